What follows belongs to an exercise in optimizing a design on an open flow for small area; a production flow would make more cautious choices. Function was checked by simulation only, so behaviour that the tests miss may differ from the original. Runs are listed by start time; runs that overlapped did not see each other's results, and the first one shown may already differ from the original design. Not every run is shown, and edits may drop behaviour that the tests do not exercise.

[design/flow/run.sh]
#!/bin/bash
# synth_recipe.tcl (not shown) runs the flow's synth.tcl, then flattens the netlist and writes it again
# the make line also repeats each setting of config.mk as NAME=value (left out here)
make -C /OpenROAD-flow-scripts/flow DESIGN_CONFIG=/design/flow/config.mk WORK_HOME=/design/flow/orfs CLKGATE_MAP_FILE= SYNTH_SCRIPT=/design/flow/synth_recipe.tcl finish
[design/flow/config.mk]
export PLATFORM = sky130hd
export DESIGN_NAME = farm_top
export DESIGN_NICKNAME = farm_top
export VERILOG_FILES = /design/flow/design.v
export SDC_FILE = /design/flow/constraint.sdc
export NUM_CORES = 4
export LEC_CHECK = 0
export CAP_MARGIN = 20
export CORE_MARGIN = 2
export CORE_UTILIZATION = 25
export GPL_ROUTABILITY_DRIVEN = 1
export PLACE_DENSITY = 0.4
export SLEW_MARGIN = 20
[design/flow/constraint.sdc]
create_clock -name core_clock -period 10.0 [get_ports {clk}]
set_input_delay 2.0000 -clock core_clock [delete_from_list [all_inputs] [get_ports {clk}]]
set_output_delay 2.0000 -clock core_clock [all_outputs]
set_load 0.01 [all_outputs]
[design/flow/design.v]
 module muxMto1 (Z, SEL, D);
 parameter N = 8;   
 parameter M = 4;   
 parameter S = 2;   
 parameter W = M * N;
 input [W-1:0] D;
 input [S-1:0] SEL;
 output [N-1:0] Z;
 reg[N-1:0] tmp, Z;
 integer i;
 always @(SEL or D) begin
	 for (i = 0; i < N; i = i + 1)
		 tmp[i] = D[N*SEL + i];
	 Z = tmp;
 end
 endmodule
 module regFile(
	 Ad_A,
	 Ad_B, 
	 Ad_C,
	 clk,
	 RD,
	 rst_n,
	 RF_write,
	 A,
	 B,
	 C);
 input [4:0] Ad_A, Ad_B, Ad_C;
 output [31:0] A, B;
 input [31:0] C;
 input clk, RD, rst_n, RF_write;
 integer i;
 reg [31:0] rf [0:31];
 always @(posedge clk or negedge rst_n) begin
	 if (rst_n == 0)begin
		 for(i = 0; i < 32; i++)
			 rf[i] <=32'h0;
	 end
	 else begin
		 if (RF_write == 1 && Ad_C != 0)
			 rf[Ad_C] <=C; 
	 end
 end
assign A = rf[Ad_A];
assign B = rf[Ad_B];
endmodule
 module ins_ad_gen(
     input clk,
	 input rst_n,
	 input PC_sel,
	 input PC_en,
	 input INC_sel,
	 input [31:0] ra,
	 input [31:0] branch_offset,
	 output [31:0] ret_ad,
     output [31:0] ins_ad);
 reg [31:0] PC;
 reg [31:0] PC_temp;
 wire [31:0] muxPC_out;
 wire [31:0] muxInc_out;
 wire [31:0] add_out;
 assign ret_ad = PC_temp;
 assign ins_ad = PC;
 assign muxPC_out = PC_sel ? add_out[31:0]:ra[31:0];
 assign muxInc_out = INC_sel? branch_offset[31:0]:32'd4;  
 assign add_out = muxInc_out + PC;
 always@(posedge clk) begin
	 if (rst_n == 0)begin
		 PC <=0;
	 end
	 else if (PC_en) begin
		 PC <=muxPC_out;
	 end
 end
always @(posedge clk)
	PC_temp <=PC;
 endmodule
 module ins_fetch(
	 input clk,
	 input rst_n,
	 input PC_sel,
	 input PC_en,
	 input INC_sel,
	 input IR_en,
	 input [31:0] ra,
	 input [31:0] ins_mem,
	 input [31:0] branch_offset,
	 output [31:0] ins_ad,
	 output [31:0] ins,
     output [31:0] ret_ad);
 reg [31:0] IR;
 assign ins = IR;
 ins_ad_gen iag (
     .clk(clk),
	 .rst_n(rst_n),
	 .PC_sel(PC_sel),
	 .PC_en(PC_en),
	 .INC_sel(INC_sel),
	 .ra(ra),
	 .branch_offset(branch_offset),
	 .ins_ad(ins_ad),
	 .ret_ad(ret_ad)
 );  
 always @(posedge clk)
	 if (rst_n == 0)
		 IR <=0;
	 else if (IR_en)
   		IR <=ins_mem;
 endmodule
module alu(inA, inB, alu_out, ALU_op);
input logic [31:0] inA, inB;
output logic [31:0] alu_out;
input logic [4:0] ALU_op;
always_comb begin
	case(ALU_op)
		5'b00000: alu_out = inA + inB;
		5'b00001: alu_out = inA - inB;
		5'b00010: alu_out = inA | inB;
		5'b00011: alu_out = inA ^ inB;
		5'b00100: alu_out = inA & inB;
		5'b00101: alu_out = inA << inB;
		5'b00110: alu_out = inA >> inB;
		5'b00111: alu_out = inA >>> inB;  
		5'b01000: alu_out = inB;  
		default: alu_out = 0;
	endcase
end
endmodule
 module control_gen(
	clk, 
	rst_n,
	ins,
	mfc,
	PC_sel,
	PC_en,
	INC_sel,
	IR_en,
	imm,
    RF_wr,
    B_sel, 
    ALU_op,
    Y_sel,
    Mem_rd,
    Mem_wr,
    MA_sel);
input logic clk, rst_n,mfc;
input logic [31:0] ins;
output logic [31:0] imm;
output logic [4:0] ALU_op;
output logic PC_sel, PC_en, INC_sel, IR_en, RF_wr, B_sel, Mem_rd, Mem_wr, MA_sel;
output logic [1:0] Y_sel;
logic wmfc;
localparam  R = 3'b000;
localparam  I = 3'b001;
localparam  L = 3'b010;
localparam JR =	3'b011;
localparam  S = 3'b100;
localparam SB = 3'b101;
localparam  U = 3'b110;
localparam UJ = 3'b111; 
 reg [4:0] state;
wire Count_en;
wire [6:0] opcode;
wire [2:0] funct3;
wire [6:0] funct7;
wire [11:0] imm12; 
reg [2:0] Ins_t;
assign opcode = ins[6:0];
assign funct3 = ins[14:12];
assign funct7 = ins[31:26];
assign imm12  = ins[21:20];    
assign Count_en = (wmfc == 0 || mfc==1); 
always @(*) begin
	case (opcode)
		7'b0110011: Ins_t = R;   
		7'b0000011: Ins_t = L;  
		7'b0010011: Ins_t = I;  
		7'b1100111: Ins_t = JR;  
		7'b0100011: Ins_t = S;  
		7'b1100111: Ins_t = SB;  
		7'b0110111: Ins_t = U;  
		7'b1101111: Ins_t = UJ;  
		default:    Ins_t = R;
	endcase
end
always_ff @(posedge clk or negedge rst_n) begin
	if (rst_n == 0)
		state <= 'b00000;
	else if (Count_en) begin
		case (state)
			'b00000:    state <= 'b00001;
			'b00001:    state <= 'b00010;
			'b00010:   state <= 'b00100;
			'b00100:  state <= 'b01000;
			'b01000:      state <= 'b10000;
			'b10000:       state <= 'b00001;
			default:   state <= 'b00001;
		endcase
	end
end  
always_comb begin
	if (state == 'b00100) INC_sel = 1; else INC_sel = 0;  
	if (state == 'b00001)   PC_sel =  1; else PC_sel = 0;  
	if (state == 'b00001)   PC_en = 1; else PC_en = 0;
	if (state == 'b00001)   IR_en = 1; else IR_en = 0;
	if (state == 'b10000 && (Ins_t == R || Ins_t == I || Ins_t == UJ || Ins_t == L || Ins_t ==JR || Ins_t==U ) ) RF_wr = 1; else RF_wr = 0;
	if ((Ins_t == I || Ins_t == L || Ins_t == JR)|| Ins_t ==U ) B_sel = 1; else B_sel = 0;
    if (Ins_t == I || Ins_t == R || Ins_t==U) Y_sel = 2'b00;
	else if (Ins_t == L) Y_sel = 2'b01;
	else if (Ins_t == JR) Y_sel = 2'b10;
	else Y_sel = 2'b11;
    if (state == 'b00001 || (state== 'b01000 && Ins_t==L)) Mem_rd = 1; else Mem_rd = 0;
	if (state == 'b01000 && Ins_t==S) Mem_wr = 1; else Mem_wr = 0;
    if (state == 'b00001 || (state == 'b01000 && Ins_t == L) || (state == 'b01000 && Ins_t == S)) wmfc = 1; else wmfc = 0;
    if (state == 'b01000 && (Ins_t ==L || Ins_t == S)) MA_sel = 0; else MA_sel = 1;
end
always @ (*) begin
case (Ins_t)
	I: imm  = { {20{ins[31]}}, ins[31:20]};
	S: imm  = { {20{ins[31]}}, ins[31:25] ,ins[11:7]};
	SB: imm = { {19{ins[31]}}, ins[31], ins[7], ins[30:25], ins[11:8] ,1'b0 };
    U : imm = (ins[31:12] << 12);
    UJ: imm = { {11{ins[31]}},ins[31], ins[19:12], ins[20], ins[30:21], 1'b0};
	default: imm = 32'd0;
endcase
end
logic is_ld;
logic is_st;
logic is_alu_add;
assign is_ld = (opcode == 7'b0000011);
assign is_st = (opcode == 7'b0100011);
assign is_alu_sub     = (Ins_t == R && funct3 == 3'b000 && funct7 == 7'b0100000);
assign is_alu_add     = (Ins_t == R && funct3 == 3'b000 && funct7 == 7'b0000000);
assign is_alu_or      = (Ins_t == R && funct3 == 3'b110 && funct7 == 7'b0000000);
assign is_alu_xor     = (Ins_t == R && funct3 == 3'b100 && funct7 == 7'b0000000);
assign is_alu_and     = (Ins_t == R && funct3 == 3'b111 && funct7 == 7'b0000000);
assign is_alu_sll     = (Ins_t == R && funct3 == 3'b001 && funct7 == 7'b0000000);
assign is_alu_srl     = (Ins_t == R && funct3 == 3'b101 && funct7 == 7'b0000000);
assign is_alu_sra     = (Ins_t == R && funct3 == 3'b101 && funct7 == 7'b0100000);
assign is_alu_addi    = ( Ins_t == I && funct3 == 3'b000);
assign is_alu_andi    = ( Ins_t == I && funct3 == 3'b111);
assign is_alu_ori     = ( Ins_t == I && funct3 == 3'b110);
assign is_alu_xori    = ( Ins_t == I && funct3 == 3'b100);
assign is_alu_lui = (opcode == 7'b0110111);
always_comb
 begin
	 if (is_ld || is_st || is_alu_add || is_alu_addi) ALU_op = 5'd0;
	 else if (is_alu_sub)                ALU_op = 5'd1;
	 else if (is_alu_or  || is_alu_ori)  ALU_op = 5'd2;
	 else if (is_alu_xor || is_alu_xori) ALU_op = 5'd3;
	 else if (is_alu_and || is_alu_andi) ALU_op = 5'd4;
	 else if (is_alu_sll)                ALU_op = 5'd5;
	 else if (is_alu_srl)                ALU_op = 5'd6;
	 else if (is_alu_sra)                ALU_op = 5'd7;
	 else if (is_alu_lui)                ALU_op = 5'd8;
	 else ALU_op = 5'd1;
 end
endmodule
module decode(
	clk,
	rst_n,
	RF_write,
	ins,
	A,
	B,
	C);
input clk, rst_n, RF_write;
input [31:0] ins;
input [31:0] C;
output [31:0] A, B;
reg [31:0] A, B;
wire [31:0] A_w, B_w;
wire [4:0] rs1, rs2, rd;
wire [6:0] opcode;
wire [2:0] funct3;
wire [6:0] funct7;
wire [31:0] C;
assign rd     = ins[11:7];
assign rs1    = ins[19:15];
assign rs2    = ins[25:20];
regFile RF(
	 .Ad_A(rs1),
	 .Ad_B(rs2),
	 .Ad_C(rd),
	 .clk(clk),
	 .RD(),
	 .rst_n(rst_n),
	 .RF_write(RF_write),
	 .A(A_w),
	 .B(B_w),
	 .C(C)); 
 always @(posedge clk) begin
	 if (rst_n==0)begin
		 A <=0; 
		 B <=0;
	 end
	 else begin 
		 A <=A_w;
		 B <=B_w;
	 end
 end
endmodule
 module compute(clk, rst_n, ra, rb, imm, ALU_op, B_sel, rz, rm);
 input clk, rst_n;
 input [31:0] ra, rb, imm;
 input [4:0] ALU_op;
 input B_sel;
 output [31:0] rz, rm;
 reg [31:0] rz, rm;
 wire [31:0] muxB_out;
 wire [31:0] alu_out;
 assign muxB_out = B_sel? imm: rb;
alu farm_alu (
	.inA(ra), 
	.inB(muxB_out),
	.alu_out(alu_out), 
	.ALU_op(ALU_op)
); 
 always_ff @(posedge clk) begin
	 if (rst_n == 0)begin
		 rz = 32'd0;
		 rm = 32'd0;
	 end
	 else begin
		 rz <= alu_out;
		 rm <= rb;
	 end
 end
 endmodule
module memAccess(
	input logic clk,
	input logic rst_n,
	input logic [31:0] rz,
	input logic [31:0] rm,
	input logic [1:0] Y_sel,
	input logic [31:0] mem_data,
	input logic [31:0] ret_ad,
	output logic [31:0] mem_adr,
	output logic[31:0] ry
);
logic [31:0] muxY_out;
assign mem_adr = rm;
muxMto1 #(32, 4, 2) muxY(.D ({32'd0 ,ret_ad, mem_data, rz}),
	                     .SEL(Y_sel),
						 .Z(muxY_out));
always_ff @(posedge clk) begin
	if (rst_n == 0) ry <= 0;
	else            ry <= muxY_out;
end
endmodule
module pmi(
	input logic clk,
	input logic rst_n,
	input logic [31:0] data_in,
	input logic [31:0] address,
	input logic mem_rd,
	input logic mem_wr,
	output wire [31:0] data,
	output logic mfc,
	output logic [31:0] bus_addr,
	output logic [31:0] bus_wdata,
	output logic bus_rd,
	output logic bus_wr,
	input  logic [31:0] bus_rdata);
logic ins_rd;
logic data_access;
assign ins_rd = (mem_rd && address <= 32'h0000ffff)? 1'b1:1'b0;
assign data_access = (mem_rd || mem_wr) && (address >= 32'h00030000);
assign mfc = ins_rd || (data_access); 
assign bus_addr  = address;
assign bus_wdata = data_in;
assign bus_rd    = mem_rd;
assign bus_wr    = mem_wr;
assign data      = bus_rdata;
  endmodule
module farm_top(
	input clk,
	input rst_n,
	output [31:0] ins,
	output [31:0] ret_ad,
	output [31:0] mem_addr,
	output [31:0] mem_wdata,
	output mem_rd,
	output mem_wr,
	input  [31:0] mem_rdata);
wire [31:0] imem_data;
logic [31:0] imem_ad;
logic [31:0] imm; 
logic [4:0] ALU_op;  
logic [31:0] ra, rb;  
logic [31:0] rz, rm;  
logic [31:0] ry;      
logic [1:0] y_sel;
wire [31:0] mem_ad;
wire MA_sel;
ins_fetch farm_fetch(
.clk(clk),
.rst_n(rst_n),
.PC_sel(PC_sel),
.PC_en(PC_en),
.INC_sel(INC_sel),
.IR_en(IR_en),
.ra(ra),
.ins_mem(imem_data),
.branch_offset(imm),
.ins_ad(imem_ad),
.ins(ins),
.ret_ad(ret_ad));
assign mem_ad = MA_sel ? imem_ad : rz;  
pmi farm_pmi(
	 .clk(clk),
	 .rst_n(rst_n),
	 .data_in(rm),
	 .address(mem_ad),
	 .mem_rd(Mem_rd),
	 .mem_wr(Mem_wr),
	 .data(imem_data),
	 .mfc(mfc),
	 .bus_addr(mem_addr),
	 .bus_wdata(mem_wdata),
	 .bus_rd(mem_rd),
	 .bus_wr(mem_wr),
	 .bus_rdata(mem_rdata));     
 control_gen cg(
 .clk   (clk),
 .rst_n (rst_n),
 .ins   (ins),
 .mfc   (mfc),
 .PC_sel(PC_sel),
 .PC_en (PC_en),
 .INC_sel(INC_sel),
 .IR_en (IR_en),
 .imm(imm),
 .RF_wr(RF_write),
 .B_sel(B_sel),
 .ALU_op(ALU_op),
 .Y_sel(y_sel),
 .Mem_rd(Mem_rd),
 .Mem_wr(Mem_wr),
 .MA_sel(MA_sel)
 );
 decode farm_dec(
 .clk(clk),
 .rst_n(rst_n),
 .RF_write(RF_write),
 .ins(ins),
 .A(ra),
 .B(rb),
 .C(rz));
compute farm_compute(
.clk(clk),
.rst_n(rst_n),
.ra(ra),
.rb(rb),
.imm(imm),
.ALU_op(ALU_op),
.B_sel(B_sel),
.rz(rz),
.rm(rm)
);
memAccess farm_ma(
.clk (clk),
.rst_n (rst_n),
.rz (rz),
.rm (rm),
.Y_sel(y_sel),  
.mem_data(),   
.ret_ad(ret_ad),
.mem_adr(),
.ry(ry)
);
endmodule
==> impl_metrics.env, run 1 <==
export IMPL_rsz0062_at_grt="no"
export IMPL_core_region_area_mm2=0.2649
export IMPL_hold_viol=0
export IMPL_startpoint="farm_fetch.IR[5]"
export IMPL_async_reset_ff_frac=0.8212
export IMPL_die_width_um=519.8
export IMPL_synth_adder_area_share=0.02374
export IMPL_clock_path_buffers=3
export IMPL_ff2ff_path_depth=25
export IMPL_timing_final_crit_share=0.8638
export IMPL_final_common_cell="mux2_2"
export IMPL_r2r_setup_slack_ns=1.36
export IMPL_placed_area_mm2=0.07323
export IMPL_port_buffers=163
export IMPL_hold_buffers=0
export IMPL_arrival_ns=9.38
export IMPL_timing_rr_start="farm_fetch.IR[5]"
export IMPL_timing_fmax_mhz=115.8
export IMPL_wire_per_inst_um=41.13
export IMPL_placementRows=189
export IMPL_period_needed_ns=8.638
export IMPL_yosysWarnings=31
export IMPL_synth_top_family_by_area="compound AO/OA/AOI/OAI gates"
export IMPL_critical_path_class="reg -> reg"
export IMPL_slowest_stage="a2111oi_0"
export IMPL_dr_pass1_iters=6
export IMPL_htree_levels=4
export IMPL_start_util=0.2512
export IMPL_layout_common_cells="1,035 x mux2_2, 1,029 x dfrtp_1, 379 x a22oi_1"
export IMPL_synth_compound_area_frac=0.1986
export IMPL_maxCapViolCount=0
export IMPL_clock_sinks=1253
export IMPL_cts_tree="yes"
export IMPL_setup_violations=0
export IMPL_nets=6376
export IMPL_path_common_cell="nor2_1"
export IMPL_min_from="farm_dec.RF.rf[0][29]"
export IMPL_synth_mux_area_frac=0.1873
export IMPL_grt_pass1_wl_um=543500
export IMPL_grt_ovfl_total=0
export IMPL_fp_dieArea_mm2=0.2702
export IMPL_postSynthCellCount=6228
export IMPL_maxSlewHeadroom=0.1622
export IMPL_synth_xor_area_share=0.01053
export IMPL_synth_edff_count=0
export IMPL_tns_ns=0
export IMPL_drtIter0Drc=8053
export IMPL_start_kind="flip-flop"
export IMPL_skew_ns=0.03210
export IMPL_yosys_area_share_simple=0.08624
export IMPL_numCtsBuffers=152
export IMPL_cts_clk_slew_worst_paths_ns=0.06
export IMPL_seq_area_frac_synth=0.4545
export IMPL_grt_pass1_vias=59110
export IMPL_grt_max_degree=149
export IMPL_postCtsSetupBuffers=0
export IMPL_synth_area_mm2=0.06652
export IMPL_dp_final_hpwl_um=253900
export IMPL_hp_class="reg -> reg"
export IMPL_die_h_um=519.8
export IMPL_synth_cell_types=88
export IMPL_syn_area_per_cell_um2=10.68
export IMPL_drc=0
export IMPL_layout_drive_gt1_share=0.2666
export IMPL_worst_pin_slew_ns=1.247
export IMPL_cp_endpoint="farm_compute.rz[29]"
export IMPL_synthToLayoutAreaGrowth_pct=17.88
export IMPL_clockRootBuffer="clkbuf_16"
export IMPL_antenna_found_initial=29
export IMPL_grt_use_total=0.2915
export IMPL_drtAntennaViolNets=0
export IMPL_ios=164
export IMPL_cp_end_kind="flip-flop"
export IMPL_report_final_slew_viol_count=0
export IMPL_crit_fanout=46
export IMPL_via_count=61180
export IMPL_synthFlopType="dfrtp_1"
export IMPL_insertion_delay_ns=0.86
export IMPL_outcome="finished clean"
export IMPL_stdcell_area_mm2=0.07841
export IMPL_avgViaCountPerCell=6.184
export IMPL_worst_path_largest_cell_delay_ns=0.89
export IMPL_ys_ff_latch=1253
export IMPL_cts_resized=0
export IMPL_globalplace_congestion=0.9663
export IMPL_cp_required_ns=10.74
export IMPL_wirelength_um=406900
export IMPL_r2r_end="farm_compute.rz[29]"
## worst min-delay path by stage
| stage | to | slack [ns] | depth (start not counted) |
|---|---|---|---|
| after floorplan | farm_fetch.iag.PC_temp[18] | 0.36 | 0 |
| after global placement | farm_dec.RF.rf[0][3] | 0.38 | 0 |
| after CTS | farm_dec.RF.rf[0][29] | 0.39 | 0 |
| final | farm_dec.RF.rf[0][29] | 0.39 | 0 |
| after detailed placement | farm_dec.RF.rf[0][14] | 0.38 | 0 |
| after global routing | farm_dec.RF.rf[0][19] | 0.40 | 0 |
## stage by stage
stage / instances / utilization / worst slack (ns) / hold slack [ns]
2_1_floorplan: 6228 / - / 3.255 / 0.3601
3_3_place_gp: 9595 / 0.2764 / 1.449 / 0.3760
3_5_place_dp: 9596 / 0.2765 / 1.593 / 0.3794
4_1_cts: 9875 / 0.2958 / 1.593 / 0.3917
5_1_grt: 9876 / 0.2959 / 1.021 / 0.3980
6_report: 9893 / 0.2961 / 1.362 / 0.3883
## area by class of cell
cell class,instances,area (um^2)
well taps,3533,4420
multi-input cells,4294,34510
clock buffers,221,4417
clock inverters,58,701.9
inverters,91,341.6
fillers,27410,186400
repair buffers,425,3727
diodes,18,45.04
flip-flops and latches,1253,30250
## synth_stat cells, drive strengths merged (58+ instances only)
cell,count,area (um^2)
a221oi,311,2724
mux2i,76,760.7
nor3,103,520.5
clkbuf,446,1674
a22o,313,2741
ha,123,1539
nor2,289,1085
nand2,283,1062
mux2,1035,11650
a21oi,250,1251
buf,144,579.3
nand4,149,938.4
o21ai,203,1016
nand3,167,835.8
xnor2,58,508.0
inv,88,330.3
a22oi,379,2845
dfxtp,224,4484
dfrtp,1029,25750
## layer usage
metal / GRT usage / part of all wire / vias to the layer above
li1: - / - / 23870
met1: 0.3872 / 0.42 / 32040
met2: 0.4298 / 0.42 / 4123
met3: 0.08177 / 0.10 / 1134
met4: 0.1487 / 0.061 / 10
met5: 0 / 0.00017 / -
## registers in the layout, indices dropped and copies added, names as in the netlist
signal	count
farm_fetch.iag.PC	32
cg.state	5
farm_compute.rz	32
farm_fetch.IR	32
farm_fetch.iag.PC_temp	32
farm_compute.rm	32
farm_dec.B	32
farm_dec.A	32
farm_dec.RF.rf	1024
## worst max-delay path, delay by kind of cell, from the launching register on
family / cells / cell delay [ns]
compound gates: 9 / 3.03
xor+xnor: 2 / 0.39
fa+ha+maj: 1 / 0.32
buf+inv: 4 / 1.33
flops: 1 / 0.86
simple gates: 9 / 2.52
## kinds of logic (layout without fill, tap and decap cells)
family | after synthesis | after routing
AND/OR/NAND/NOR | 1187 | 1187
flip-flops | 1253 | 1253
other | 0 | 18
AO/OA/AOI/OAI | 1789 | 1789
XOR/XNOR | 80 | 80
adder cells (fa/ha/maj) | 125 | 125
multiplexers | 1113 | 1113
buffers and inverters | 681 | 795
Power of run 1 is not shown: the default activity estimate is doubtful for this run.
==> inputs of run 2 (changes only) <==
==> design/flow/design.v (replaced) <==
module farm_top(
	input clk,
	input rst_n,
	output [31:0] ins,
	output [31:0] ret_ad,
	output [31:0] mem_addr,
	output [31:0] mem_wdata,
	output mem_rd,
	output mem_wr,
	input  [31:0] mem_rdata);
localparam S_RESET   = 3'd0;
localparam S_FETCH   = 3'd1;
localparam S_DECODE  = 3'd2;
localparam S_COMPUTE = 3'd3;
localparam S_MEM     = 3'd4;
localparam S_WB      = 3'd5;
reg  [2:0] state;
wire st_fetch  = (state == S_FETCH);
wire st_decode = (state == S_DECODE);
wire st_mem    = (state == S_MEM);
wire st_wb     = (state == S_WB);
reg  [31:0] IR;
reg  [31:2] PC;
reg  [31:2] PC_prev;
assign ins    = IR;
assign ret_ad = {PC_prev, 2'b00};
wire [6:0] opc = IR[6:0];
wire [2:0] f3  = IR[14:12];
wire is_L  = (opc == 7'b0000011);
wire is_I  = (opc == 7'b0010011);
wire is_JR = (opc == 7'b1100111);
wire is_S  = (opc == 7'b0100011);
wire is_U  = (opc == 7'b0110111);
wire is_UJ = (opc == 7'b1101111);
wire is_R  = ~(is_L | is_I | is_JR | is_S | is_U | is_UJ);
wire f7z   = (IR[31:26] == 6'b000000);
wire f7s   = (IR[31:26] == 6'b100000);
wire op_add = is_L | is_S | (f3 == 3'b000 & ((is_R & f7z) | is_I));
wire op_or  = (f3 == 3'b110) & ((is_R & f7z) | is_I);
wire op_xor = (f3 == 3'b100) & ((is_R & f7z) | is_I);
wire op_and = (f3 == 3'b111) & ((is_R & f7z) | is_I);
wire op_sll = (f3 == 3'b001) & is_R & f7z;
wire op_srl = (f3 == 3'b101) & is_R & (f7z | f7s);
wire op_lui = is_U;
wire op_sub = ~(op_add | op_or | op_xor | op_and | op_sll | op_srl | op_lui);
reg [31:0] rf [1:31];
reg [31:1] rv;
wire [4:0] rs1 = IR[19:15];
wire [4:0] rs2 = IR[24:20];
wire [4:0] rd  = IR[11:7];
wire [4:0] raddr = st_decode ? rs2 : rs1;
reg [31:0] port;
integer k;
always @(*) begin
	port = 32'd0;
	for (k = 1; k < 32; k = k + 1)
		if (raddr == k && rv[k]) port = rf[k];
end
reg [31:0] H;
always @(posedge clk)
	if (st_decode) H <= port;
wire [31:0] A = port;
wire [31:0] B = is_I ? {{20{IR[31]}}, IR[31:20]} :
                is_U ? {IR[31:12], 12'd0} :
                (is_L | is_JR) ? 32'd0 : H;
wire [31:0] sum = A + (op_sub ? ~B : B) + {31'd0, op_sub};
reg  [31:0] a_rev, sh_rev;
wire [31:0] sh_in = op_sll ? a_rev : A;
wire [31:0] sh_r  = sh_in >> B[4:0];
integer j;
always @(*) begin
	for (j = 0; j < 32; j = j + 1) begin
		a_rev[j]  = A[31-j];
		sh_rev[j] = sh_r[31-j];
	end
end
wire        sh_big = |B[31:5];
wire [31:0] sh_out = sh_big ? 32'd0 : (op_sll ? sh_rev : sh_r);
wire [31:0] alu = (op_add | op_sub) ? sum :
                  op_or  ? (A | B) :
                  op_xor ? (A ^ B) :
                  op_and ? (A & B) :
                  (op_sll | op_srl) ? sh_out :
                  B;
assign mem_addr  = st_fetch ? {PC, 2'b00} : alu;
assign mem_wdata = H;
assign mem_rd    = st_fetch | (st_mem & is_L);
assign mem_wr    = st_mem & is_S;
wire a_lo = (mem_addr[31:16] == 16'd0);
wire a_hi = (|mem_addr[31:18]) | (&mem_addr[17:16]);
wire mfc  = a_hi | (a_lo & mem_rd);
wire stall = (st_fetch | (st_mem & (is_L | is_S))) & ~mfc;
always @(posedge clk or negedge rst_n) begin
	if (!rst_n)
		state <= S_RESET;
	else if (!stall) begin
		case (state)
			S_RESET:   state <= S_FETCH;
			S_FETCH:   state <= S_DECODE;
			S_DECODE:  state <= S_COMPUTE;
			S_COMPUTE: state <= S_MEM;
			S_MEM:     state <= S_WB;
			default:   state <= S_FETCH;
		endcase
	end
end
wire rf_we = st_wb & ~is_S;
integer m;
always @(posedge clk) begin
	for (m = 1; m < 32; m = m + 1)
		if (rf_we && rd == m) rf[m] <= alu;
end
always @(posedge clk or negedge rst_n) begin
	if (!rst_n)
		rv <= 31'd0;
	else if (rf_we && rd != 5'd0)
		rv[rd] <= 1'b1;
end
always @(posedge clk) begin
	if (!rst_n)
		IR <= 32'd0;
	else if (st_fetch)
		IR <= mem_rdata;
end
always @(posedge clk) begin
	if (!rst_n)
		PC <= 30'd0;
	else if (st_fetch)
		PC <= PC + 30'd1;
end
always @(posedge clk)
	PC_prev <= PC;
endmodule
==> run 2 against run 1 <==
Now fails the layout checks on negative setup slack. Die area decreased by 10%. Area after synthesis decreased by 10%. Sequential share of layout area increased by 4.8 points. Non-clock buffer count increased by 630. Flip-flop and latch count decreased by 103. Final cell count decreased by 2.7%. Hold slack improved by 0.0075 ns. Largest cell class is now registers. Highest routed layer unchanged.
==> impl_metrics.env, run 2 <==
export IMPL_seq_area_frac_synth=0.5600
export IMPL_port_buffers=161
export IMPL_tns_ns=-0.002096
export IMPL_final_setup_worst_slack_ns=-0.002096
export IMPL_fp_dieArea_mm2=0.2428
export IMPL_yosys_top_cells_area="edfxtp_1 51%, nand2_1 4.2%, dfxtp_1 3.1%"
export IMPL_cts_tree="yes"
export IMPL_rsz0062_at_grt="yes"
export IMPL_synth_top_area_cell="edfxtp_1"
export IMPL_synthFlopType="edfxtp_1"
export IMPL_grt_ovfl_total=0
export IMPL_async_reset_ff_frac=0.02957
export IMPL_layout_common_cells="1,024 x edfxtp_1, 831 x buf_4, 660 x nand2_1"
export IMPL_top_register="rf"
export IMPL_timing_fmax_mhz=99.98
export IMPL_ys_ff_latch=1150
export IMPL_synth_compound_area_frac=0.1989
export IMPL_clockRootBuffer="clkbuf_16"
export IMPL_synth_edff_count=1024
export IMPL_grt_pass1_wl_um=531000
export IMPL_synth_area_mm2=0.05971
export IMPL_layout_drive_gt1_share=0.2259
export IMPL_core_region_area_mm2=0.2376
export IMPL_hold_viol=0
export IMPL_synth_top_cell_area_share=0.5150
export IMPL_skew_ns=0.04962
export IMPL_synth_top_family_by_area="compound AO/OA/AOI/OAI gates"
export IMPL_crit_fanout=15
export IMPL_timing_rr_start="IR[21]"
export IMPL_top_regs="rf (992), H (32), IR (32)"
export IMPL_synthToLayoutAreaGrowth_pct=29.25
export IMPL_maxCapViolCount=0
export IMPL_die_h_um=492.7
export IMPL_r2r_end="state[0]"
export IMPL_wire_per_inst_um=42.35
export IMPL_antenna_found_initial=55
export IMPL_insertion_delay_ns=0.83
export IMPL_drtIter0Drc=8325
export IMPL_ff2ff_path_depth=29
export IMPL_outcome="complete, but fails checks"
export IMPL_via_count=58250
export IMPL_grt_pass1_vias=54690
export IMPL_worst_pin_slew_ns=1.198
export IMPL_clock_path_buffers=3
export IMPL_multi_input_area_mm2=0.02552
export IMPL_cp_required_ns=8.00
export IMPL_dp_final_hpwl_um=294800
export IMPL_register_area_mm2=0.03348
export IMPL_hold_buffers=0
export IMPL_start_kind="flip-flop"
export IMPL_wirelength_um=407700
export IMPL_hold_depth=0
export IMPL_htree_levels=4
export IMPL_synth_adder_area_share=0.007501
export IMPL_cts_clk_slew_worst_paths_ns=0.06
export IMPL_min_from="PC[17]"
export IMPL_synth_xor_area_share=0.01569
export IMPL_r2r_setup_slack_ns=1.41
export IMPL_start_util=0.2513
export IMPL_critical_path_class="reg -> out"
export IMPL_avgViaCountPerCell=6.050
export IMPL_report_final_slew_viol_count=0
export IMPL_synth_most_common_cell="edfxtp_1"
export IMPL_holdWs_ns=0.3957
export IMPL_drtAntennaViolNets=0
export IMPL_synth_mux_area_frac=0.01408
export IMPL_syn_area_per_cell_um2=10.74
export IMPL_drc=0
export IMPL_largest_reg_flops=992
export IMPL_ios=164
export IMPL_cp_end_kind="output port"
export IMPL_synthTopCellsByCount="1,024 x edfxtp_1, 667 x nand2_1, 364 x nor2_1, 293 x clkbuf_1, 279 x o21ai_0"
export IMPL_hp_class="reg -> reg"
export IMPL_yosys_area_share_simple=0.1659
export IMPL_nets=6397
export IMPL_globalplace_congestion=1.015
export IMPL_postSynthCellCount=5561
export IMPL_numCtsBuffers=145
export IMPL_placementRows=179
export IMPL_dr_pass1_iters=6
export IMPL_clock_sinks=1150
export IMPL_grt_use_total=0.3240
export IMPL_timing_final_crit_share=1.000
export IMPL_die_width_um=492.7
export IMPL_period_needed_ns=10.00
export IMPL_final_common_cell="edfxtp_1"
export IMPL_min_to="PC_prev[17]"
export IMPL_violations="negative setup slack"
export IMPL_synth_cell_types=115
export IMPL_yosysWarnings=2
export IMPL_n_fill_cell=24270
export IMPL_arrival_ns=8.00
export IMPL_maxSlewHeadroom=0.1976
export IMPL_setup_violations=1
export IMPL_grt_max_degree=62
run 2: cell count changes after synthesis, moves of 76 or more:
| cell | before | now |
|---|---|---|
| a221oi_1 | 311 | 41 |
| a22o_1 | 313 | 48 |
| a22oi_1 | 379 | 73 |
| clkbuf_1 | 446 | 293 |
| dfrtp_1 | 1029 | 34 |
| dfxtp_1 | 224 | 92 |
| edfxtp_1 | 0 | 1024 |
| ha_1 | 123 | 31 |
| mux2_2 | 1035 | 26 |
| nand2_1 | 283 | 667 |
| nor4_1 | 20 | 115 |
| o211ai_1 | 41 | 127 |
| o21ai_0 | 203 | 279 |
| o22ai_1 | 20 | 134 |
run 2: worst max-delay path, cell delays in order (launching register included):
cell             delay [ns]
dfxtp_4                0.57
buf_4                  0.30
and3b_1                0.52
nand2_1                0.41
o22ai_1                0.69
a221o_1                0.37
nor4_1                 0.08
buf_4                  0.16
nand4_1                0.24
nand2_2                0.23
o21ai_0                0.61
a211oi_1               0.16
o21ai_0                0.48
buf_4                  0.20
o21a_1                 0.13
a221o_1                0.29
nand2_1                0.08
o21ai_0                0.10
a22oi_1                0.09
a311o_1                0.41
buf_4                  0.17
o21ai_4                0.08
nand2_1                0.09
nand2_1                0.12
clkdlybuf4s50_1        0.55
run 2: worst max-delay path by stage:
stage / endpoint / from
floorplan: mem_addr[30] / IR[1]
global placement: mem_addr[9] / state[0]
detailed placement: mem_addr[31] / state[1]
CTS: mem_addr[31] / state[1]
global route: mem_addr[8] / state[0]
finish: mem_addr[12] / IR[22]
run 2: kinds of logic after synthesis:
logic type,count (synthesis)
other,1
AND/OR/NAND/NOR,2014
multiplexers,72
adder cells (fa/ha/maj),37
XOR/XNOR,107
AO/OA/AOI/OAI,1655
flip-flops,1150
buffers and inverters,525
run 2: timing repair:
item | CTS | global route
setup endpoints to repair | 30 | 25
setup buffers | 7 | 17
cloned | 2 | 4
pin swaps | 11 | 30
gates resized for setup | 94 | 111
run 2: routing by layer:
| metal | share of wire | vias to the layer above | GRT usage | wire length [um] |
|---|---|---|---|---|
| li1 | - | 23430 | - | - |
| met1 | 0.40 | 30180 | 0.4165 | 163200 |
| met2 | 0.44 | 3628 | 0.4998 | 178500 |
| met3 | 0.087 | 982 | 0.06809 | 35330 |
| met4 | 0.075 | 26 | 0.1945 | 30580 |
| met5 | 0.00041 | - | 0 | 169 |
run 2: cell type report:
type | count | share of cell area
Clock inverter | 75 | 0.009905
Clock buffer | 189 | 0.05191
Antenna cell | 11 | 0.0003566
Timing Repair inverter | 1 | 0.0002107
Inverter | 91 | 0.004636
Sequential cell | 1150 | 0.4337
Timing Repair Buffer | 1055 | 0.1173
Multi-Input combinational cell | 3888 | 0.3306
Tap cell | 3167 | 0.05134
run 2: per-stage QoR:
stage	std cells	setup slack, ns	instance area, um^2	util
final	9627	-0.002096	77180	0.3248
after global routing	9618	-0.002464	77160	0.3247
after CTS	9595	-0.1639	76440	0.3217
after detailed placement	9322	-0.01064	71150	0.2994
after global placement	9320	-0.6405	71110	0.2992
after floorplan	5562	0.08155	59720	-
Power of run 2 is not shown: the default activity estimate is doubtful for this run.
==> inputs of run 3 (changes only) <==
==> design/flow/design.v (replaced) <==
module g_inv(input a, output y);            assign y = ~a;                     endmodule
module g_nand2(input a, input b, output y); assign y = ~(a & b);               endmodule
module g_nand3(input a, input b, input c, output y); assign y = ~(a & b & c);  endmodule
module g_nand4(input a, input b, input c, input d, output y);
	assign y = ~(a & b & c & d);
endmodule
module g_nor2(input a, input b, output y);  assign y = ~(a | b);               endmodule
module g_or3(input a, input b, input c, output y); assign y = a | b | c;       endmodule
module g_xor2(input a, input b, output y);  assign y = a ^ b;                  endmodule
module g_xnor2(input a, input b, output y); assign y = ~(a ^ b);               endmodule
module g_a22o(input a1, input a2, input b1, input b2, output y);
	assign y = (a1 & a2) | (b1 & b2);
endmodule
module g_a222oi(input a1, input a2, input b1, input b2, input c1, input c2, output y);
	assign y = ~((a1 & a2) | (b1 & b2) | (c1 & c2));
endmodule
module g_mux2i(input a, input b, input s, output y); assign y = ~(s ? b : a);  endmodule
module g_and2(input a, input b, output y);  assign y = a & b;                  endmodule
module g_a21oi(input a1, input a2, input b, output y); assign y = ~((a1 & a2) | b); endmodule
module g_o21ai(input a1, input a2, input b, output y); assign y = ~((a1 | a2) & b); endmodule
module g_a21o(input a1, input a2, input b, output y);  assign y = (a1 & a2) | b;    endmodule
module g_nand2b(input an, input b, output y); assign y = ~(~an & b);            endmodule
module g_ha(input a, input b, output s, output co); assign {co, s} = a + b;    endmodule
module rf_rdbit(input [30:0] s, input [30:0] d, output y);
	wire [10:0] n;
	wire [2:0] q;
	genvar i;
	generate for (i = 0; i < 10; i = i + 1) begin : t
		g_a222oi u(.a1(s[3*i]), .a2(d[3*i]), .b1(s[3*i+1]), .b2(d[3*i+1]),
		           .c1(s[3*i+2]), .c2(d[3*i+2]), .y(n[i]));
	end endgenerate
	g_nand2 u30(.a(s[30]), .b(d[30]), .y(n[10]));
	g_nand4 c0(.a(n[0]), .b(n[1]), .c(n[2]), .d(n[3]), .y(q[0]));
	g_nand4 c1(.a(n[4]), .b(n[5]), .c(n[6]), .d(n[7]), .y(q[1]));
	g_nand3 c2(.a(n[8]), .b(n[9]), .c(n[10]), .y(q[2]));
	g_or3   c3(.a(q[0]), .b(q[1]), .c(q[2]), .y(y));
endmodule
module alu_out(input ks, input s, input kp, input p, input kg, input g,
               input kb, input b, input sh, output r);
	wire n1, v;
	g_a222oi o0(.a1(ks), .a2(s), .b1(kp), .b2(p), .c1(kg), .c2(g), .y(n1));
	g_a21o   o1(.a1(kb), .a2(b), .b(sh), .y(v));
	g_nand2b o2(.an(v), .b(n1), .y(r));
endmodule
module alu_pair(input [1:0] a, input [1:0] b, input sub, input cin, input ks,
                input kp, input kg, input kb, input [1:0] sh, output [1:0] r,
                output cout, output [1:0] p, output [1:0] g);
	wire bx0, p0, g0, c1n, s0;
	wire bx1, p1n, g1n, p1, g1, s1;
	g_xor2  x00(.a(b[0]), .b(sub), .y(bx0));
	g_xor2  x01(.a(a[0]), .b(bx0), .y(p0));
	g_and2  a00(.a(a[0]), .b(bx0), .y(g0));
	g_a21oi c0(.a1(p0), .a2(cin), .b(g0), .y(c1n));
	g_xor2  x02(.a(p0), .b(cin), .y(s0));
	alu_out u0(.ks(ks), .s(s0), .kp(kp), .p(p0), .kg(kg), .g(g0), .kb(kb),
	           .b(b[0]), .sh(sh[0]), .r(r[0]));
	g_xor2  x10(.a(b[1]), .b(sub), .y(bx1));
	g_xnor2 x11(.a(a[1]), .b(bx1), .y(p1n));
	g_nand2 a10(.a(a[1]), .b(bx1), .y(g1n));
	g_o21ai c1(.a1(p1n), .a2(c1n), .b(g1n), .y(cout));
	g_xor2  x12(.a(p1n), .b(c1n), .y(s1));
	g_inv   i10(.a(p1n), .y(p1));
	g_inv   i11(.a(g1n), .y(g1));
	alu_out u1(.ks(ks), .s(s1), .kp(kp), .p(p1), .kg(kg), .g(g1), .kb(kb),
	           .b(b[1]), .sh(sh[1]), .r(r[1]));
	assign p = {p1, p0};
	assign g = {g1, g0};
endmodule
module alu_cla4(input [3:0] p, input [3:0] g, input cin, output cout);
	wire gg = g[3] | (p[3] & g[2]) | (p[3] & p[2] & g[1]) | (p[3] & p[2] & p[1] & g[0]);
	wire pp = &p;
	assign cout = gg | (pp & cin);
endmodule
module alu_shift(input [31:0] x, input [4:0] n, input rev, input left,
                 input right, output [31:0] y);
	wire [31:0] l0, l1, l2, l3, l4, l5;
	wire [4:0] nn;
	genvar i, k;
	generate
	for (k = 0; k < 5; k = k + 1) begin : ni
		g_inv u(.a(n[k]), .y(nn[k]));
	end
	for (i = 0; i < 32; i = i + 1) begin : st
		g_mux2i m0(.a(x[i]), .b(x[31-i]), .s(rev), .y(l0[i]));
		if (i + 1 < 32) begin : s1m
			g_mux2i m(.a(l0[i]), .b(l0[i+1]), .s(n[0]), .y(l1[i]));
		end else begin : s1z
			g_nor2 m(.a(l0[i]), .b(n[0]), .y(l1[i]));
		end
		if (i + 2 < 32) begin : s2m
			g_mux2i m(.a(l1[i]), .b(l1[i+2]), .s(n[1]), .y(l2[i]));
		end else begin : s2z
			g_nand2 m(.a(l1[i]), .b(nn[1]), .y(l2[i]));
		end
		if (i + 4 < 32) begin : s3m
			g_mux2i m(.a(l2[i]), .b(l2[i+4]), .s(n[2]), .y(l3[i]));
		end else begin : s3z
			g_nor2 m(.a(l2[i]), .b(n[2]), .y(l3[i]));
		end
		if (i + 8 < 32) begin : s4m
			g_mux2i m(.a(l3[i]), .b(l3[i+8]), .s(n[3]), .y(l4[i]));
		end else begin : s4z
			g_nand2 m(.a(l3[i]), .b(nn[3]), .y(l4[i]));
		end
		if (i + 16 < 32) begin : s5m
			g_mux2i m(.a(l4[i]), .b(l4[i+16]), .s(n[4]), .y(l5[i]));
		end else begin : s5z
			g_nor2 m(.a(l4[i]), .b(n[4]), .y(l5[i]));
		end
	end
	for (i = 0; i < 32; i = i + 1) begin : ov
		g_a22o o(.a1(right), .a2(l5[i]), .b1(left), .b2(l5[31-i]), .y(y[i]));
	end
	endgenerate
endmodule
module farm_top(
	input clk,
	input rst_n,
	output [31:0] ins,
	output [31:0] ret_ad,
	output [31:0] mem_addr,
	output [31:0] mem_wdata,
	output mem_rd,
	output mem_wr,
	input  [31:0] mem_rdata);
localparam S_RESET   = 3'd0;
localparam S_FETCH   = 3'd1;
localparam S_DECODE  = 3'd2;
localparam S_COMPUTE = 3'd3;
localparam S_MEM     = 3'd4;
localparam S_WB      = 3'd5;
reg  [2:0] state;
wire st_fetch   = (state == S_FETCH);
wire st_decode  = (state == S_DECODE);
wire st_compute = (state == S_COMPUTE);
wire st_mem     = (state == S_MEM);
wire st_wb      = (state == S_WB);
reg  [31:0] IR;
reg  [31:0] H;
reg  [31:2] T;         
reg         pc_inc;    
reg         pc_zero;   
assign ins    = IR;
assign ret_ad = {T, 2'b00};
wire [6:0] opc = IR[6:0];
wire [2:0] f3  = IR[14:12];
wire is_L  = (opc == 7'b0000011);
wire is_I  = (opc == 7'b0010011);
wire is_JR = (opc == 7'b1100111);
wire is_S  = (opc == 7'b0100011);
wire is_U  = (opc == 7'b0110111);
wire is_UJ = (opc == 7'b1101111);
wire is_R  = ~(is_L | is_I | is_JR | is_S | is_U | is_UJ);
wire f7z   = (IR[31:26] == 6'b000000);
wire f7s   = (IR[31:26] == 6'b100000);
wire op_add = is_L | is_S | (f3 == 3'b000 & ((is_R & f7z) | is_I));
wire op_or  = (f3 == 3'b110) & ((is_R & f7z) | is_I);
wire op_xor = (f3 == 3'b100) & ((is_R & f7z) | is_I);
wire op_and = (f3 == 3'b111) & ((is_R & f7z) | is_I);
wire op_sll = (f3 == 3'b001) & is_R & f7z;
wire op_srl = (f3 == 3'b101) & is_R & (f7z | f7s);
wire op_lui = is_U;
wire op_sub = ~(op_add | op_or | op_xor | op_and | op_sll | op_srl | op_lui);
reg [31:0] ring [0:30];
reg [30:0] vs;         
reg [4:0]  p;          
reg [4:0]  rsl;        
reg        rnone;      
reg [4:0]  wsl;        
reg        pw;         
wire [4:0] rd  = IR[11:7];
wire [4:0] src = st_fetch ? mem_rdata[19:15] : st_decode ? IR[24:20] : rd;
wire [5:0] s6  = {1'b0, src} + {1'b0, p} + 6'd1;
wire [4:0] s5  = s6[4:0] + {4'd0, s6[5]};
wire [4:0] slot_nx = (s5 == 5'd31) ? 5'd0 : s5;
function [4:0] inc31(input [4:0] x);
	inc31 = (x == 5'd30) ? 5'd0 : x + 5'd1;
endfunction
wire [7:0] wp_hit;
genvar g;
generate for (g = 0; g < 8; g = g + 1) begin : wph
	assign wp_hit[g] = pw & (wsl == ((4 * g + 30) % 31));
end endgenerate
wire wdone = |wp_hit;
integer j;
always @(posedge clk) begin
	for (j = 0; j < 31; j = j + 1)
		if (j % 4 == 0 && wp_hit[j / 4])
			ring[j] <= H;
		else
			ring[j] <= ring[(j + 30) % 31];
end
always @(posedge clk or negedge rst_n) begin
	if (!rst_n)
		vs <= 31'd0;
	else
		for (j = 0; j < 31; j = j + 1)
			if (j % 4 == 0 && wp_hit[j / 4])
				vs[j] <= 1'b1;
			else
				vs[j] <= vs[(j + 30) % 31];
end
always @(posedge clk) begin
	p <= inc31(p);
	rsl <= (st_fetch | st_decode) ? slot_nx : inc31(rsl);
	if (st_fetch | st_decode)
		rnone <= (src == 5'd0);
end
always @(posedge clk or negedge rst_n) begin
	if (!rst_n)
		pw <= 1'b0;
	else if (st_compute)
		pw <= ~is_S & (rd != 5'd0);
	else if (wdone)
		pw <= 1'b0;
end
always @(posedge clk) begin
	if (st_compute)
		wsl <= slot_nx;
	else
		wsl <= inc31(wsl);
end
wire [30:0] rsel;
generate for (g = 0; g < 31; g = g + 1) begin : sel
	assign rsel[g] = (rsl == g) & ~rnone & vs[g];
end endgenerate
wire [31:0] port;
generate for (g = 0; g < 32; g = g + 1) begin : rdp
	wire [30:0] col;
	genvar r;
	for (r = 0; r < 31; r = r + 1) begin : c
		assign col[r] = ring[r][g];
	end
	rf_rdbit u(.s(rsel), .d(col), .y(port[g]));
end endgenerate
wire bypass = pw & ~rnone & (rsl == wsl);
wire useI = is_I & ~st_decode;
wire useU = is_U & ~st_decode;
wire useZ = (is_L | is_JR) & ~st_decode;
wire [31:0] immI = {{20{IR[31]}}, IR[31:20]};
wire [31:0] immU = {IR[31:12], 12'd0};
wire [31:0] B = useI ? immI : useU ? immU : useZ ? 32'd0 : port;
wire c_sub = op_sub & ~st_decode;
wire c_ks  = (op_add | op_sub) & ~st_decode;
wire c_kp  = (op_or | op_xor) & ~st_decode;
wire c_kg  = (op_or | op_and) & ~st_decode;
wire c_kb  = op_lui | st_decode;
wire big   = |B[31:5];
wire c_l   = op_sll & ~st_decode & ~big;
wire c_r   = op_srl & ~st_decode & ~big;
wire [31:0] sh;
alu_shift ush(.x(H), .n(B[4:0]), .rev(op_sll), .left(c_l), .right(c_r), .y(sh));
wire [31:0] alu_r;
wire [31:0] ap, ag;
wire [8:0]  cy4;
wire [15:0] cmid;
assign cy4[0] = c_sub;
generate for (g = 0; g < 16; g = g + 1) begin : ab
	wire cout_unused;
	alu_pair u(.a(H[2*g+1:2*g]), .b(B[2*g+1:2*g]), .sub(c_sub),
	           .cin((g % 2 == 0) ? cy4[g/2] : cmid[g-1]),
	           .ks(c_ks), .kp(c_kp), .kg(c_kg), .kb(c_kb), .sh(sh[2*g+1:2*g]),
	           .r(alu_r[2*g+1:2*g]), .cout(cmid[g]),
	           .p(ap[2*g+1:2*g]), .g(ag[2*g+1:2*g]));
end
for (g = 0; g < 8; g = g + 1) begin : cla
	alu_cla4 u(.p(ap[4*g+3:4*g]), .g(ag[4*g+3:4*g]), .cin(cy4[g]), .cout(cy4[g+1]));
end endgenerate
always @(posedge clk)
	if ((st_decode & ~bypass) | st_compute) H <= alu_r;
assign mem_wdata = port;
assign mem_rd    = st_fetch | (st_mem & is_L);
assign mem_wr    = st_mem & is_S;
wire a_lo  = (mem_addr[31:16] == 16'd0);
wire a_hi  = (|mem_addr[31:18]) | (&mem_addr[17:16]);
wire mfc   = a_hi | (a_lo & mem_rd);
wire stall = (st_fetch | (st_mem & (is_L | is_S))) & ~mfc;
always @(posedge clk or negedge rst_n) begin
	if (!rst_n)
		state <= S_RESET;
	else if (!stall) begin
		case (state)
			S_RESET:   state <= S_FETCH;
			S_FETCH:   state <= S_DECODE;
			S_DECODE:  state <= S_COMPUTE;
			S_COMPUTE: state <= S_MEM;
			S_MEM:     state <= S_WB;
			default:   state <= S_FETCH;
		endcase
	end
end
wire ir_ld = st_fetch & rst_n;
wire ir_hd = ~st_fetch & rst_n;
wire [31:0] ir_d;
wire [32:2] pc_c;
wire [31:2] pc_s, T_d;
wire pc_nz = ~pc_zero;
wire pc_fz = st_fetch & ~pc_zero;
wire nf    = ~st_fetch;
assign pc_c[2] = pc_inc;
generate for (g = 0; g < 32; g = g + 1) begin : fb
	g_a22o ui(.a1(ir_ld), .a2(mem_rdata[g]), .b1(ir_hd), .b2(IR[g]), .y(ir_d[g]));
	if (g >= 2) begin : pcb
		g_ha   uh(.a(T[g]), .b(pc_c[g]), .s(pc_s[g]), .co(pc_c[g+1]));
		g_and2 uz(.a(pc_s[g]), .b(pc_nz), .y(T_d[g]));
		g_a22o um(.a1(pc_fz), .a2(pc_s[g]), .b1(nf), .b2(H[g]), .y(mem_addr[g]));
	end else begin : lo
		g_and2 um(.a(nf), .b(H[g]), .y(mem_addr[g]));
	end
end endgenerate
always @(posedge clk) begin
	IR      <= ir_d;
	T       <= T_d;
	pc_inc  <= st_fetch & rst_n;
	pc_zero <= ~rst_n;
end
endmodule
==> design/flow/flow/run.sh (new file) <==
#!/bin/bash
set -euo pipefail
bash standard.sh synth > synth.log 2>&1
export BUFFER_PORTS_ARGS="-buffer_cell sky130_fd_sc_hd__buf_1"
bash standard.sh floorplan > floorplan.log 2>&1
bash standard.sh place > place.log 2>&1
bash standard.sh cts > cts.log 2>&1
bash standard.sh route > route.log 2>&1
bash standard.sh finish > finish.log 2>&1
==> design/flow/standard.sh (new file) <==
#!/bin/bash
# synth_recipe.tcl (not shown) runs the flow's synth.tcl, then flattens the netlist and writes it again
# the make line also repeats each setting of config.mk as NAME=value (left out here)
make -C /OpenROAD-flow-scripts/flow DESIGN_CONFIG=/design/flow/config.mk WORK_HOME=/design/flow/orfs CLKGATE_MAP_FILE= SYNTH_SCRIPT=/design/flow/synth_recipe.tcl "${@:-finish}"
--- a/design/flow/config.mk
+++ b/design/flow/config.mk
@@ -9,5 +9,9 @@
 export CORE_MARGIN = 2
-export CORE_UTILIZATION = 25
+export CORE_UTILIZATION = 60
+export CTS_BUF_LIST = sky130_fd_sc_hd__clkbuf_8
+export CTS_CLUSTER_DIAMETER = 45
+export CTS_CLUSTER_SIZE = 18
 export GPL_ROUTABILITY_DRIVEN = 1
-export PLACE_DENSITY = 0.4
+export PLACE_DENSITY = 0.7
 export SLEW_MARGIN = 20
+export SYNTH_HIERARCHICAL = 1
removed: design/flow/run.sh
==> run 3 against run 2 <==
Now clean on timing, DRC and antenna. Fmax up 10%. First-iteration DRC count down 43%. Via count down 51%. Clock skew down 0.00062 ns. Area after synthesis down 35%. Final cell count down 57%. Wire length down 70%. Sequential share of layout area up 11 points.
==> impl_metrics.env, run 3 <==
export IMPL_cts_tree="yes"
export IMPL_fp_dieArea_mm2=0.06688
export IMPL_grt_use_total=0.3613
export IMPL_dp_slack_ns=1.379
export IMPL_final_util=0.6685
export IMPL_rsz0062_at_grt="no"
export IMPL_clockRootBuffer="clkbuf_8"
export IMPL_grt_pass1_vias=28050
export IMPL_dr_pass1_iters=10
export IMPL_cp_required_ns=8.00
export IMPL_grt_pass1_wl_um=181100
export IMPL_hold_viol=0
export IMPL_hp_class="reg -> reg"
export IMPL_tns_ns=0
export IMPL_die_width_um=258.6
export IMPL_grt_max_degree=41
export IMPL_syn_area_per_cell_um2=12.85
export IMPL_r2r_setup_slack_ns=1.17
export IMPL_clock_sinks=1139
export IMPL_drtIter0Drc=4714
export IMPL_skew_ns=0.04901
export IMPL_synth_area_mm2=0.03890
export IMPL_dp_final_hpwl_um=83330
export IMPL_drc=0
export IMPL_arrival_ns=7.09
export IMPL_htree_levels=3
export IMPL_report_final_slew_viol_count=0
export IMPL_outcome="finished clean"
export IMPL_postSynthCellCount=3026
export IMPL_period_needed_ns=9.086
export IMPL_cp_end_kind="output port"
export IMPL_min_from="ring[1][21]"
export IMPL_port_buffers=161
export IMPL_synthToLayoutAreaGrowth_pct=10.39
export IMPL_cts_clk_slew_worst_paths_ns=0.10
export IMPL_start_kind="flip-flop"
export IMPL_final_setup_worst_slack_ns=0.9143
export IMPL_wirelength_um=123500
export IMPL_timing_rr_start="rsl[0]"
export IMPL_numCtsBuffers=102
export IMPL_clock_path_buffers=3
export IMPL_largest_reg_flops=992
export IMPL_postCtsSetupBuffers=0
export IMPL_setup_violations=0
export IMPL_holdWs_ns=0.3387
export IMPL_timing_final_crit_share=0.9086
export IMPL_grt_ovfl_total=0
export IMPL_critical_path_class="reg -> out"
export IMPL_path_common_cell="ha_1"
export IMPL_start_util=0.6056
export IMPL_layout_drive_gt1_share=0.1799
export IMPL_timing_fmax_mhz=110.1
export IMPL_worst_path_largest_cell_delay_ns=0.33
export IMPL_layout_common_cells="1,071 x dfxtp_1, 353 x a222oi_1, 257 x mux2_2"
export IMPL_core_region_area_mm2=0.06423
export IMPL_maxCapViolCount=0
export IMPL_top_regs="ring (992), H (32), IR (32)"
export IMPL_crit_fanout=2
export IMPL_die_h_um=258.6
export IMPL_n_fill_cell=4813
export IMPL_ios=164
export IMPL_insertion_delay_ns=0.74
export IMPL_r2r_end="H[31]"
export IMPL_slowest_stage="dfxtp_1"
export IMPL_avgViaCountPerCell=6.762
export IMPL_via_count=28310
export IMPL_placementRows=93
export IMPL_worst_pin_slew_ns=1.180
export IMPL_min_to="ring[2][21]"
export IMPL_maxSlewHeadroom=0.2131
export IMPL_wire_per_inst_um=29.48
export IMPL_yosysWarnings=8
export IMPL_ff2ff_path_depth=32
export IMPL_hold_buffers=0
export IMPL_globalplace_congestion=0.9707
export IMPL_nets=3328
export IMPL_hold_depth=0
export IMPL_final_common_cell="dfxtp_1"
export IMPL_top_register="ring"
export IMPL_antenna_found_initial=10
export IMPL_drtAntennaViolNets=0
export IMPL_cts_resized=0
[run 3: cell count changes in the layout (fill, tap and decap cells not counted), moves of 155 or more]
cell,delta
mux2_2,+232
buf_1,+160
clkdlybuf4s50_1,-156
o21ai_0,-238
edfxtp_1,-991
clkbuf_16,-155
buf_4,-766
dfxtp_1,+989
a222oi_1,+334
nor2_1,-259
nand3_1,-168
nand2_1,-571
[run 3: stage by stage]
| step | std cells | area (um^2) |
|---|---|---|
| floorplan | 3027 | 38900 |
| global placement | 3997 | 40520 |
| detailed placement | 3997 | 40540 |
| CTS | 4184 | 42930 |
| global route | 4185 | 42930 |
| finish | 4187 | 42940 |
[run 3: layout make-up]
type                            count  area [um^2]  share of cell area
Clock buffer                      107         1473             0.03430
Multi-Input combinational cell   1725        14870              0.3463
Tap cell                          855         1070             0.02491
Antenna cell                        3        7.507           0.0001748
Timing Repair Buffer              226         1094             0.02547
Inverter                           52        195.2            0.004546
Sequential cell                  1139        23310              0.5428
Clock inverter                     80        923.4             0.02150
[run 3: worst max-delay path, delay by kind of cell (launching register included)]
family / cells / cell delay [ns]
fa+ha+maj: 30 / 5.69
buf+inv: 1 / 0.13
flops: 1 / 0.33
compound gates: 1 / 0.22
[run 3: worst max path at each step]
stage             start      endpoint  slack (ns)  cells after the start
2_1_floorplan  state[1]         H[31]        0.14                     29
3_3_place_gp     rsl[0]         H[31]        1.61                     32
3_5_place_dp     rsl[0]         H[31]        1.38                     32
4_1_cts            T[2]  mem_addr[31]        0.79                     32
5_1_grt            T[2]  mem_addr[31]        0.52                     32
6_report           T[2]  mem_addr[31]        0.91                     32
[run 3: per-layer routing]
metal / wire length (um) / GRT usage / vias to the layer above
met5: 0 / 0 / -
met2: 56980 / 0.5842 / 1652
li1: - / - / 12310
met4: 6576 / 0.1848 / 0
met3: 12080 / 0.07815 / 331
met1: 47820 / 0.4579 / 14020
Power of run 3 is not shown: the default activity estimate is doubtful for this run.
==> inputs of run 4 (changes only) <==
--- a/design/flow/config.mk
+++ b/design/flow/config.mk
@@ -9,8 +9,8 @@
 export CORE_MARGIN = 2
-export CORE_UTILIZATION = 60
-export CTS_BUF_LIST = sky130_fd_sc_hd__clkbuf_8
-export CTS_CLUSTER_DIAMETER = 45
-export CTS_CLUSTER_SIZE = 18
+export CORE_UTILIZATION = 70
+export CTS_BUF_LIST = sky130_fd_sc_hd__clkbuf_16
+export CTS_CLUSTER_DIAMETER = 60
+export CTS_CLUSTER_SIZE = 30
 export GPL_ROUTABILITY_DRIVEN = 1
-export PLACE_DENSITY = 0.7
+export PLACE_DENSITY = 0.8
 export SLEW_MARGIN = 20
==> run 4 against run 3 <==
Still clean on timing, DRC and antenna. Clock skew decreased by 0.0014 ns. Global-route usage up 4.5 points. Area after synthesis is the same. Highest routed layer is now met5.
==> impl_metrics.env, run 4 <==
export IMPL_outcome="finished clean"
export IMPL_dp_final_hpwl_um=82550
export IMPL_hold_viol=0
export IMPL_hp_class="reg -> reg"
export IMPL_largest_reg_flops=992
export IMPL_clock_path_buffers=3
export IMPL_maxCapViolCount=0
export IMPL_drtAntennaViolNets=0
export IMPL_drtIter0Drc=4852
export IMPL_holdWs_ns=0.3258
export IMPL_insertion_delay_ns=0.67
export IMPL_core_region_area_mm2=0.05499
export IMPL_cts_tree="yes"
export IMPL_timing_final_crit_share=0.8975
export IMPL_avgViaCountPerCell=7.143
export IMPL_cts_clk_slew_worst_paths_ns=0.11
export IMPL_clockRootBuffer="clkbuf_16"
export IMPL_synth_area_mm2=0.03890
export IMPL_start_util=0.7074
export IMPL_die_h_um=239.7
export IMPL_htree_levels=2
export IMPL_port_buffers=161
export IMPL_syn_area_per_cell_um2=12.85
export IMPL_worst_pin_slew_ns=1.103
export IMPL_grt_use_total=0.4058
export IMPL_die_width_um=239.7
export IMPL_grt_max_degree=41
export IMPL_postCtsSetupBuffers=0
export IMPL_grt_ovfl_total=0
export IMPL_cp_end_kind="output port"
export IMPL_layout_common_cells="1,071 x dfxtp_1, 353 x a222oi_1, 257 x mux2_2"
export IMPL_place_inst=3884
export IMPL_cts_resized=0
export IMPL_synthToLayoutAreaGrowth_pct=7.994
export IMPL_path_common_cell="ha_1"
export IMPL_fin_cells=3965
export IMPL_dr_pass1_iters=10
export IMPL_rsz0062_at_grt="no"
export IMPL_postSynthCellCount=3026
export IMPL_crit_fanout=2
export IMPL_maxSlewHeadroom=0.2620
export IMPL_cp_required_ns=8.00
export IMPL_timing_fmax_mhz=111.4
export IMPL_worst_path_largest_cell_delay_ns=0.32
export IMPL_final_common_cell="dfxtp_1"
export IMPL_wire_per_inst_um=30.10
export IMPL_slowest_stage="dfxtp_1"
export IMPL_yosysWarnings=8
export IMPL_arrival_ns=6.97
export IMPL_hold_buffers=0
export IMPL_nets=3273
export IMPL_antenna_found_initial=10
export IMPL_critical_path_class="reg -> out"
export IMPL_numCtsBuffers=52
export IMPL_tns_ns=0
export IMPL_start_kind="flip-flop"
export IMPL_setup_violations=0
export IMPL_drc=0
export IMPL_n_fill_cell=3500
export IMPL_top_register="ring"
export IMPL_globalplace_congestion=0.9950
export IMPL_wirelength_um=119300
export IMPL_layout_drive_gt1_share=0.1509
export IMPL_top_regs="ring (992), H (32), IR (32)"
export IMPL_clock_sinks=1139
export IMPL_placementRows=86
export IMPL_via_count=28320
export IMPL_skew_ns=0.04764
export IMPL_fp_dieArea_mm2=0.05747
export IMPL_grt_pass1_vias=27780
export IMPL_period_needed_ns=8.975
export IMPL_cp_buffers_inverters=1
export IMPL_grt_pass1_wl_um=174000
export IMPL_ios=164
export IMPL_final_util=0.7639
export IMPL_cpLargestDelayFamily="adder cells"
export IMPL_report_final_slew_viol_count=0
==> run 4: final cells by class <==
class                      count  area [um^2]  share of cell area
multi-input combinational   1725        14880              0.3543
inverter                      52        195.2            0.004647
clock inverter                24        261.5            0.006225
clock buffer                  54         1351             0.03217
timing repair buffer         221         1069             0.02544
sequential                  1139        23310              0.5549
antenna                        2        5.005           0.0001191
tap                          748        935.9             0.02228
==> run 4: stage by stage <==
stage	instance area [um^2]	setup WS [ns]
3_3_place_gp	40350	1.804
6_report	42010	1.025
5_1_grt	42000	0.7429
3_5_place_dp	40350	1.487
2_1_floorplan	38900	0.1358
4_1_cts	41970	1.002
==> run 4: final timing paths <==
kind	startpoint	endpoint	slack [ns]	depth (start not counted)
max	T[2]	mem_addr[31]	1.03	32
min	ring[18][15]	ring[19][15]	0.33	0
max reg2reg	rsl[0]	H[31]	1.17	31
min reg2reg	ring[18][15]	ring[19][15]	0.33	0
max in group asynchronous	rst_n	vs[12]	8.01	1
min in group asynchronous	rst_n	vs[0]	1.44	1
==> run 4: metal layers <==
metal,vias up,global-route usage,routed length [um]
li1,12160,-,-
met1,13950,0.5421,46360
met2,1851,0.6175,52580
met3,360,0.1051,14440
met4,8,0.1941,5920
met5,-,0,38
Power of run 4 is not shown: the default activity estimate is doubtful for this run.
==> inputs of run 5 (changes only) <==
--- a/design/flow/design.v
+++ b/design/flow/design.v
@@ -236,5 +236,8 @@
 wire bypass = pw & ~rnone & (rsl == wsl);
-wire useI = is_I & ~st_decode;
-wire useU = is_U & ~st_decode;
-wire useZ = (is_L | is_JR) & ~st_decode;
+wire act  = st_compute;
+wire pass = st_decode & ~bypass;
+wire hold = ~(act | pass);
+wire useI = is_I & act;
+wire useU = is_U & act;
+wire useZ = ((is_L | is_JR) & act) | hold;
 wire [31:0] immI = {{20{IR[31]}}, IR[31:20]};
@@ -242,10 +245,10 @@
 wire [31:0] B = useI ? immI : useU ? immU : useZ ? 32'd0 : port;
-wire c_sub = op_sub & ~st_decode;
-wire c_ks  = (op_add | op_sub) & ~st_decode;
-wire c_kp  = (op_or | op_xor) & ~st_decode;
-wire c_kg  = (op_or | op_and) & ~st_decode;
-wire c_kb  = op_lui | st_decode;
+wire c_sub = op_sub & act;
+wire c_ks  = ((op_add | op_sub) & act) | hold;
+wire c_kp  = (op_or | op_xor) & act;
+wire c_kg  = (op_or | op_and) & act;
+wire c_kb  = (op_lui & act) | pass;
 wire big   = |B[31:5];
-wire c_l   = op_sll & ~st_decode & ~big;
-wire c_r   = op_srl & ~st_decode & ~big;
+wire c_l   = op_sll & act & ~big;
+wire c_r   = op_srl & act & ~big;
 wire [31:0] sh;
@@ -269,3 +272,3 @@
 always @(posedge clk)
-	if ((st_decode & ~bypass) | st_compute) H <= alu_r;
+	H <= alu_r;
 assign mem_wdata = port;
==> run 5 against run 4 <==
Area after synthesis decreased by 1.1%. Core utilization increased by 0.79 points. Wire length rose by 4.5%. Setup slack better by 0.0022 ns. Via count is 1.5% higher. Highest routed layer unchanged. Critical path type unchanged.
==> impl_metrics.env, run 5 <==
export IMPL_outcome="finished clean"
export IMPL_tns_ns=0
export IMPL_die_h_um=238.4
export IMPL_drc=0
export IMPL_final_setup_worst_slack_ns=1.027
export IMPL_hold_viol=0
export IMPL_grt_max_degree=39
export IMPL_path_common_cell="ha_1"
export IMPL_nets=3283
export IMPL_min_from="ring[25][7]"
export IMPL_place_inst=3843
export IMPL_layout_drive_gt1_share=0.1504
export IMPL_cts_resized=0
export IMPL_top_regs="ring (992), H (32), IR (32)"
export IMPL_cts_clk_slew_worst_paths_ns=0.11
export IMPL_report_final_slew_viol_count=0
export IMPL_antenna_found_initial=7
export IMPL_largest_reg_flops=992
export IMPL_die_width_um=238.4
export IMPL_crit_fanout=2
export IMPL_wirelength_um=124700
export IMPL_cp_required_ns=8.00
export IMPL_drtIter0Drc=5599
export IMPL_hold_buffers=0
export IMPL_cp_end_kind="output port"
export IMPL_dp_slack_ns=1.727
export IMPL_r2r_end="H[31]"
export IMPL_clock_sinks=1139
export IMPL_holdWs_ns=0.3281
export IMPL_timing_rr_start="rsl[0]"
export IMPL_port_buffers=161
export IMPL_hold_depth=0
export IMPL_setup_violations=0
export IMPL_insertion_delay_ns=0.67
export IMPL_fin_cells=3931
export IMPL_r2r_setup_slack_ns=1.33
export IMPL_hp_class="reg -> reg"
export IMPL_fp_dieArea_mm2=0.05683
export IMPL_postCtsSetupBuffers=0
export IMPL_critical_path_class="reg -> out"
export IMPL_syn_area_per_cell_um2=12.73
export IMPL_postSynthCellCount=3022
export IMPL_start_util=0.7119
export IMPL_layout_common_cells="1,103 x dfxtp_1, 352 x a222oi_1, 257 x mux2_2"
export IMPL_top_register="ring"
export IMPL_ff2ff_path_depth=31
export IMPL_grt_use_total=0.4301
export IMPL_core_region_area_mm2=0.05403
export IMPL_cts_tree="yes"
export IMPL_grt_ovfl_total=0
export IMPL_maxCapViolCount=0
export IMPL_arrival_ns=6.97
export IMPL_final_common_cell="dfxtp_1"
export IMPL_globalplace_congestion=0.9431
export IMPL_yosysWarnings=8
export IMPL_grt_pass1_wl_um=180600
export IMPL_timing_final_crit_share=0.8973
export IMPL_min_to="ring[26][7]"
export IMPL_ios=164
export IMPL_dp_final_hpwl_um=82200
export IMPL_placementRows=85
export IMPL_timing_fmax_mhz=111.5
export IMPL_drtAntennaViolNets=0
export IMPL_worst_pin_slew_ns=1.216
export IMPL_via_count=28760
export IMPL_period_needed_ns=8.973
export IMPL_avgViaCountPerCell=7.315
export IMPL_clockRootBuffer="clkbuf_16"
export IMPL_dr_pass1_iters=9
export IMPL_wire_per_inst_um=31.72
export IMPL_slowest_stage="dfxtp_1"
export IMPL_synthToLayoutAreaGrowth_pct=8.429
export IMPL_rsz0062_at_grt="no"
export IMPL_htree_levels=2
export IMPL_clock_path_buffers=3
export IMPL_worst_path_largest_cell_delay_ns=0.33
export IMPL_synth_area_mm2=0.03846
export IMPL_skew_ns=0.05657
export IMPL_numCtsBuffers=52
export IMPL_start_kind="flip-flop"
export IMPL_grt_pass1_vias=28050
export IMPL_maxSlewHeadroom=0.1894
==> run 5: metal layers <==
metal / wire, um / vias up / share of wire / track usage
met5: 33 / - / 0.00026 / 0
met2: 54200 / 2119 / 0.43 / 0.6478
met1: 46580 / 14120 / 0.37 / 0.5614
met3: 15800 / 412 / 0.13 / 0.1033
li1: - / 12100 / - / -
met4: 8081 / 6 / 0.065 / 0.2686
==> run 5: through the flow <==
step,util,instance area (um^2)
global route,0.7717,41690
CTS,0.7716,41690
global placement,0.7390,39920
finish,0.7719,41700
floorplan,-,38460
detailed placement,0.7390,39920
==> run 5: worst max path at each step <==
stage / end / from / cells past startpoint / slack (ns)
global route: mem_addr[31] / T[2] / 32 / 0.75
global placement: mem_addr[31] / T[2] / 32 / 1.75
detailed placement: mem_addr[31] / T[2] / 32 / 1.73
CTS: mem_addr[31] / T[2] / 32 / 1.01
floorplan: H[31] / IR[4] / 29 / 2.10
finish: mem_addr[31] / T[2] / 32 / 1.03
==> run 5: layout make-up <==
class	count	area (um^2)
multi-input combinational	1726	14760
clock inverter	31	435.4
clock buffer	53	1326
inverter	53	198.9
antenna	4	10.01
tap	696	870.8
timing repair buffer	229	1116
fill	3412	12330
sequential	1139	22990
==> run 5: critical path: cells and delay by family, from the launching register on <==
kind	cells	cell delay, ns
AO/OA/AOI/OAI	1	0.23
buffers and inverters	1	0.13
adder cells (fa/ha/maj)	30	5.63
flip-flops	1	0.33
Power of run 5 is not shown: the default activity estimate is doubtful for this run.
==> inputs of run 6 (changes only) <==
--- a/design/flow/config.mk
+++ b/design/flow/config.mk
@@ -9,3 +9,3 @@
 export CORE_MARGIN = 2
-export CORE_UTILIZATION = 70
+export CORE_UTILIZATION = 78
 export CTS_BUF_LIST = sky130_fd_sc_hd__clkbuf_16
@@ -14,3 +14,3 @@
 export GPL_ROUTABILITY_DRIVEN = 1
-export PLACE_DENSITY = 0.8
+export PLACE_DENSITY = 0.88
 export SLEW_MARGIN = 20
==> run 6 against run 5 <==
Setup slack gained 0.014 ns. Core utilization grew 7.7 points. Still clean. Via count grew 4.2%. Area after synthesis is the same. Final area decreased by 0.59%. Wire length rose by 4.8%. Synthesized cell count stayed put. Die area fell by 10%.
==> impl_metrics.env, run 6 <==
export IMPL_outcome="finished clean"
export IMPL_drtAntennaViolNets=0
export IMPL_htree_levels=2
export IMPL_top_register="ring"
export IMPL_wire_per_inst_um=33.65
export IMPL_setup_violations=0
export IMPL_start_kind="flip-flop"
export IMPL_layout_drive_gt1_share=0.1484
export IMPL_cts_tree="yes"
export IMPL_fp_dieArea_mm2=0.05110
export IMPL_drc=0
export IMPL_startpoint="T[2]"
export IMPL_final_common_cell="dfxtp_1"
export IMPL_min_from="ring[28][1]"
export IMPL_avgViaCountPerCell=7.714
export IMPL_dr_pass1_iters=13
export IMPL_worst_path_largest_cell_delay_ns=0.33
export IMPL_period_needed_ns=8.958
export IMPL_worst_pin_slew_ns=1.205
export IMPL_dp_final_hpwl_um=80250
export IMPL_hp_class="reg -> reg"
export IMPL_cp_end_kind="output port"
export IMPL_antenna_found_initial=8
export IMPL_drtIter0Drc=6465
export IMPL_postCtsSetupBuffers=0
export IMPL_die_h_um=226.1
export IMPL_postSynthCellCount=3022
export IMPL_ff2ff_path_depth=30
export IMPL_core_region_area_mm2=0.04885
export IMPL_clockRootBuffer="clkbuf_16"
export IMPL_synth_area_mm2=0.03846
export IMPL_clock_sinks=1139
export IMPL_globalplace_congestion=0.9639
export IMPL_timing_final_crit_share=0.8958
export IMPL_maxSlewHeadroom=0.1954
export IMPL_hold_viol=0
export IMPL_hold_buffers=0
export IMPL_largest_reg_flops=992
export IMPL_synthToLayoutAreaGrowth_pct=7.792
export IMPL_top_regs="ring (992), H (32), IR (32)"
export IMPL_layout_common_cells="1,100 x dfxtp_1, 352 x a222oi_1, 257 x mux2_2"
export IMPL_yosysWarnings=8
export IMPL_cts_resized=0
export IMPL_tns_ns=0
export IMPL_grt_max_degree=39
export IMPL_insertion_delay_ns=0.67
export IMPL_path_depth=32
export IMPL_ios=164
export IMPL_grt_pass1_vias=29590
export IMPL_numCtsBuffers=50
export IMPL_start_util=0.7873
export IMPL_crit_fanout=2
export IMPL_cts_clk_slew_worst_paths_ns=0.11
export IMPL_cpLargestDelayFamily="adder cells"
export IMPL_die_width_um=226.1
export IMPL_timing_rr_start="rsl[0]"
export IMPL_maxCapViolCount=0
export IMPL_grt_pass1_wl_um=187800
export IMPL_cp_required_ns=8.00
export IMPL_nets=3275
export IMPL_grt_use_total=0.5000
export IMPL_grt_ovfl_total=0
export IMPL_wirelength_um=130700
export IMPL_slowest_stage="dfxtp_1"
export IMPL_timing_fmax_mhz=111.6
export IMPL_via_count=29950
export IMPL_hold_depth=0
export IMPL_cp_buffers_inverters=1
export IMPL_arrival_ns=6.96
export IMPL_clock_path_buffers=3
export IMPL_critical_path_class="reg -> out"
export IMPL_syn_area_per_cell_um2=12.73
export IMPL_rsz0062_at_grt="no"
export IMPL_port_buffers=161
export IMPL_report_final_slew_viol_count=0
export IMPL_placementRows=81
export IMPL_path_common_cell="ha_1"
export IMPL_skew_ns=0.04557
[run 6: cell count changes in the layout (fill, tap and decap cells not counted), moves of 2 or more]
| cell | change |
|---|---|
| clkinv_8 | -2 |
| dfxtp_1 | -3 |
| buf_4 | -7 |
| inv_1 | -4 |
| clkbuf_16 | -2 |
| dfxtp_2 | +3 |
| clkinv_4 | +3 |
| clkinv_16 | -3 |
[run 6: final cells by class]
| class | instances | area, um^2 |
|---|---|---|
| antenna | 4 | 10.01 |
| clock buffer | 51 | 1276 |
| clock inverter | 23 | 316.6 |
| fill | 2570 | 7393 |
| inverter | 53 | 198.9 |
| multi-input combinational | 1726 | 14750 |
| sequential | 1139 | 22990 |
| tap | 664 | 830.8 |
| timing repair buffer | 223 | 1079 |
[run 6: worst paths after layout]
path,to,slack (ns)
hold / removal,ring[29][1],0.34
setup / recovery,mem_addr[31],1.04
min in group asynchronous,vs[27],1.38
hold reg to reg,ring[29][1],0.34
setup reg to reg,H[31],1.31
max in group asynchronous,vs[26],8.26
[run 6: per-stage QoR]
stage / cell area (um^2) / utilization / worst slack, ns / hold WS (ns) / cells
after floorplan: 38460 / - / 2.105 / 0.3298 / 3023
after global placement: 39830 / 0.8153 / 1.756 / 0.3321 / 3804
after detailed placement: 39830 / 0.8153 / 1.738 / 0.3348 / 3804
after CTS: 41420 / 0.8479 / 1.042 / 0.3433 / 3878
after global routing: 41450 / 0.8485 / 0.7516 / 0.3423 / 3880
final: 41460 / 0.8487 / 1.042 / 0.3378 / 3883
[run 6: metal layers]
metal,up-vias,GRT usage,routed length [um],share of wire
met5,-,0,106,0.00081
met4,16,0.3788,11350,0.087
met3,766,0.1581,18910,0.14
met2,2796,0.7298,54920,0.42
met1,14290,0.6211,45390,0.35
li1,12080,-,-,-
Power of run 6 is not shown: the default activity estimate is doubtful for this run.
==> inputs of run 7 (changes only) <==
--- a/design/flow/config.mk
+++ b/design/flow/config.mk
@@ -7,5 +7,5 @@
 export LEC_CHECK = 0
-export CAP_MARGIN = 20
+export CAP_MARGIN = 10
 export CORE_MARGIN = 2
-export CORE_UTILIZATION = 78
+export CORE_UTILIZATION = 70
 export CTS_BUF_LIST = sky130_fd_sc_hd__clkbuf_16
@@ -14,4 +14,5 @@
 export GPL_ROUTABILITY_DRIVEN = 1
-export PLACE_DENSITY = 0.88
-export SLEW_MARGIN = 20
+export GPL_TIMING_DRIVEN = 0
+export PLACE_DENSITY = 0.8
+export SLEW_MARGIN = 10
 export SYNTH_HIERARCHICAL = 1
==> run 7 against run 6 <==
Still clean on timing, DRC and antenna. Critical path depth did not move. Via count fell by 2.5%. Die area rose by 11%. Final area rose by 2.9%. Wire length fell by 4.5%. Area after synthesis did not move. Final cell count rose by 3.2%. Setup slack got worse by 0.20 ns. Critical path type unchanged.
==> impl_metrics.env, run 7 <==
export IMPL_r2r_setup_slack_ns=1.00
export IMPL_place_inst=3925
export IMPL_globalplace_congestion=0.9627
export IMPL_rsz0062_at_grt="no"
export IMPL_worst_pin_slew_ns=1.300
export IMPL_slowest_stage="dfxtp_1"
export IMPL_crit_fanout=2
export IMPL_die_h_um=238.4
export IMPL_n_fill_cell=3311
export IMPL_final_common_cell="dfxtp_1"
export IMPL_drtAntennaViolNets=0
export IMPL_drtIter0Drc=5293
export IMPL_cp_required_ns=8.00
export IMPL_layout_common_cells="1,103 x dfxtp_1, 352 x a222oi_1, 257 x mux2_2"
export IMPL_final_util=0.7895
export IMPL_via_count=29200
export IMPL_grt_use_total=0.4296
export IMPL_wire_per_inst_um=31.16
export IMPL_postSynthCellCount=3022
export IMPL_top_regs="ring (992), H (32), IR (32)"
export IMPL_port_buffers=161
export IMPL_fin_cells=4006
export IMPL_outcome="finished clean"
export IMPL_period_needed_ns=9.157
export IMPL_nets=3365
export IMPL_antenna_found_initial=5
export IMPL_cts_clk_slew_worst_paths_ns=0.11
export IMPL_worst_path_largest_cell_delay_ns=0.39
export IMPL_clockRootBuffer="clkbuf_16"
export IMPL_cp_end_kind="output port"
export IMPL_min_from="ring[21][7]"
export IMPL_placementRows=85
export IMPL_insertion_delay_ns=0.67
export IMPL_holdWs_ns=0.3393
export IMPL_yosysWarnings=8
export IMPL_setup_violations=0
export IMPL_grt_pass1_wl_um=181500
export IMPL_numCtsBuffers=52
export IMPL_grt_max_degree=35
export IMPL_avgViaCountPerCell=7.290
export IMPL_skew_ns=0.04104
export IMPL_postCtsSetupBuffers=0
export IMPL_placed_area_mm2=0.04096
export IMPL_dp_final_hpwl_um=84910
export IMPL_path_common_cell="ha_1"
export IMPL_start_kind="flip-flop"
export IMPL_htree_levels=2
export IMPL_fp_dieArea_mm2=0.05683
export IMPL_hold_buffers=0
export IMPL_min_to="ring[22][7]"
export IMPL_clock_path_buffers=3
export IMPL_timing_fmax_mhz=109.2
export IMPL_hold_viol=0
export IMPL_hp_class="reg -> reg"
export IMPL_layout_drive_gt1_share=0.1596
export IMPL_stdcell_area_mm2=0.04265
export IMPL_cts_resized=0
export IMPL_syn_area_per_cell_um2=12.73
export IMPL_dr_pass1_iters=10
export IMPL_start_util=0.7119
export IMPL_synth_area_mm2=0.03846
export IMPL_timing_final_crit_share=0.9157
export IMPL_ios=164
export IMPL_core_region_area_mm2=0.05403
export IMPL_top_register="ring"
export IMPL_r2r_end="H[31]"
export IMPL_report_final_slew_viol_count=0
export IMPL_grt_pass1_vias=28760
export IMPL_critical_path_class="reg -> out"
export IMPL_timing_rr_start="rsl[0]"
export IMPL_cts_tree="yes"
export IMPL_grt_ovfl_total=0
export IMPL_maxSlewHeadroom=0.1320
export IMPL_largest_reg_flops=992
export IMPL_ff2ff_path_depth=32
export IMPL_maxCapViolCount=0
export IMPL_synthToLayoutAreaGrowth_pct=10.91
export IMPL_wirelength_um=124800
export IMPL_drc=0
export IMPL_arrival_ns=7.16
export IMPL_clock_sinks=1139
export IMPL_die_width_um=238.4
export IMPL_hold_depth=0
==> run 7: changes by cell type in the layout (fill, tap and decap cells not counted), moves of 4 or more <==
cell      change
buf_16        +8
clkinv_4      -4
buf_1         +7
buf_12       +32
nor2_1        +4
buf_6         +5
clkbuf_1     +28
buf_2         +7
==> run 7: metrics by stage <==
step | setup TNS [ns] | worst slack (ns)
5_1_grt | 0 | 0.6199
3_3_place_gp | -2.423 | -0.7409
6_report | 0 | 0.8428
2_1_floorplan | 0 | 2.105
3_5_place_dp | 0 | 1.410
4_1_cts | 0 | 0.8384
==> run 7: worst max-delay path, delay by kind of cell, from the launching register on <==
family	cells	cell delay (ns)
buffers and inverters	1	0.13
DFF	1	0.39
adders and majority gates	30	5.77
AOI/OAI and AO/OA	1	0.22
==> run 7: how the worst max path moves through the flow <==
stage	depth (start not counted)	endpoint	startpoint
5_1_grt	32	mem_addr[31]	pc_inc
3_5_place_dp	31	H[31]	rsl[0]
3_3_place_gp	31	H[31]	rsl[0]
6_report	32	mem_addr[31]	pc_inc
2_1_floorplan	29	H[31]	IR[4]
4_1_cts	32	mem_addr[31]	pc_inc
==> run 7: area by class of cell <==
class | instances | area, um^2 | area share
Tap cell | 696 | 870.8 | 0.02042
Sequential cell | 1139 | 22990 | 0.5389
Multi-Input combinational cell | 1726 | 14740 | 0.3455
Timing Repair Buffer | 206 | 1511 | 0.03544
Buffer | 105 | 650.6 | 0.01525
Inverter | 53 | 198.9 | 0.004664
Clock buffer | 53 | 1326 | 0.03109
Clock inverter | 26 | 365.4 | 0.008566
Antenna cell | 2 | 5.005 | 0.0001173
==> run 7: routing by layer <==
layer  GRT usage  up-vias  wire length (um)
li1            -    12270                 -
met1      0.5421    14270             45700
met2      0.6524     2141             54020
met3      0.1133      520             15750
met4      0.2837        6              9270
met5    0.009524        -                95
Power of run 7 is not shown: the default activity estimate is doubtful for this run.
==> inputs of run 8 (changes only) <==
--- a/design/flow/design.v
+++ b/design/flow/design.v
@@ -38,10 +38,12 @@
 module alu_out(input ks, input s, input kp, input p, input kg, input g,
-               input kb, input b, input sh, output r);
-	wire n1, v;
+               input kb, input b, input rt, input shr, input lf, input shl,
+               output r);
+	wire n1, n2;
 	g_a222oi o0(.a1(ks), .a2(s), .b1(kp), .b2(p), .c1(kg), .c2(g), .y(n1));
-	g_a21o   o1(.a1(kb), .a2(b), .b(sh), .y(v));
-	g_nand2b o2(.an(v), .b(n1), .y(r));
+	g_a222oi o1(.a1(kb), .a2(b), .b1(rt), .b2(shr), .c1(lf), .c2(shl), .y(n2));
+	g_nand2  o2(.a(n1), .b(n2), .y(r));
 endmodule
 module alu_pair(input [1:0] a, input [1:0] b, input sub, input cin, input ks,
-                input kp, input kg, input kb, input [1:0] sh, output [1:0] r,
+                input kp, input kg, input kb, input rt, input lf,
+                input [1:0] shr, input [1:0] shl, output [1:0] r,
                 output cout, output [1:0] p, output [1:0] g);
@@ -55,3 +57,3 @@
 	alu_out u0(.ks(ks), .s(s0), .kp(kp), .p(p0), .kg(kg), .g(g0), .kb(kb),
-	           .b(b[0]), .sh(sh[0]), .r(r[0]));
+	           .b(b[0]), .rt(rt), .shr(shr[0]), .lf(lf), .shl(shl[0]), .r(r[0]));
 	g_xor2  x10(.a(b[1]), .b(sub), .y(bx1));
@@ -64,3 +66,3 @@
 	alu_out u1(.ks(ks), .s(s1), .kp(kp), .p(p1), .kg(kg), .g(g1), .kb(kb),
-	           .b(b[1]), .sh(sh[1]), .r(r[1]));
+	           .b(b[1]), .rt(rt), .shr(shr[1]), .lf(lf), .shl(shl[1]), .r(r[1]));
 	assign p = {p1, p0};
@@ -73,4 +75,3 @@
 endmodule
-module alu_shift(input [31:0] x, input [4:0] n, input rev, input left,
-                 input right, output [31:0] y);
+module alu_shift(input [31:0] x, input [4:0] n, input rev, output [31:0] y);
 	wire [31:0] l0, l1, l2, l3, l4, l5;
@@ -110,5 +111,3 @@
 	end
-	for (i = 0; i < 32; i = i + 1) begin : ov
-		g_a22o o(.a1(right), .a2(l5[i]), .b1(left), .b2(l5[31-i]), .y(y[i]));
-	end
+	assign y = l5;
 	endgenerate
@@ -254,3 +253,7 @@
 wire [31:0] sh;
-alu_shift ush(.x(H), .n(B[4:0]), .rev(op_sll), .left(c_l), .right(c_r), .y(sh));
+alu_shift ush(.x(H), .n(B[4:0]), .rev(op_sll), .y(sh));
+wire [31:0] shrev;
+generate for (g = 0; g < 32; g = g + 1) begin : shr
+	assign shrev[g] = sh[31-g];
+end endgenerate
 wire [31:0] alu_r;
@@ -264,3 +267,4 @@
 	           .cin((g % 2 == 0) ? cy4[g/2] : cmid[g-1]),
-	           .ks(c_ks), .kp(c_kp), .kg(c_kg), .kb(c_kb), .sh(sh[2*g+1:2*g]),
+	           .ks(c_ks), .kp(c_kp), .kg(c_kg), .kb(c_kb), .rt(c_r), .lf(c_l),
+	           .shr(sh[2*g+1:2*g]), .shl(shrev[2*g+1:2*g]),
 	           .r(alu_r[2*g+1:2*g]), .cout(cmid[g]),
--- a/design/flow/config.mk
+++ b/design/flow/config.mk
@@ -7,5 +7,5 @@
 export LEC_CHECK = 0
-export CAP_MARGIN = 10
+export CAP_MARGIN = 20
 export CORE_MARGIN = 2
-export CORE_UTILIZATION = 70
+export CORE_UTILIZATION = 78
 export CTS_BUF_LIST = sky130_fd_sc_hd__clkbuf_16
@@ -14,5 +14,4 @@
 export GPL_ROUTABILITY_DRIVEN = 1
-export GPL_TIMING_DRIVEN = 0
-export PLACE_DENSITY = 0.8
-export SLEW_MARGIN = 10
+export PLACE_DENSITY = 0.88
+export SLEW_MARGIN = 20
 export SYNTH_HIERARCHICAL = 1
==> run 8 against run 7 <==
Hold slack worse by 0.010 ns. Flip-flop and latch count unchanged. Sequential share of layout area up 2.1 points. Final area is 3.8% lower. Register-to-register slack gained 0.26 ns. Clock skew down 0.010 ns. Setup slack better by 0.015 ns. Critical path depth did not move. Non-clock buffer count down 99. Final cell count fell by 5.2%. Highest routed layer unchanged. Die area down 11%. Global-route usage grew 4.2 points. Largest cell class unchanged.
==> impl_metrics.env, run 8 <==
export IMPL_outcome="finished clean"
export IMPL_die_width_um=225.2
export IMPL_die_h_um=225.2
export IMPL_dr_pass1_iters=14
export IMPL_final_common_cell="dfxtp_1"
export IMPL_maxSlewHeadroom=0.1536
export IMPL_nets=3232
export IMPL_layout_common_cells="1,103 x dfxtp_1, 384 x a222oi_1, 257 x mux2_2"
export IMPL_top_register="ring"
export IMPL_path_common_cell="ha_1"
export IMPL_top_regs="ring (992), H (32), IR (32)"
export IMPL_yosysWarnings=8
export IMPL_largest_reg_flops=992
export IMPL_grt_pass1_vias=28270
export IMPL_grt_pass1_wl_um=177800
export IMPL_critical_path_class="reg -> out"
export IMPL_wire_per_inst_um=32.45
export IMPL_core_region_area_mm2=0.04865
export IMPL_arrival_ns=7.14
export IMPL_hold_buffers=0
export IMPL_period_needed_ns=9.142
export IMPL_numCtsBuffers=50
export IMPL_via_count=29310
export IMPL_timing_final_crit_share=0.9142
export IMPL_wirelength_um=123300
export IMPL_worst_pin_slew_ns=1.268
export IMPL_clockRootBuffer="clkbuf_16"
export IMPL_rsz0062_at_grt="no"
export IMPL_cts_tree="yes"
export IMPL_synthToLayoutAreaGrowth_pct=7.436
export IMPL_globalplace_congestion=1.058
export IMPL_clock_path_buffers=3
export IMPL_insertion_delay_ns=0.67
export IMPL_drtIter0Drc=7572
export IMPL_hp_class="reg -> reg"
export IMPL_report_final_slew_viol_count=0
export IMPL_startpoint="T[2]"
export IMPL_crit_fanout=2
export IMPL_grt_ovfl_total=0
export IMPL_min_from="ring[14][17]"
export IMPL_ios=164
export IMPL_syn_area_per_cell_um2=12.77
export IMPL_r2r_setup_slack_ns=1.26
export IMPL_skew_ns=0.03058
export IMPL_worst_path_largest_cell_delay_ns=0.33
export IMPL_drtAntennaViolNets=0
export IMPL_slowest_stage="dfxtp_1"
export IMPL_n_fill_cell=2572
export IMPL_cp_required_ns=8.00
export IMPL_cts_resized=0
export IMPL_start_kind="flip-flop"
export IMPL_antenna_found_initial=8
export IMPL_layout_drive_gt1_share=0.1456
export IMPL_dp_final_hpwl_um=80690
export IMPL_hold_viol=0
export IMPL_avgViaCountPerCell=7.716
export IMPL_drc=0
export IMPL_htree_levels=2
export IMPL_timing_rr_start="rsl[0]"
export IMPL_setup_violations=0
export IMPL_placementRows=81
export IMPL_cts_clk_slew_worst_paths_ns=0.11
export IMPL_grt_max_degree=39
export IMPL_fp_dieArea_mm2=0.05073
export IMPL_tns_ns=0
export IMPL_grt_use_total=0.4713
export IMPL_start_util=0.7848
export IMPL_maxCapViolCount=0
export IMPL_synth_area_mm2=0.03818
export IMPL_clock_sinks=1139
export IMPL_timing_fmax_mhz=109.4
export IMPL_port_buffers=161
export IMPL_cp_end_kind="output port"
export IMPL_postCtsSetupBuffers=0
export IMPL_postSynthCellCount=2990
run 8: worst max-delay path, delay by kind of cell (launching register included):
| kind | cells | cell delay (ns) |
|---|---|---|
| AO/OA/AOI/OAI | 1 | 0.24 |
| adder cells (fa/ha/maj) | 30 | 5.75 |
| buffers and inverters | 1 | 0.14 |
| flip-flops | 1 | 0.33 |
run 8: per-layer routing:
metal,global-route usage,wire [um]
met5,0,111
met4,0.2640,8045
met3,0.1548,18330
met2,0.6845,52060
met1,0.6230,44720
run 8: worst paths after layout:
kind | to | cells past startpoint
max reg2reg | H[31] | 31
min in group asynchronous | vs[0] | 1
min reg2reg | ring[15][17] | 0
max | mem_addr[31] | 32
min | ring[15][17] | 0
max in group asynchronous | vs[28] | 1
run 8: final cells by class:
class                      instances  area (um^2)  share of cell area
sequential                      1139        22990              0.5604
timing repair buffer             212         1001             0.02440
clock buffer                      51         1276             0.03111
tap                              622        778.2             0.01897
clock inverter                    23        289.0            0.007046
multi-input combinational       1694        14480              0.3530
inverter                          53        198.9            0.004850
antenna                            4        10.01           0.0002440
run 8: through the flow:
stage	cell area [um^2]	util	hold slack [ns]	setup WS [ns]	instances
2_1_floorplan	38180	-	0.3298	2.105	2991
3_3_place_gp	39410	0.8102	0.3313	1.681	3719
3_5_place_dp	39410	0.8102	0.3353	1.616	3719
4_1_cts	40980	0.8424	0.3366	0.8901	3793
5_1_grt	41010	0.8430	0.3281	0.6027	3794
6_report	41020	0.8432	0.3292	0.8575	3798
Power of run 8 is not shown: the default activity estimate is doubtful for this run.
==> inputs of run 9 (changes only) <==
--- a/design/flow/config.mk
+++ b/design/flow/config.mk
@@ -9,3 +9,3 @@
 export CORE_MARGIN = 2
-export CORE_UTILIZATION = 78
+export CORE_UTILIZATION = 70
 export CTS_BUF_LIST = sky130_fd_sc_hd__clkbuf_16
@@ -14,3 +14,3 @@
 export GPL_ROUTABILITY_DRIVEN = 1
-export PLACE_DENSITY = 0.88
+export PLACE_DENSITY = 0.8
 export SLEW_MARGIN = 20
==> run 9 against run 8 <==
Critical path depth stayed put. Area after synthesis stayed put. Setup slack better by 0.089 ns. Final area is 0.57% higher. Die area is 11% higher. Synthesized cell count stayed put. Clock skew is 0.0075 ns lower.
==> impl_metrics.env, run 9 <==
export IMPL_cp_buffers_inverters=1
export IMPL_port_buffers=161
export IMPL_ios=164
export IMPL_hp_class="reg -> reg"
export IMPL_grt_pass1_wl_um=173900
export IMPL_grt_max_degree=39
export IMPL_cts_clk_slew_worst_paths_ns=0.11
export IMPL_antenna_found_initial=4
export IMPL_n_fill_cell=3465
export IMPL_clockRootBuffer="clkbuf_16"
export IMPL_synthToLayoutAreaGrowth_pct=8.049
export IMPL_cts_resized=0
export IMPL_arrival_ns=7.05
export IMPL_core_region_area_mm2=0.05392
export IMPL_start_util=0.7081
export IMPL_stdcell_area_mm2=0.04125
export IMPL_clock_path_buffers=3
export IMPL_worst_path_largest_cell_delay_ns=0.33
export IMPL_cp_end_kind="output port"
export IMPL_clock_sinks=1139
export IMPL_cts_tree="yes"
export IMPL_grt_pass1_vias=27740
export IMPL_drc=0
export IMPL_wire_per_inst_um=30.65
export IMPL_report_final_slew_viol_count=0
export IMPL_top_register="ring"
export IMPL_maxSlewHeadroom=0.2115
export IMPL_rsz0062_at_grt="no"
export IMPL_placed_area_mm2=0.03951
export IMPL_drtAntennaViolNets=0
export IMPL_setup_violations=0
export IMPL_nets=3233
export IMPL_fp_dieArea_mm2=0.05643
export IMPL_final_common_cell="dfxtp_1"
export IMPL_die_width_um=237.5
export IMPL_placementRows=85
export IMPL_avgViaCountPerCell=7.302
export IMPL_syn_area_per_cell_um2=12.77
export IMPL_holdWs_ns=0.3379
export IMPL_timing_fmax_mhz=110.5
export IMPL_hold_buffers=0
export IMPL_insertion_delay_ns=0.66
export IMPL_drtIter0Drc=5254
export IMPL_place_inst=3794
export IMPL_start_kind="flip-flop"
export IMPL_postCtsSetupBuffers=0
export IMPL_htree_levels=2
export IMPL_worst_pin_slew_ns=1.183
export IMPL_layout_drive_gt1_share=0.1469
export IMPL_die_h_um=237.5
export IMPL_period_needed_ns=9.054
export IMPL_postSynthCellCount=2990
export IMPL_grt_ovfl_total=0
export IMPL_slowest_stage="dfxtp_1"
export IMPL_outcome="finished clean"
export IMPL_globalplace_congestion=0.9686
export IMPL_hold_viol=0
export IMPL_top_regs="ring (992), H (32), IR (32)"
export IMPL_layout_common_cells="1,103 x dfxtp_1, 384 x a222oi_1, 257 x mux2_2"
export IMPL_grt_use_total=0.4094
export IMPL_dr_pass1_iters=11
export IMPL_dp_final_hpwl_um=77730
export IMPL_via_count=28310
export IMPL_crit_fanout=2
export IMPL_wirelength_um=118800
export IMPL_fin_cells=3877
export IMPL_tns_ns=0
export IMPL_skew_ns=0.02309
export IMPL_path_common_cell="ha_1"
export IMPL_critical_path_class="reg -> out"
export IMPL_numCtsBuffers=50
export IMPL_cpLargestDelayFamily="adder cells"
export IMPL_largest_reg_flops=992
export IMPL_yosysWarnings=8
export IMPL_timing_final_crit_share=0.9054
export IMPL_synth_area_mm2=0.03818
export IMPL_maxCapViolCount=0
export IMPL_cp_required_ns=8.00
run 9: path summary, 6_finish.rpt:
check                                 start      endpoint  slack [ns]  depth (start not counted)
worst max-delay path                   T[2]  mem_addr[31]        0.95                         32
worst min-delay path            ring[28][1]   ring[29][1]        0.34                          0
worst max register to register       rsl[0]         H[31]        1.15                         32
worst min register to register  ring[28][1]   ring[29][1]        0.34                          0
max in group asynchronous             rst_n        vs[16]        7.95                          1
min in group asynchronous             rst_n            pw        1.46                          1
run 9: cell type report:
type | count | area [um^2] | area share
clock buffer | 52 | 1301 | 0.03154
inverter | 53 | 198.9 | 0.004823
multi-input combinational | 1694 | 14470 | 0.3509
antenna | 1 | 2.502 | 0.00006066
sequential | 1139 | 22990 | 0.5572
timing repair buffer | 213 | 1003 | 0.02433
tap | 696 | 870.8 | 0.02111
clock inverter | 29 | 414.1 | 0.01004
run 9: layer usage:
layer  vias to the layer above  part of all wire  wire [um]  GRT usage
li1                      12020                 -          -          -
met4                         6             0.059       7009     0.2243
met2                      1951              0.44      51780     0.6193
met5                         -           0.00039         46          0
met3                       379              0.12      14620     0.1071
met1                     13960              0.38      45380     0.5393
run 9: through the flow:
stage | worst slack, ns | util
floorplan | 2.105 | -
global placement | 1.638 | 0.7328
detailed placement | 1.583 | 0.7328
CTS | 0.9639 | 0.7646
global route | 0.7140 | 0.7650
finish | 0.9464 | 0.7651
Power of run 9 is not shown: the default activity estimate is doubtful for this run.

## separate check: timing with driven ports
In the flow no input, the clock included, has a driving cell. The finished layouts below were timed again as built, in two steps. Step 1 (the two cells are an assumption about what drives the block):
set clk [get_ports {clk}]
set_driving_cell -lib_cell sky130_fd_sc_hd__clkbuf_16 $clk
set_driving_cell -lib_cell sky130_fd_sc_hd__buf_2 [delete_from_list [all_inputs] $clk]
Step 2, shift: input delay + t, output delay - t, t = (earliest + latest rising clock arrival at the registers) / 2. This alone moves slack from input paths to output paths. Three values: ideal, step 1, step 2; two values: the first two.
| run | t (ns) | setup slack, ns | slew at the worst register clock pin (ns) | worst slew at a driven data input, ns | pins driven straight from the clock port |
|---|---|---|---|---|---|
| run 1 | 0.941 | 1.362 / 1.362 / 1.362 | 0.07 / 0.07 | 0.06 | 1 |
| run 2 | 0.891 | -0.002 / -0.090 / 0.801 | 0.07 / 0.07 | 0.13 | 1 |
| run 3 | 0.772 | 0.914 / 0.859 / 1.170 | 0.11 / 0.11 | 0.05 | 1 |
| run 4 | 0.707 | 1.025 / 0.961 / 1.169 | 0.11 / 0.11 | 0.06 | 1 |
| run 5 | 0.712 | 1.027 / 0.962 / 1.333 | 0.11 / 0.11 | 0.06 | 1 |
| run 6 | 0.714 | 1.042 / 0.979 / 1.308 | 0.12 / 0.12 | 0.11 | 1 |
| run 7 | 0.717 | 0.843 / 0.776 / 1.001 | 0.11 / 0.11 | 0.06 | 1 |
| run 8 | 0.714 | 0.858 / 0.792 / 1.257 | 0.12 / 0.12 | 0.06 | 1 |
| run 9 | 0.712 | 0.946 / 0.880 / 1.153 | 0.11 / 0.11 | 0.05 | 1 |
